This design comes from an exercise in tuning for small area on the open sky130 flow, not from production work. In this exercise RTL edits were held to simulation tests only and were not proved equivalent to the original. Order is by start time. A run may have started before the one above it ended, and the first run may already hold edits. Some runs may be left out. An edit can pass the tests and still lose a function that they never use. Power and IR drop assume default switching activity.

**design/flow/config.mk**
```make
export PLATFORM = sky130hd
export DESIGN_NAME = Hdlc
export DESIGN_NICKNAME = Hdlc
export VERILOG_FILES = /design/flow/design.v
export SDC_FILE = /design/flow/constraint.sdc
export NUM_CORES = 4
export LEC_CHECK = 0
export CAP_MARGIN = 20
export CORE_MARGIN = 2
export CORE_UTILIZATION = 35
export PLACE_DENSITY_LB_ADDON = 0.1
export SLEW_MARGIN = 20
```
**design/flow/constraint.sdc**
```tcl
create_clock -name core_clock -period 10.0 [get_ports {Clk}]
set_input_delay 2.0000 -clock core_clock [delete_from_list [all_inputs] [get_ports {Clk}]]
set_output_delay 2.0000 -clock core_clock [all_outputs]
set_load 0.01 [all_outputs]
```
**design/flow/design.v**
```verilog
module AddressIF (
  input logic        Clk,              
  input logic        Rst,              
  input logic  [2:0] Address,          
  input logic        WriteEnable,      
  input logic        ReadEnable,       
  input logic  [7:0] DataIn,           
  output logic [7:0] DataOut,          
  input logic        Rx_Overflow,      
  input logic        Rx_AbortedFrame,  
  input logic        Rx_FrameError,    
  input logic        RxReady,          
  input logic  [7:0] Rx_FrameSize,     
  input logic  [7:0] Rx_DataBuffer,    
  input logic        Tx_Done,          
  input logic        Tx_Full,          
  input logic        Tx_AbortedTrans,  
  output logic       Rx_Drop,          
  output logic       Rx_FCSen,         
  output logic       Rx_ReadBuff,      
  output logic       Tx_WrBuff,        
  output logic       Tx_Enable,        
  output logic [7:0] Tx_DataInBuff,    
  output logic       Tx_AbortFrame     
);
  logic [7:0] Rx_SC;    
  logic [7:0] Rx_Len;   
  logic [7:0] Rx_Buff;  
  logic [7:0] Tx_SC;    
  logic [7:0] Tx_Buff;  
  assign Rx_Drop       = Rx_SC[1];
  assign Rx_FCSen      = Rx_SC[5];
  assign Rx_Len        = Rx_FrameSize;
  assign Rx_Buff       = Rx_DataBuffer;
  assign Tx_Enable     = Tx_SC[1];
  assign Tx_AbortFrame = Tx_SC[2];
  assign Tx_DataInBuff = Tx_Buff;
  always_ff @(posedge Clk or negedge Rst) begin : proc_Write
    if(~Rst) begin
      Rx_SC <= '0;
      Tx_SC <= '0;
      Tx_WrBuff <= 1'b0;
      Tx_Buff   <=   '0;
    end else begin
      if(WriteEnable) begin
        case (Address)
          3'b000 : begin
            Tx_SC[1] <= DataIn[1];  
            Tx_SC[2] <= DataIn[2];  
          end
          3'b001 : begin
            Tx_Buff   <= DataIn;
            Tx_WrBuff <= 1'b1;
          end
          3'b010 : begin
            Rx_SC[1] <= DataIn[1];  
            Rx_SC[5] <= DataIn[5];  
          end
        endcase
      end
      else begin
        Tx_SC[1]  <= 1'b0;
        Tx_SC[2]  <= 1'b0;
        Tx_WrBuff <= 1'b0;
        Tx_Buff   <=   '0;
        Rx_SC[1]  <= 1'b0;
      end
      Rx_SC[0]   <= RxReady;
      Rx_SC[2]   <= Rx_FrameError;
      Rx_SC[3]   <= Rx_AbortedFrame;
      Rx_SC[4]   <= Rx_Overflow;
      Rx_SC[7:6] <= '0;
      Tx_SC[0]   <= Tx_Done;
      Tx_SC[3]   <= Tx_AbortedTrans;
      Tx_SC[4]   <= Tx_Full;
      Tx_SC[7:5] <= '0;
    end
  end
  always_comb begin : proc_Read
    DataOut     = '0;
    Rx_ReadBuff = 1'b0;
    if(ReadEnable) begin
      case (Address)
        3'b000 : DataOut = Tx_SC;
        3'b010 : DataOut = Rx_SC;
        3'b011 : begin
          DataOut     = Rx_Buff;
          Rx_ReadBuff = 1'b1;
        end
        3'b100 : DataOut = Rx_Len;
      endcase
    end
  end
endmodule
module TxController (
  input  logic Clk,           
  input  logic Rst,           
  input  logic DataAvail,     
  input  logic AbortFrame,    
  input  logic NewByte,       
  input  logic WrBuff,        
  input  logic FCSDone,       
  output logic ValidFrame,    
  output logic RdBuff,        
  output logic WriteFCS,      
  output logic AbortedTrans,  
  output logic InitZero,      
  output logic StartFCS       
);
  enum logic [2:0] {
    IDLE,
    WAIT_FCS,
    FIRST_READ,
    START,
    RUN,
    READ,
    FCS,
    ABORT
  } ControllerState;
  logic [2:0] NewByteCounter;  
  always_ff @(posedge Clk or negedge Rst) begin : la_Controller
    if(~Rst) begin
      ControllerState <= IDLE;
      ValidFrame      <= 1'b0;
      RdBuff          <= 1'b0;
      WriteFCS        <= 1'b0;
      AbortedTrans    <= 1'b0;
      InitZero        <= 1'b0;
      StartFCS        <= 1'b0;
      NewByteCounter  <=   '0;
    end else begin
      case (ControllerState)
        IDLE : begin
          ValidFrame      <= 1'b0;
          WriteFCS        <= 1'b0;
          AbortedTrans    <= 1'b0;
          InitZero        <= 1'b0;
          RdBuff          <= 1'b0;
          NewByteCounter  <=   '0;
          if(DataAvail && !AbortFrame) begin
            ControllerState <= WAIT_FCS;
            StartFCS        <= 1'b1;
          end
          else begin
            ControllerState <= IDLE;
            StartFCS        <= 1'b0;
          end
        end
        WAIT_FCS : begin
          StartFCS        <= 1'b0;
          if(AbortFrame)
            ControllerState <= ABORT;
          else if(FCSDone) begin
            ControllerState <= FIRST_READ;
            RdBuff          <= 1'b1;
          end
          else
            ControllerState <= WAIT_FCS;
        end
        FIRST_READ : begin
          RdBuff          <= 1'b0;
          if(AbortFrame)
            ControllerState <= ABORT;
          else 
            ControllerState <= START;
        end
        START : begin
          if(AbortFrame)
            ControllerState <= ABORT;
          else begin
            ControllerState <= READ;
            InitZero        <= 1'b1;
          end
        end
        RUN : begin
          ValidFrame      <= 1'b1;
          RdBuff          <= 1'b0;
          if(AbortFrame) begin
            ControllerState <= ABORT;
            WriteFCS        <=  1'b0;
          end
          else if(NewByte) begin
            if(DataAvail) begin  
              ControllerState <= READ;
              WriteFCS        <= 1'b0;
            end
            else begin  
              ControllerState <=  FCS;  
              WriteFCS        <= 1'b1;
            end
          end
          else begin
            ControllerState <=  RUN;
            WriteFCS        <= 1'b0;
          end
        end
        READ : begin
          ValidFrame      <= 1'b1;
          RdBuff          <= 1'b1;
          InitZero        <= 1'b0;
          if(AbortFrame)
            ControllerState <= ABORT;
          else
            ControllerState <= RUN;
        end
        FCS : begin
          if(AbortFrame)
            ControllerState <= ABORT;
          else begin
            if(NewByte) begin
              WriteFCS        <= 1'b1;
              NewByteCounter  <= NewByteCounter + 1;
            end
            else
              WriteFCS        <= 1'b0;
            if((NewByteCounter == 4) && NewByte) begin  
              ControllerState <= IDLE;
              ValidFrame      <= 1'b0;
            end
            else
              ControllerState <=  FCS;
          end
        end
        ABORT : begin
          ValidFrame   <= 1'b0;
          RdBuff       <= 1'b0;
          WriteFCS     <= 1'b0;
          InitZero     <= 1'b0;
          if(WrBuff) begin  
            ControllerState <= IDLE;
            AbortedTrans    <= 1'b0;
          end
          else begin
            ControllerState <= ABORT;
            AbortedTrans    <=  1'b1;
          end
        end
      endcase
    end
  end
endmodule
module TxBuff(
  input logic               Clk,           
  input logic               Rst,           
  input logic               RdBuff,        
  input logic               WrBuff,        
  input logic               Enable,        
  input logic         [7:0] DataInBuff,    
  input logic               AbortedTrans,  
  output logic              DataAvail,     
  output logic              Done,          
  output logic        [7:0] DataOutBuff,   
  output logic              Full,          
  output logic [127:0][7:0] DataArray,     
  output logic        [7:0] FrameSize      
);
  localparam MAX_COUNT = 8'b0111_1110;  
  enum logic [1:0] {
    IDLE  = 2'b00,
    WRITE = 2'b01,
    READ  = 2'b10
  } CurrentState, NextState;
  logic       LoadFrameSize;  
  logic       EnCount;        
  logic [7:0] Count;          
  logic       RstCount;       
  assign DataOutBuff = Count[7] ? 8'h00 : DataArray[Count[6:0]];
  assign Full        = (Count == MAX_COUNT) ? 1'b1 : 1'b0;
  always_ff @(posedge Clk or negedge Rst) begin : la_Buffer
    if(~Rst) begin
      DataArray <= 0;
    end else begin
      if(WrBuff && !Full && !DataAvail)
        DataArray[Count[6:0]] <= DataInBuff;
      else if(CurrentState==IDLE)  
        DataArray <= '0;
    end
  end
  always_ff @(posedge Clk or negedge Rst) begin : la_Counter
    if(~Rst) begin
      Count <= '0;
    end else begin
      if(RstCount)
        Count <= '0;
      else if(EnCount)
        Count <= Count + 1;
    end
  end
  always_ff @(posedge Clk or negedge Rst) begin : la_FrameSize
    if(~Rst) begin
      FrameSize <= '0;
    end else begin
      if(LoadFrameSize)
        FrameSize <= Count;
    end
  end
  always_ff @(posedge Clk or negedge Rst) begin : la_FSM
    if(~Rst) begin
      CurrentState <= IDLE;
    end else begin
      CurrentState <= NextState;
    end
  end
  always_comb begin : la_ReadWrite
    case (CurrentState)
      IDLE : begin
        Done          = 1'b1;
        DataAvail     = 1'b0;
        LoadFrameSize = 1'b0;
        if(WrBuff) begin
          NextState = WRITE;
          EnCount   =  1'b1;
          RstCount  =  1'b0;
        end
        else begin
          NextState = IDLE;
          EnCount   = 1'b0;
          RstCount  = 1'b1;
        end
      end
      WRITE : begin
        if(Count == MAX_COUNT)
          EnCount = 1'b0;
        else
          EnCount = WrBuff;
        Done      = 1'b0;
        DataAvail = 1'b0;
        if(Enable) begin
          NextState     = READ;
          LoadFrameSize = 1'b1;
          RstCount      = 1'b1;
        end
        else begin
          NextState     = WRITE;
          LoadFrameSize =  1'b0;
          RstCount      =  1'b0;
        end
      end
      READ : begin
        DataAvail     = 1'b1;
        EnCount       = RdBuff;
        LoadFrameSize = 1'b0;
        if((Count == (FrameSize-1)) || AbortedTrans) begin  
          Done      = 1'b1;
          NextState = IDLE;
          RstCount  = 1'b1;
        end
        else begin
          Done      = 1'b0;
          NextState = READ;
          RstCount  = 1'b0;
        end
      end
      default : begin
        Done          = 1'b0;
        DataAvail     = 1'b0;
        LoadFrameSize = 1'b0;
        NextState     = IDLE;
        EnCount       = 1'b0;
        RstCount      = 1'b1;
      end
    endcase
  end
endmodule
module TxFCS(
  input logic               Clk,         
  input logic               Rst,         
  input logic               DataAvail,   
  input logic               ValidFrame,  
  input logic  [127:0][7:0] DataBuff,    
  input logic         [7:0] TxBuff,      
  input logic         [7:0] FrameSize,   
  input logic               WriteFCS,    
  input logic               StartFCS,    
  output logic        [7:0] Data,        
  output logic              FCSDone      
);
  enum logic [2:0] {
    IDLE,
    CALC_FCS,
    RUN,
    FCS1,
    FCS2
  } FCSstate;
  logic [15:0] FCS_reg;          
  logic  [7:0] FCSFrameCounter;  
  logic  [2:0] BitCounter;       
  always_ff @(posedge Clk or negedge Rst) begin : la_FCS
    if(~Rst) begin
      Data            <=   '1;
      FCS_reg         <=   '1;
      FCSstate        <= IDLE;
      FCSFrameCounter <=   '0;
      BitCounter      <=   '0;
      FCSDone         <= 1'b0;
    end else begin
      case (FCSstate)
        IDLE : begin
          Data            <=   '1;
          FCS_reg         <=   '0;
          FCSFrameCounter <=   '0;
          BitCounter      <=   '0;
          FCSDone         <= 1'b0;
          FCSFrameCounter <=   '0;
          if(StartFCS)
            FCSstate        <= CALC_FCS;
          else
            FCSstate        <= IDLE;
        end
        CALC_FCS : begin
          FCS_reg[0]    <= (FCSFrameCounter[7] ? 1'b0 : DataBuff[FCSFrameCounter[6:0]][BitCounter]) ^ FCS_reg[15];
          FCS_reg[1]    <= FCS_reg[0];
          FCS_reg[2]    <= FCS_reg[1] ^ FCS_reg[15];
          FCS_reg[14:3] <= FCS_reg[13:2];
          FCS_reg[15]   <= FCS_reg[14] ^ FCS_reg[15];
          Data    <= TxBuff;
          if(BitCounter == 7) begin
            BitCounter      <=   '0;
            FCSFrameCounter <= FCSFrameCounter + 1;
            if(FCSFrameCounter != (FrameSize+1)) begin  
              FCSstate <= CALC_FCS;
              FCSDone  <= 1'b0;
            end
            else begin
              FCSstate <=  RUN;
              FCSDone  <= 1'b1;
            end
          end
          else begin
            FCSstate        <= CALC_FCS;
            BitCounter      <= BitCounter + 1;
            FCSFrameCounter <= FCSFrameCounter;
          end
        end
        RUN : begin
          FCS_reg <= FCS_reg;
          if(DataAvail)
            Data <= TxBuff;
          else
            Data <= Data;
          if(!ValidFrame && !DataAvail)
            FCSstate <= IDLE;
          else if(WriteFCS)
            FCSstate <= FCS1;
          else
            FCSstate <= RUN;
        end
        FCS1 : begin
          FCS_reg  <= FCS_reg;
          if(!ValidFrame) begin
            FCSstate <= IDLE;
            Data     <= Data;
          end
          else if(WriteFCS) begin  
            FCSstate  <= FCS2;
            Data[7] <= FCS_reg[0];
            Data[6] <= FCS_reg[1];
            Data[5] <= FCS_reg[2];
            Data[4] <= FCS_reg[3];
            Data[3] <= FCS_reg[4];
            Data[2] <= FCS_reg[5];
            Data[1] <= FCS_reg[6];
            Data[0] <= FCS_reg[7];
          end
          else begin  
            FCSstate  <= FCS1;
            Data[7] <= FCS_reg[8];
            Data[6] <= FCS_reg[9];
            Data[5] <= FCS_reg[10];
            Data[4] <= FCS_reg[11];
            Data[3] <= FCS_reg[12];
            Data[2] <= FCS_reg[13];
            Data[1] <= FCS_reg[14];
            Data[0] <= FCS_reg[15];
          end
        end
        FCS2 : begin
          FCS_reg  <= FCS_reg;
          if(!ValidFrame) begin
            FCSstate <= IDLE;
            Data     <=   '0;
          end
          else if(WriteFCS) begin  
            FCSstate <= FCS2;
            Data     <=   '0;
          end
          else begin
            FCSstate <= FCS2;
          end
        end
      endcase
    end
  end
endmodule
module TxChannel(
  input logic       Clk,           
  input logic       Rst,           
  input logic       TxEN,          
  input logic       ValidFrame,    
  input logic       AbortedTrans,  
  input logic [7:0] Data,          
  input logic       InitZero,      
  output logic      Tx,            
  output logic      NewByte        
);
  logic        TxD;            
  logic [15:0] Temp_reg;       
  logic  [2:0] ZeroCounter;    
  logic  [7:0] Transmitt_reg;  
  logic        FlagState;      
  logic        OnesDetected;   
  assign OnesDetected = &Temp_reg[4:0];
  always_ff @(posedge Clk or negedge Rst) begin : la_ZeroDetect
    if(~Rst) begin
      NewByte     <= 1'b0;
      TxD         <= 1'b0;
      Temp_reg    <=   '0;
      ZeroCounter <=   '0;
    end
    else begin
      if(TxEN) begin
        TxD <= Temp_reg[0];
        if(ValidFrame) begin
          if(OnesDetected) begin  
            Temp_reg[3:0] <= Temp_reg[4:1];
            Temp_reg[4]   <= 1'b0;
            NewByte       <= 1'b0;
          end
          else begin
            if(ZeroCounter == 3'b111) begin  
              ZeroCounter <= '0;
              Temp_reg[7:0]  <= Temp_reg >> 1;
              Temp_reg[15:8] <= Data;
              NewByte        <= 1'b1;
            end
            else begin
              ZeroCounter  <= ZeroCounter + 1;
              Temp_reg     <= Temp_reg >> 1;
              Temp_reg[15] <= 1'b0;
              NewByte      <= 1'b0;
            end
          end
        end
        else begin
          if(InitZero)
            Temp_reg[7:0]  <= Temp_reg[7:0];
          else
            Temp_reg[7:0]  <= Data;
          Temp_reg[15:8] <= Data;
          NewByte        <= 1'b0;
          ZeroCounter    <=   '0;
        end
      end
    end
  end
  always_ff @(posedge Clk or negedge Rst) begin : la_FlagInsert
    if(~Rst) begin
      Tx            <= 1'b1;
      FlagState     <= 1'b0;
      Transmitt_reg <=   '1;
    end
    else begin
      case (FlagState)
        0 : begin 
          Tx <= Transmitt_reg[0];
          if(ValidFrame && !AbortedTrans) begin  
            Transmitt_reg <= 8'b0111_1110;  
            FlagState     <= 1'b1;
          end
          else begin
            Transmitt_reg[7]   <= 1'b1;
            Transmitt_reg[6:0] <= Transmitt_reg >> 1;
          end
        end
        1 : begin 
          if(AbortedTrans) begin  
            Transmitt_reg <= 8'b1111_1110;  
            FlagState     <= 1'b0;
            Tx            <= Transmitt_reg[0];
          end
          else if(!ValidFrame) begin  
            Transmitt_reg <= 8'b1011_1111;  
            FlagState     <= 1'b0;
            Tx            <= 1'b0;
          end
          else begin
            Transmitt_reg[7]   <= TxD;
            Transmitt_reg[6:0] <= Transmitt_reg >> 1;
            Tx                 <= Transmitt_reg[0];
          end
        end
      endcase
    end
  end
endmodule
module RxController(
  input logic       Clk,              
  input logic       Rst,              
  input logic       NewByte,          
  input logic       FlagDetect,       
  input logic       Overflow,         
  input logic       FCSerror,         
  input logic       Abort,            
  output logic      EoF,              
  output logic      ValidFrame,       
  output logic      AbortedFrame,     
  output logic      WriteByte,        
  output logic      StartZeroDetect,  
  output logic      FrameError,       
  output logic      StartFCS,         
  output logic      StopFCS           
);
  enum logic [1:0] {
    IDLE,
    WAIT,
    OVERFLOW
  } Controlstate;
  logic [2:0] FlagCounter;          
  logic       FrameStatus;          
  logic [7:0] FrameStatusReg;       
  logic       NonByteAlignedError;  
  assign ValidFrame = (FrameStatusReg[0] || StartZeroDetect) && FrameStatusReg[5];
  assign StopFCS    = FrameStatus && FlagDetect;
  assign StartFCS   = StartZeroDetect;
  always_ff @(posedge Clk or negedge Rst) begin : la_ValidFrame
    if(~Rst) begin
      FrameStatus     <= 1'b0;
      FrameStatusReg  <=   '0;
      FlagCounter     <=   '0;
      StartZeroDetect <= 1'b0;
      AbortedFrame    <= 1'b0;
    end else begin
      if(Abort) begin
        FrameStatus  <= 1'b0;
        FlagCounter  <=   '0;
        if(ValidFrame)
          AbortedFrame <= 1'b1;
        else
          AbortedFrame <= 1'b0;
      end
      else if(FlagDetect) begin
        if(!ValidFrame) begin
          FrameStatus  <= 1'b1;
          FlagCounter  <= FlagCounter + 1;
          AbortedFrame <= 1'b0;
        end
        else begin
          FrameStatus <= 1'b0;
          FlagCounter <= 1'b0;
        end
      end
      else if(FlagCounter == 7) begin
          StartZeroDetect <= 1'b1;
          FlagCounter     <= 1'b0;
      end
      else if(FlagCounter > 0) begin  
        FlagCounter <= FlagCounter + 1;
      end
      else
        StartZeroDetect <= 1'b0;
      FrameStatusReg[6:0] <= FrameStatusReg >> 1;
      FrameStatusReg[7]   <= FrameStatus;
    end
  end
  always_ff @(posedge Clk or negedge Rst) begin : la_Controller
    if(~Rst) begin
      WriteByte           <= 1'b0;
      Controlstate        <= IDLE;
      EoF                 <= 1'b0;
      NonByteAlignedError <= 1'b0;
    end else begin
      case (Controlstate)
        IDLE : begin
          WriteByte           <= 1'b0;
          EoF                 <= 1'b0;
          NonByteAlignedError <= 1'b0;
          if(ValidFrame)
            Controlstate <= WAIT;
          else
            Controlstate <= IDLE;
        end
        WAIT : begin
          WriteByte  <= 1'b0;
          if(ValidFrame) begin
            if(Overflow)
              Controlstate <= OVERFLOW;
            else
              Controlstate <= WAIT;
              if(NewByte)
                WriteByte    <= 1'b1;
              else if(FlagDetect && !NewByte) begin
                NonByteAlignedError <= 1'b1;
                WriteByte           <= 1'b0;
              end
              else
                WriteByte    <= 1'b0;
            end
          else begin
            EoF          <= 1'b1;
            Controlstate <= IDLE;
            WriteByte    <= 1'b0;
          end
        end
        OVERFLOW : begin
          if(ValidFrame) begin
            Controlstate <= OVERFLOW;
            if(FlagDetect && !NewByte)
              NonByteAlignedError <= 1'b1;
          end
          else begin
            Controlstate <= IDLE;
            EoF          <= 1'b1;
          end
        end
      endcase
    end
  end
  always_ff @(posedge Clk or negedge Rst) begin : la_Error
    if(~Rst) begin
      FrameError <= 1'b0;
    end else begin
      if(NonByteAlignedError || FCSerror)
        FrameError <= 1'b1;
      else if(FlagDetect)  
        FrameError <= 1'b0;
    end
  end
endmodule
module RxBuff(
  input logic        Clk,            
  input logic        Rst,            
  input logic  [7:0] DataBuff,      
  input logic        EoF,            
  input logic        WrBuff,         
  input logic        ReadBuff,       
  input logic        AbortedFrame,   
  input logic        FrameError,     
  input logic        Drop,           
  input logic        FlagDetect,     
  output logic [7:0] FrameSize,      
  output logic       RxReady,        
  output logic [7:0] RxDataBuffOut,  
  output logic       Overflow        
);
  localparam [7:0] MAX_COUNT = 8'b1000_0000;  
  logic              LoadFrameSize;  
  logic              EnCount;        
  logic              RstCount;       
  logic        [7:0] Count;          
  logic [127:0][7:0] DataArray;      
  logic              OverflowHold;   
  enum logic [1:0] {
    IDLE,
    WRITE,
    READ
  } CurrentState, NextState;
  always_ff @(posedge Clk or negedge Rst) begin : la_Buffer
    if(~Rst) begin
      DataArray     <= '0;
      RxDataBuffOut <= '0;
    end else begin
      if(WrBuff && !Overflow) begin
        if(!Count[7])
          DataArray[Count[6:0]] <= DataBuff;
        RxDataBuffOut     <= '0;
      end
      else if(!RxReady) begin
        RxDataBuffOut <= '0;
      end
      else
        RxDataBuffOut <= Count[7] ? 8'h00 : DataArray[Count[6:0]];
    end
  end
  always_ff @(posedge Clk or negedge Rst) begin : la_OverflowHold
    if(~Rst) begin
      OverflowHold <= 1'b0;
    end else begin
      OverflowHold <= Overflow;
    end
  end
  always_ff @(posedge Clk or negedge Rst) begin : la_Counter
    if(~Rst) begin
      Count <= '0;
    end else begin
      if(RstCount)
        Count <= '0;
      else if(EnCount)
        Count <= Count + 1;
    end
  end
  always_ff @(posedge Clk or negedge Rst) begin : la_FrameSize
    if(~Rst) begin
      FrameSize   <= '0;
    end else begin
      if(LoadFrameSize)
        FrameSize <= Count - 2;
    end
  end
  always_ff @(posedge Clk or negedge Rst) begin : la_FSM
    if(~Rst) begin
      CurrentState <= IDLE;
    end else begin
      CurrentState <= NextState;
    end
  end
  always_comb begin : la_ReadWrite
    RxReady       = 1'b0;
    LoadFrameSize = 1'b0;
    Overflow      = OverflowHold;
    NextState     = IDLE;
    EnCount       = 1'b0;
    RstCount      = 1'b1;
    case (CurrentState)
      IDLE : begin
        RxReady       = 1'b0;
        LoadFrameSize = 1'b0;
        Overflow      = 1'b0;
        if(WrBuff) begin
          NextState = WRITE;
          EnCount   =  1'b1;
          RstCount  =  1'b0;
        end
        else begin
          NextState = IDLE;
          EnCount   = 1'b0;
          RstCount  = 1'b1;
        end
      end
      WRITE : begin
        if(Count == MAX_COUNT) begin
          if(WrBuff)
            Overflow = 1'b1;
          EnCount = 1'b0;
        end
        else begin
          Overflow = 1'b0;
          EnCount  = WrBuff;
        end
        if(FrameError) begin
          RxReady   = 1'b0;
          NextState = IDLE;
          RstCount  = 1'b1;
        end
        else if((EoF)) begin
          RxReady       = 1'b1;
          NextState     = READ;
          LoadFrameSize = 1'b1;
          RstCount      = 1'b1;
        end
        else begin
          RxReady       = 1'b0;
          NextState     = WRITE;
          LoadFrameSize = 1'b0;
          RstCount      = 1'b0;
        end
      end
      READ : begin
        EnCount       = ReadBuff;
        LoadFrameSize = 1'b0;
        if((Count == FrameSize) || Drop || FrameError || AbortedFrame) begin
          Overflow  = 1'b0;
          RxReady   = 1'b0;
          NextState = IDLE;
          RstCount  = 1'b1;
        end
        else begin
          RxReady = 1'b1;
          if(FlagDetect) begin  
            NextState = WRITE;
            Overflow  =  1'b0;
            RxReady   =  1'b0;
            RstCount  =  1'b1;
          end
          else begin
            NextState = READ;
            RstCount  = 1'b0;
          end
        end
      end
    endcase
  end
endmodule
module RxFCS(
  input logic       Clk,       
  input logic       Rst,       
  input logic       Rx,        
  input logic       StartFCS,  
  input logic       StopFCS,   
  input logic       FCSen,     
  output logic      FCSerr     
);
  enum logic {
    IDLE,
    RUN
  } FCSState;
  logic [15:0] FCS_reg;     
  logic  [4:0] ZeroRemove;  
  always_ff @(posedge Clk or negedge Rst) begin : la_FCS
    if(~Rst) begin
      FCS_reg    <=   '0;
      FCSState   <= IDLE;
      ZeroRemove <=   '0;
      FCSerr     <= 1'b0;
    end else begin
      case (FCSState)
        IDLE : begin
          if(StartFCS) begin
            FCSState        <= RUN;
            FCS_reg[0]      <= Rx;
            ZeroRemove[4]   <= Rx;
            ZeroRemove[3:0] <= ZeroRemove[4:1];
          end
          else begin
            FCS_reg    <= '0;
            FCSState   <= IDLE;
            ZeroRemove <= '0;
          end
          FCSerr     <= 1'b0;
        end
        RUN : begin
          if(StopFCS) begin
            FCSState <= IDLE;
            FCSerr   <= FCSen && (|FCS_reg);
          end
          else begin
            FCSerr     <= 1'b0;
            FCSState <= RUN;
            ZeroRemove[4]   <= Rx;
            ZeroRemove[3:0] <= ZeroRemove[4:1];
            if(&ZeroRemove) begin  
              FCS_reg <= FCS_reg;
            end
            else begin
              FCS_reg[0]    <= Rx ^ FCS_reg[15];
              FCS_reg[1]    <= FCS_reg[0];
              FCS_reg[2]    <= FCS_reg[1] ^ FCS_reg[15];
              FCS_reg[14:3] <= FCS_reg[13:2];
              FCS_reg[15]   <= FCS_reg[14] ^ FCS_reg[15];
            end
          end
        end
      endcase
    end
  end
endmodule
module RxChannel (
  input logic        Clk,              
  input logic        Rst,              
  input logic        RxEN,             
  input logic        Rx,               
  input logic        ValidFrame,       
  input logic        StartZeroDetect,  
  output logic       FlagDetect,       
  output logic [7:0] RxData,           
  output logic       Abort,            
  output logic       NewByte,          
  output logic       RxD               
);
  logic       ZeroDetect;    
  logic [7:0] TempRegister;  
  logic [2:0] BitCounter;    
  logic [5:0] CheckReg;      
  logic [7:0] ShiftReg;      
  assign ZeroDetect = !RxD && &CheckReg[5:1];
  always_ff @(posedge Clk or negedge Rst) begin : la_ZeroDetect
    if(~Rst) begin
      BitCounter   <=   '0;
      TempRegister <=   '0;
      NewByte      <= 1'b0;
      CheckReg     <=   '0;
      RxData       <= 1'b0;
    end else begin
      if(ValidFrame) begin
        if(!StartZeroDetect) begin
          CheckReg[4:0] <= CheckReg >> 1;
          CheckReg[5]   <= RxD;
        end
        else begin
          CheckReg[4:0] <=  '0;
          CheckReg[5]   <= RxD;
          BitCounter    <=  '0;
        end
          TempRegister[BitCounter] <= RxD;
        if(ZeroDetect) begin
          NewByte <= 1'b0;
        end
        else begin
          if(BitCounter == 7) begin
            BitCounter  <=   '0;
            NewByte     <= 1'b1;
          end
          else begin
            BitCounter <= BitCounter + 1;
            NewByte    <= 1'b0;
          end
        end
        if(NewByte)
          RxData <= TempRegister;
      end
      else begin
        NewByte    <= 1'b0;
        BitCounter <= 1'b0;
      end
    end
  end
  always_ff @(posedge Clk or negedge Rst) begin : la_FlagDetect
    if(~Rst) begin
      FlagDetect <= 1'b0;
      Abort      <= 1'b0;
      RxD        <= 1'b0;
      ShiftReg   <=   '0;
    end else begin
      FlagDetect    <= !ShiftReg[0] && &ShiftReg[6:1] && !ShiftReg[7];
      Abort         <= !ShiftReg[0] && &ShiftReg[7:1];
      ShiftReg[6:0] <= ShiftReg >> 1;
      ShiftReg[7]   <= Rx;
      RxD           <= ShiftReg[0];
    end
  end
endmodule
module Hdlc (
  input logic        Clk,  
  input logic        Rst,  
  input logic  [2:0] Address,      
  input logic        WriteEnable,  
  input logic        ReadEnable,   
  input logic  [7:0] DataIn,       
  output logic [7:0] DataOut,      
  output logic       Tx,       
  input logic        TxEN,     
  output logic       Tx_Done,  
  input logic        Rx,       
  input logic        RxEN,     
  output logic       Rx_Ready  
);
  logic Tx_ValidFrame;    
  logic Tx_AbortedTrans;  
  logic Tx_WriteFCS;      
  logic Tx_InitZero;      
  logic Tx_StartFCS;      
  logic Tx_RdBuff;        
  logic Tx_NewByte;  
  logic       Tx_FCSDone;  
  logic [7:0] Tx_Data;     
  logic              Tx_Full;         
  logic              Tx_DataAvail;    
  logic        [7:0] Tx_FrameSize;    
  logic [127:0][7:0] Tx_DataArray;    
  logic        [7:0] Tx_DataOutBuff;  
  logic       Tx_WrBuff;      
  logic       Tx_Enable;      
  logic [7:0] Tx_DataInBuff;  
  logic       Tx_AbortFrame;  
  logic Rx_ValidFrame;       
  logic Rx_WrBuff;           
  logic Rx_EoF;              
  logic Rx_AbortSignal;      
  logic Rx_StartZeroDetect;  
  logic Rx_FrameError;       
  logic Rx_StartFCS;         
  logic Rx_StopFCS;          
  logic [7:0] Rx_Data;         
  logic       Rx_NewByte;      
  logic       Rx_FlagDetect;   
  logic       Rx_AbortDetect;  
  logic       RxD;             
  logic Rx_FCSerr;  
  logic [7:0] Rx_FrameSize;    
  logic       Rx_Overflow;     
  logic [7:0] Rx_DataBuffOut;  
  logic Rx_FCSen;   
  logic Rx_RdBuff;  
  logic Rx_Drop;    
  AddressIF u_AddressIF(
    .Clk(             Clk             ),
    .Rst(             Rst             ),
    .Address(         Address         ),
    .WriteEnable(     WriteEnable     ),
    .ReadEnable(      ReadEnable      ),
    .DataIn(          DataIn          ),
    .DataOut(         DataOut         ),
    .Rx_Overflow(     Rx_Overflow     ),
    .Rx_AbortedFrame( Rx_AbortSignal  ),
    .Rx_FrameError(   Rx_FrameError   ),
    .RxReady(         Rx_Ready        ),
    .Rx_FrameSize(    Rx_FrameSize    ),
    .Rx_DataBuffer(   Rx_DataBuffOut  ),
    .Tx_Done(         Tx_Done         ),
    .Tx_Full(         Tx_Full         ),
    .Tx_AbortedTrans( Tx_AbortedTrans ),
    .Rx_Drop(         Rx_Drop         ),
    .Rx_ReadBuff(     Rx_RdBuff       ),
    .Rx_FCSen(        Rx_FCSen        ),
    .Tx_WrBuff(       Tx_WrBuff       ),
    .Tx_Enable(       Tx_Enable       ),
    .Tx_DataInBuff(   Tx_DataInBuff   ),
    .Tx_AbortFrame(   Tx_AbortFrame   )
  );
  TxController u_TxController(
    .Clk(          Clk             ),
    .Rst(          Rst             ),
    .DataAvail(    Tx_DataAvail    ),
    .AbortFrame(   Tx_AbortFrame   ),
    .NewByte(      Tx_NewByte      ),
    .WrBuff(       Tx_WrBuff       ),
    .FCSDone(      Tx_FCSDone      ),
    .ValidFrame(   Tx_ValidFrame   ),
    .RdBuff(       Tx_RdBuff       ),
    .WriteFCS(     Tx_WriteFCS     ),
    .AbortedTrans( Tx_AbortedTrans ),
    .InitZero(     Tx_InitZero     ),
    .StartFCS(     Tx_StartFCS     )
  );
  TxBuff u_TxBuff(
    .Clk(          Clk             ),
    .Rst(          Rst             ),
    .RdBuff(       Tx_RdBuff       ),
    .WrBuff(       Tx_WrBuff       ),
    .Enable(       Tx_Enable       ),
    .DataInBuff(   Tx_DataInBuff   ),
    .AbortedTrans( Tx_AbortedTrans ),
    .DataOutBuff(  Tx_DataOutBuff  ),
    .DataAvail(    Tx_DataAvail    ),
    .Done(         Tx_Done         ),
    .Full(         Tx_Full         ),
    .DataArray(    Tx_DataArray    ),
    .FrameSize(    Tx_FrameSize    )
  );
  TxFCS u_TxFCS(
    .Clk(         Clk            ),
    .Rst(         Rst            ),
    .ValidFrame(  Tx_ValidFrame  ),
    .DataAvail(   Tx_DataAvail   ),
    .DataBuff(    Tx_DataArray   ),
    .TxBuff(      Tx_DataOutBuff ),
    .WriteFCS(    Tx_WriteFCS    ),
    .FrameSize(   Tx_FrameSize   ),
    .StartFCS(    Tx_StartFCS    ),
    .Data(        Tx_Data        ),
    .FCSDone(     Tx_FCSDone     )
  );
  TxChannel u_TxChannel(
    .Clk(          Clk             ),
    .Rst(          Rst             ),
    .TxEN(         TxEN            ),
    .ValidFrame(   Tx_ValidFrame   ),
    .AbortedTrans( Tx_AbortedTrans ),
    .Data(         Tx_Data         ),
    .InitZero(     Tx_InitZero     ),
    .Tx(           Tx              ),
    .NewByte(      Tx_NewByte      )
  );
  RxController u_RxController(
    .Clk(             Clk                ),
    .Rst(             Rst                ),
    .NewByte(         Rx_NewByte         ),
    .FlagDetect(      Rx_FlagDetect      ),
    .Overflow(        Rx_Overflow        ),
    .FCSerror(        Rx_FCSerr          ),
    .Abort(           Rx_AbortDetect     ),
    .AbortedFrame(    Rx_AbortSignal     ),
    .EoF(             Rx_EoF             ),
    .ValidFrame(      Rx_ValidFrame      ),
    .WriteByte(       Rx_WrBuff          ),
    .StartZeroDetect( Rx_StartZeroDetect ),
    .FrameError(      Rx_FrameError      ),
    .StartFCS(        Rx_StartFCS        ),
    .StopFCS(         Rx_StopFCS         )
  );
  RxBuff u_RxBuff(
    .Clk(           Clk             ),
    .Rst(           Rst             ),
    .DataBuff(      Rx_Data         ),
    .EoF(           Rx_EoF          ),
    .WrBuff(        Rx_WrBuff       ),
    .Drop(          Rx_Drop         ),
    .FlagDetect(    Rx_FlagDetect   ),
    .AbortedFrame(  Rx_AbortSignal  ),
    .FrameError(    Rx_FrameError   ),
    .ReadBuff(      Rx_RdBuff       ),
    .Overflow(      Rx_Overflow     ),
    .RxReady(       Rx_Ready        ),
    .FrameSize(     Rx_FrameSize    ),
    .RxDataBuffOut( Rx_DataBuffOut  )
  );
  RxFCS u_RxFCS(
    .Clk(        Clk           ),
    .Rst(        Rst           ),
    .Rx(         RxD           ),
    .StartFCS(   Rx_StartFCS   ),
    .StopFCS(    Rx_StopFCS    ),
    .FCSen(      Rx_FCSen      ),
    .FCSerr(     Rx_FCSerr     )
  );
  RxChannel u_RxChannel(
    .Clk(              Clk                ),
    .Rst(              Rst                ),
    .RxEN(             RxEN               ),
    .Rx(               Rx                 ),
    .ValidFrame(       Rx_ValidFrame      ),
    .StartZeroDetect(  Rx_StartZeroDetect ),
    .RxD(              RxD                ),
    .FlagDetect(       Rx_FlagDetect      ),
    .RxData(           Rx_Data            ),
    .Abort(            Rx_AbortDetect     ),
    .NewByte(          Rx_NewByte         )
  );
endmodule
```
**design/flow/run.sh**
```bash
#!/bin/bash
# synth_recipe.tcl (not shown) runs the flow's synth.tcl, then flattens the netlist and writes it again
# the make line also repeats each setting of config.mk as NAME=value (left out here)
make -C /OpenROAD-flow-scripts/flow DESIGN_CONFIG=/design/flow/config.mk WORK_HOME=/design/flow/orfs CLKGATE_MAP_FILE= SYNTH_SCRIPT=/design/flow/synth_recipe.tcl finish
```
==> results.toml, run 1 <==
[clock_network]
cts_tree = "yes"
cts-resized-gates = 0
root_buffer = "clkbuf_16"
cts_buffers = 278
clkLatencyLatePin_ps = 850
clk_pin_slew_ps = 60
cts_num_sinks = 2273
clock_tree.buffer_depth = 4
post_cts_buffers = 0
cts_max_level = 5
hold_buffers = 0

[sta]
max_freq_mhz = 155.9
worst_pin_slew_ps = 1198
final_hold_viol_count = 0
tns_ps = 0
grt_setup_unrepaired = "false"
worst_clock_skew_ps = 37.22
whs_ps = 343.7
period_needed_ps = 6416
final_max_slew_viol_count = 0
slew_headroom_pct = 19.79
final-setup-viol-count = 0
fin_crit_sh_pct = 64.16

[drt]
drtAntennaViolNets = 0
viasPerCell = 6.004
vias = 75651
drt_wl_total_mm = 393.1
firstDrtPassIters = 5
avgRoutedWirePerCell_um = 31.20
drc_errors = 0
drt_iter0_drc = 6123

[cells_and_area]
nets = 8127
layout_commonest_cell = "dfrtp_1"
area_growth_pct = 11.52
layout_common_cells = "2208 x dfrtp_1, 1054 x a22o_1, 988 x mux2_2, 686 x mux4_2, 452 x nand2_1"
post_route_cells_drive_above_1_share_pct = 30.60

[logic_synthesis]
yosysSeqAreaShare_pct = 50.12
synth_enable_flop_cells = 0
yosys_warnings = 9
synth.net_count = 8350
syn_inst = 8296
synth_seq_cells = 2273
async_reset_ff_share_pct = 100.0
ys.flop_type = "dfrtp_1"
yosysUniqueCellTypes = 76
synth_area_mm2 = 0.1136
post_synth.cell_area_avg_um2 = 13.69

[global_route]
antenna_found_initial = 19
grt_use_total_pct = 23.55
grt_pass1_vias = 77477
grt_max_degree = 192
grt_pass1_wl_mm = 577.8
grt_overflow = 0

[pwr]
peakVddDrop_mv = 0.2065
leakagePower_nw = 55.42
power_density_mw_per_mm2 = 180.9
power.total_mw = 22.91

[worst_setup_path]
start_kind = "primary input"
crit_type = "primary input to primary output"
crit_fanout = 13
cp_data_arrival_time_ps = 4420
critical_path.max_stage_delay_ps = 690
critPathCaptureType = "primary output"
cp_cell_sequence = "clkdlybuf4s50_1, nor2_1, a22oi_1, o21ai_0, and2_1, clkdlybuf4s50_1"
slowest_stage = "nor2_1"
crit_family = "buffers and inverters"
crit_required_ps = 8000
path_buf_inv = 2
critPathMostFrequentCell = "clkdlybuf4s50_1"

[floorplanning]
start_util_pct = 35.11
core_area_mm2 = 0.3235
die_h_um = 573.6
die_x_um = 573.6
dieArea_mm2 = 0.3291
num_io_pins = 29
num_rows = 209

[run_status]
status = "complete, no violations"

[flow_run]
cap_viol_max_count = 0

[hold_path]
hold_path_class = "flip-flop to flip-flop"

[placement]
hpwlAfterDp_mm = 250.6
io_buffer_count = 27
gp_congestion = 0.8721
==> synthesized netlist by cell type (10+ instances only) <==
cell | count | area [µm²]
o21ai_0 | 288 | 1441
nor2_8 | 50 | 1001
nand2_1 | 456 | 1712
nand4_1 | 12 | 75.07
a31oi_1 | 14 | 87.58
mux4_2 | 686 | 15450
a221oi_1 | 12 | 105.1
a22o_1 | 1054 | 9231
and3_1 | 13 | 81.33
xor2_1 | 30 | 262.8
nor2_4 | 50 | 563.0
ha_1 | 36 | 450.4
mux2_2 | 988 | 11130
nor4_1 | 10 | 62.56
nand3_1 | 66 | 330.3
o21ai_1 | 28 | 140.1
nor2_1 | 250 | 938.4
o22ai_1 | 114 | 713.2
xnor2_1 | 29 | 254.0
mux2i_1 | 318 | 3183
or2_1 | 16 | 100.1
and2_1 | 20 | 125.1
dfstp_2 | 33 | 867.1
nor3_1 | 40 | 200.2
nor2_2 | 11 | 68.82
buf_2 | 82 | 410.4
o221ai_1 | 83 | 727.0
mux2_4 | 104 | 1562
a21oi_1 | 201 | 1006
nand2b_1 | 26 | 162.7
clkbuf_1 | 476 | 1787
a22oi_1 | 37 | 277.8
dfrtp_1 | 2240 | 56050
inv_1 | 50 | 187.7
buf_1 | 61 | 229.0
buf_6 | 22 | 247.7
a211oi_1 | 51 | 382.9
nor2b_1 | 42 | 262.8
or3_1 | 11 | 68.82
mux2_1 | 39 | 439.2
buf_4 | 27 | 202.7
==> layout make-up <==
cell class / instances / area, µm²
clock inverters: 50 / 470.5
clock buffers: 423 / 8325
well taps: 4325 / 5411
multi-input cells: 5300 / 53640
diodes: 10 / 25.02
fillers: 30340 / 196800
inverters: 53 / 198.9
flip-flops and latches: 2273 / 57030
repair buffers: 167 / 1554
==> worst paths after layout <==
path                                                         endpoint  slack, ps                                       start  cells after the start
max                                                        DataOut[4]       3580                                  Address[0]                      6
min in group asynchronous         u_TxBuff.DataArray[238]$_DFFE_PN0P_       1130                                         Rst                      1
max reg2reg                               u_TxFCS.Data[4]$_DFFE_PN1P_       4200               u_TxBuff.Count[1]$_DFFE_PN0P_                     10
min                        u_RxController.FrameStatusReg[1]$_DFF_PN0_        340  u_RxController.FrameStatusReg[2]$_DFF_PN0_                      0
max in group asynchronous           u_RxChannel.RxData[0]$_DFFE_PN0P_       6380                                         Rst                      3
min reg2reg                u_RxController.FrameStatusReg[1]$_DFF_PN0_        340  u_RxController.FrameStatusReg[2]$_DFF_PN0_                      0
==> power breakdown <==
| part | internal (mW) | switching [mW] |
|---|---|---|
| combinational | 0.988 | 2.25 |
| clock | 5.90 | 4.07 |
| sequential | 9.38 | 0.316 |
| total | 16.3 | 6.64 |
==> cell families (layout without fill, tap and decap cells) <==
kind of cell / count (synthesis) / in the layout / share of synthesized area (%)
compound gates: 1962 / 1962 / 13.03
xor+xnor: 59 / 59 / 0.4550
fa+ha+maj: 36 / 36 / 0.3966
buf+inv: 723 / 693 / 2.725
flops: 2273 / 2273 / 50.12
mux: 2135 / 2135 / 27.96
other cells: 0 / 10 / 0
simple gates: 1108 / 1108 / 5.312
==> layer usage <==
layer | track usage, % | vias to the layer above | share of wire (%)
met1 | 32.59 | 41027 | 44
met2 | 37.74 | 2393 | 47
met3 | 3.244 | 608 | 5.1
li1 | - | 31617 | -
met4 | 8.533 | 6 | 3.8
met5 | 0 | - | 0.0099
==> per-stage QoR <==
| step | cells | setup WS [ps] | util, % | instance area [µm²] |
|---|---|---|---|---|
| 2_1_floorplan | 8296 | 4891 | - | 113600 |
| 3_3_place_gp | 12117 | 3598 | 36.42 | 117800 |
| 3_5_place_dp | 12117 | 3570 | 36.42 | 117800 |
| 4_1_cts | 12590 | 3507 | 39.13 | 126600 |
| 5_1_grt | 12594 | 3363 | 39.15 | 126600 |
| 6_report | 12601 | 3584 | 39.15 | 126700 |
==> run 2: changes to the inputs <==
--- a/design/flow/design.v
+++ b/design/flow/design.v
@@ -40,7 +40,6 @@
       Rx_SC <= '0;
       Tx_SC <= '0;
       Tx_WrBuff <= 1'b0;
-      Tx_Buff   <=   '0;
     end else begin
       if(WriteEnable) begin
         case (Address)
@@ -49,7 +48,6 @@
             Tx_SC[2] <= DataIn[2];  
           end
           3'b001 : begin
-            Tx_Buff   <= DataIn;
             Tx_WrBuff <= 1'b1;
           end
           3'b010 : begin
@@ -62,7 +60,6 @@
         Tx_SC[1]  <= 1'b0;
         Tx_SC[2]  <= 1'b0;
         Tx_WrBuff <= 1'b0;
-        Tx_Buff   <=   '0;
         Rx_SC[1]  <= 1'b0;
       end
       Rx_SC[0]   <= RxReady;
@@ -76,6 +73,10 @@
       Tx_SC[7:5] <= '0;
     end
   end
+  always_ff @(posedge Clk) begin : proc_TxBuff
+    if(WriteEnable && (Address == 3'b001))
+      Tx_Buff <= DataIn;
+  end
   always_comb begin : proc_Read
     DataOut     = '0;
     Rx_ReadBuff = 1'b0;
@@ -118,6 +119,12 @@
     ABORT
   } ControllerState;
   logic [2:0] NewByteCounter;  
+  always_ff @(posedge Clk) begin : la_NewByteCounter
+    if(ControllerState == IDLE)
+      NewByteCounter <= '0;
+    else if((ControllerState == FCS) && !AbortFrame && NewByte)
+      NewByteCounter <= NewByteCounter + 1;
+  end
   always_ff @(posedge Clk or negedge Rst) begin : la_Controller
     if(~Rst) begin
       ControllerState <= IDLE;
@@ -127,7 +134,6 @@
       AbortedTrans    <= 1'b0;
       InitZero        <= 1'b0;
       StartFCS        <= 1'b0;
-      NewByteCounter  <=   '0;
     end else begin
       case (ControllerState)
         IDLE : begin
@@ -136,7 +142,6 @@
           AbortedTrans    <= 1'b0;
           InitZero        <= 1'b0;
           RdBuff          <= 1'b0;
-          NewByteCounter  <=   '0;
           if(DataAvail && !AbortFrame) begin
             ControllerState <= WAIT_FCS;
             StartFCS        <= 1'b1;
@@ -209,7 +214,6 @@
           else begin
             if(NewByte) begin
               WriteFCS        <= 1'b1;
-              NewByteCounter  <= NewByteCounter + 1;
             end
             else
               WriteFCS        <= 1'b0;
@@ -251,7 +255,9 @@
   output logic              Done,          
   output logic        [7:0] DataOutBuff,   
   output logic              Full,          
-  output logic [127:0][7:0] DataArray,     
+  input  logic        [7:0] FcsAddr,       
+  input  logic        [2:0] FcsBitSel,     
+  output logic              FcsBit,        
   output logic        [7:0] FrameSize      
 );
   localparam MAX_COUNT = 8'b0111_1110;  
@@ -264,16 +270,44 @@
   logic       EnCount;        
   logic [7:0] Count;          
   logic       RstCount;       
-  assign DataOutBuff = Count[7] ? 8'h00 : DataArray[Count[6:0]];
+  logic [7:0] Mem [0:125];
+  logic [6:0] Valid;
+  logic       Write;
+  logic [7:0] FcsByte;
+  assign Write       = WrBuff && !Full && !DataAvail;
+  logic [7:0]  HiA, HiB;
+  logic [15:0] LoA, LoB;
+  logic [7:0]  RdA, RdB;
+  always_comb begin : la_Read
+    HiA = 8'b1 << Count[6:4];
+    LoA = 16'b1 << Count[3:0];
+    HiB = 8'b1 << FcsAddr[6:4];
+    LoB = 16'b1 << FcsAddr[3:0];
+    RdA = '0;
+    RdB = '0;
+    for (int k = 0; k < 126; k++) begin
+      RdA = RdA | ({8{HiA[k/16] & LoA[k%16]}} & Mem[k]);
+      RdB = RdB | ({8{HiB[k/16] & LoB[k%16]}} & Mem[k]);
+    end
+  end
+  assign DataOutBuff = (Count < {1'b0, Valid}) ? RdA : 8'h00;
+  assign FcsByte     = (FcsAddr < {1'b0, Valid}) ? RdB : 8'h00;
+  assign FcsBit      = FcsByte[FcsBitSel];
   assign Full        = (Count == MAX_COUNT) ? 1'b1 : 1'b0;
-  always_ff @(posedge Clk or negedge Rst) begin : la_Buffer
+  always_ff @(posedge Clk) begin : la_Buffer
+    if(Write)
+      Mem[Count[6:0]] <= DataInBuff;
+  end
+  always_ff @(posedge Clk or negedge Rst) begin : la_Valid
     if(~Rst) begin
-      DataArray <= 0;
+      Valid <= '0;
     end else begin
-      if(WrBuff && !Full && !DataAvail)
-        DataArray[Count[6:0]] <= DataInBuff;
+      if(Write) begin
+        if(Count[6:0] == Valid)
+          Valid <= Valid + 1;
+      end
       else if(CurrentState==IDLE)  
-        DataArray <= '0;
+        Valid <= '0;
     end
   end
   always_ff @(posedge Clk or negedge Rst) begin : la_Counter
@@ -286,13 +320,9 @@
         Count <= Count + 1;
     end
   end
-  always_ff @(posedge Clk or negedge Rst) begin : la_FrameSize
-    if(~Rst) begin
-      FrameSize <= '0;
-    end else begin
-      if(LoadFrameSize)
-        FrameSize <= Count;
-    end
+  always_ff @(posedge Clk) begin : la_FrameSize
+    if(LoadFrameSize)
+      FrameSize <= Count;
   end
   always_ff @(posedge Clk or negedge Rst) begin : la_FSM
     if(~Rst) begin
@@ -367,7 +397,9 @@
   input logic               Rst,         
   input logic               DataAvail,   
   input logic               ValidFrame,  
-  input logic  [127:0][7:0] DataBuff,    
+  input logic               FcsBit,      
+  output logic        [7:0] FcsAddr,     
+  output logic        [2:0] FcsBitSel,   
   input logic         [7:0] TxBuff,      
   input logic         [7:0] FrameSize,   
   input logic               WriteFCS,    
@@ -385,55 +417,57 @@
   logic [15:0] FCS_reg;          
   logic  [7:0] FCSFrameCounter;  
   logic  [2:0] BitCounter;       
+  assign FcsAddr   = FCSFrameCounter;
+  assign FcsBitSel = BitCounter;
+  logic LastBit;   
+  assign LastBit = (BitCounter == 7) && (FCSFrameCounter == (FrameSize+1));  
+  always_ff @(posedge Clk) begin : la_FCSCalc
+    case (FCSstate)
+      IDLE : begin
+        FCS_reg         <= '0;
+        FCSFrameCounter <= '0;
+        BitCounter      <= '0;
+      end
+      CALC_FCS : begin
+        FCS_reg[0]    <= FcsBit ^ FCS_reg[15];
+        FCS_reg[1]    <= FCS_reg[0];
+        FCS_reg[2]    <= FCS_reg[1] ^ FCS_reg[15];
+        FCS_reg[14:3] <= FCS_reg[13:2];
+        FCS_reg[15]   <= FCS_reg[14] ^ FCS_reg[15];
+        BitCounter    <= BitCounter + 1;
+        if(BitCounter == 7)
+          FCSFrameCounter <= FCSFrameCounter + 1;
+      end
+      default : ;
+    endcase
+  end
   always_ff @(posedge Clk or negedge Rst) begin : la_FCS
     if(~Rst) begin
       Data            <=   '1;
-      FCS_reg         <=   '1;
       FCSstate        <= IDLE;
-      FCSFrameCounter <=   '0;
-      BitCounter      <=   '0;
       FCSDone         <= 1'b0;
     end else begin
       case (FCSstate)
         IDLE : begin
           Data            <=   '1;
-          FCS_reg         <=   '0;
-          FCSFrameCounter <=   '0;
-          BitCounter      <=   '0;
           FCSDone         <= 1'b0;
-          FCSFrameCounter <=   '0;
           if(StartFCS)
             FCSstate        <= CALC_FCS;
           else
             FCSstate        <= IDLE;
         end
         CALC_FCS : begin
-          FCS_reg[0]    <= (FCSFrameCounter[7] ? 1'b0 : DataBuff[FCSFrameCounter[6:0]][BitCounter]) ^ FCS_reg[15];
-          FCS_reg[1]    <= FCS_reg[0];
-          FCS_reg[2]    <= FCS_reg[1] ^ FCS_reg[15];
-          FCS_reg[14:3] <= FCS_reg[13:2];
-          FCS_reg[15]   <= FCS_reg[14] ^ FCS_reg[15];
           Data    <= TxBuff;
-          if(BitCounter == 7) begin
-            BitCounter      <=   '0;
-            FCSFrameCounter <= FCSFrameCounter + 1;
-            if(FCSFrameCounter != (FrameSize+1)) begin  
-              FCSstate <= CALC_FCS;
-              FCSDone  <= 1'b0;
-            end
-            else begin
-              FCSstate <=  RUN;
-              FCSDone  <= 1'b1;
-            end
+          if(LastBit) begin
+            FCSstate <=  RUN;
+            FCSDone  <= 1'b1;
           end
           else begin
-            FCSstate        <= CALC_FCS;
-            BitCounter      <= BitCounter + 1;
-            FCSFrameCounter <= FCSFrameCounter;
+            FCSstate <= CALC_FCS;
+            FCSDone  <= 1'b0;
           end
         end
         RUN : begin
-          FCS_reg <= FCS_reg;
           if(DataAvail)
             Data <= TxBuff;
           else
@@ -446,7 +480,6 @@
             FCSstate <= RUN;
         end
         FCS1 : begin
-          FCS_reg  <= FCS_reg;
           if(!ValidFrame) begin
             FCSstate <= IDLE;
             Data     <= Data;
@@ -475,7 +508,6 @@
           end
         end
         FCS2 : begin
-          FCS_reg  <= FCS_reg;
           if(!ValidFrame) begin
             FCSstate <= IDLE;
             Data     <=   '0;
@@ -488,6 +520,7 @@
             FCSstate <= FCS2;
           end
         end
+        default : ;
       endcase
     end
   end
@@ -747,28 +780,50 @@
   logic              EnCount;        
   logic              RstCount;       
   logic        [7:0] Count;          
-  logic [127:0][7:0] DataArray;      
+  logic        [7:0] Mem [0:127];    
+  logic        [7:0] Valid;          
+  logic              Write;          
   logic              OverflowHold;   
   enum logic [1:0] {
     IDLE,
     WRITE,
     READ
   } CurrentState, NextState;
-  always_ff @(posedge Clk or negedge Rst) begin : la_Buffer
+  assign Write = WrBuff && !Overflow && !Count[7];
+  logic [7:0]  Hi;
+  logic [15:0] Lo;
+  logic [7:0]  Rd;
+  always_comb begin : la_Read
+    Hi = 8'b1 << Count[6:4];
+    Lo = 16'b1 << Count[3:0];
+    Rd = '0;
+    for (int k = 0; k < 128; k++)
+      Rd = Rd | ({8{Hi[k/16] & Lo[k%16]}} & Mem[k]);
+  end
+  always_ff @(posedge Clk) begin : la_Buffer
+    if(Write)
+      Mem[Count[6:0]] <= DataBuff;
+  end
+  always_ff @(posedge Clk or negedge Rst) begin : la_Valid
+    if(~Rst) begin
+      Valid <= '0;
+    end else begin
+      if(Write && (Count == Valid))
+        Valid <= Valid + 1;
+    end
+  end
+  always_ff @(posedge Clk or negedge Rst) begin : la_BufferOut
     if(~Rst) begin
-      DataArray     <= '0;
       RxDataBuffOut <= '0;
     end else begin
       if(WrBuff && !Overflow) begin
-        if(!Count[7])
-          DataArray[Count[6:0]] <= DataBuff;
         RxDataBuffOut     <= '0;
       end
       else if(!RxReady) begin
         RxDataBuffOut <= '0;
       end
       else
-        RxDataBuffOut <= Count[7] ? 8'h00 : DataArray[Count[6:0]];
+        RxDataBuffOut <= (Count < Valid) ? Rd : 8'h00;
     end
   end
   always_ff @(posedge Clk or negedge Rst) begin : la_OverflowHold
@@ -965,10 +1020,8 @@
   always_ff @(posedge Clk or negedge Rst) begin : la_ZeroDetect
     if(~Rst) begin
       BitCounter   <=   '0;
-      TempRegister <=   '0;
       NewByte      <= 1'b0;
       CheckReg     <=   '0;
-      RxData       <= 1'b0;
     end else begin
       if(ValidFrame) begin
         if(!StartZeroDetect) begin
@@ -980,7 +1033,6 @@
           CheckReg[5]   <= RxD;
           BitCounter    <=  '0;
         end
-          TempRegister[BitCounter] <= RxD;
         if(ZeroDetect) begin
           NewByte <= 1'b0;
         end
@@ -994,8 +1046,6 @@
             NewByte    <= 1'b0;
           end
         end
-        if(NewByte)
-          RxData <= TempRegister;
       end
       else begin
         NewByte    <= 1'b0;
@@ -1003,6 +1053,13 @@
       end
     end
   end
+  always_ff @(posedge Clk) begin : la_Data
+    if(ValidFrame) begin
+      TempRegister[BitCounter] <= RxD;
+      if(NewByte)
+        RxData <= TempRegister;
+    end
+  end
   always_ff @(posedge Clk or negedge Rst) begin : la_FlagDetect
     if(~Rst) begin
       FlagDetect <= 1'b0;
@@ -1045,7 +1102,9 @@
   logic              Tx_Full;         
   logic              Tx_DataAvail;    
   logic        [7:0] Tx_FrameSize;    
-  logic [127:0][7:0] Tx_DataArray;    
+  logic        [7:0] Tx_FcsAddr;      
+  logic        [2:0] Tx_FcsBitSel;    
+  logic              Tx_FcsBit;       
   logic        [7:0] Tx_DataOutBuff;  
   logic       Tx_WrBuff;      
   logic       Tx_Enable;      
@@ -1123,7 +1182,9 @@
     .DataAvail(    Tx_DataAvail    ),
     .Done(         Tx_Done         ),
     .Full(         Tx_Full         ),
-    .DataArray(    Tx_DataArray    ),
+    .FcsAddr(      Tx_FcsAddr      ),
+    .FcsBitSel(    Tx_FcsBitSel    ),
+    .FcsBit(       Tx_FcsBit       ),
     .FrameSize(    Tx_FrameSize    )
   );
   TxFCS u_TxFCS(
@@ -1131,7 +1192,9 @@
     .Rst(         Rst            ),
     .ValidFrame(  Tx_ValidFrame  ),
     .DataAvail(   Tx_DataAvail   ),
-    .DataBuff(    Tx_DataArray   ),
+    .FcsBit(      Tx_FcsBit      ),
+    .FcsAddr(     Tx_FcsAddr     ),
+    .FcsBitSel(   Tx_FcsBitSel   ),
     .TxBuff(      Tx_DataOutBuff ),
     .WriteFCS(    Tx_WriteFCS    ),
     .FrameSize(   Tx_FrameSize   ),
--- a/design/flow/config.mk
+++ b/design/flow/config.mk
@@ -7,6 +7,9 @@
 export LEC_CHECK = 0
 export CAP_MARGIN = 20
 export CORE_MARGIN = 2
-export CORE_UTILIZATION = 35
+export CORE_UTILIZATION = 60
+export CTS_BUF_LIST = sky130_fd_sc_hd__clkbuf_8
+export CTS_CLUSTER_DIAMETER = 100
+export CTS_CLUSTER_SIZE = 30
 export PLACE_DENSITY_LB_ADDON = 0.1
 export SLEW_MARGIN = 20
==> run 2 against run 1 <==
  * The flow now stops in global routing
  * Synthesized cell count fell by 18%
  * Area after synthesis fell by 16%
==> results.toml, run 2 <==
[logic_synthesis]
synth_top_area_cell = "edfxtp_1"
async_reset_ff_share_pct = 7.835
synth-xor-area-share_pct = 0.5763
synth_compound_area_share_pct = 13.47
synth_enable_flop_cells = 2091
synth_fa_ha_area_share_pct = 0.9409
synth_top_family_by_area = "compound AO/OA/AOI/OAI gates"
synth.net_count = 6923
synth_top_area_share_pct = 65.58
synth.most_common_cell = "edfxtp_1"
ys.flop_type = "edfxtp_1"
yosys_warnings = 9
yosysUniqueCellTypes = 94
synth_simple_gate_area_share_pct = 11.70
synth_seq_cells = 2272
synth_mux_area_share_pct = 0.7175
syn_inst = 6833
synth_area_leaders = "edfxtp_1 66%, dfrtp_1 4.2%, a22oi_1 3.4%"
ys_top_cells_by_count = "2091 x edfxtp_1, 616 x nand3_1, 598 x nor2_1"
synth_area_mm2 = 0.09574
post_synth.cell_area_avg_um2 = 14.01
yosysSeqAreaShare_pct = 70.32

[floorplanning]
num_io_pins = 29
die_h_um = 403.5
die_x_um = 403.5
num_rows = 146
start_util_pct = 60.45

[clock_network]
cts_max_level = 3
hold_buffers = 0
root_buffer = "clkbuf_8"
cts-resized-gates = 0
cts_num_sinks = 2272
cts_buffers = 87
clock_tree.buffer_depth = 3
post_cts_buffers = 0

[run_status]
stop_error = "[ERROR GRT-0232] Routing congestion too high. Check the congestion heatmap in the GUI."
status = "did not finish"
haltStage = "global routing"

[placement]
postPlaceCellArea_mm2 = 0.1014
hpwlAfterDp_mm = 403.0
gp_congestion = 1.482
io_buffer_count = 27

[global_route]
grt_use_total_pct = 77.38
grt_overflow = 8
grt_max_degree = 112
-- run 2: changes by cell type after synthesis, moves of 401 or more --
cell,before,now
mux2_2,988,19
a22o_1,1054,249
edfxtp_1,0,2091
mux4_2,686,0
nand3_1,66,616
a22oi_1,37,438
dfrtp_1,2240,161
-- run 2: power by group through the flow --
stage	Clock, mW	Combinational, mW	Sequential [mW]
after global placement	0	2.35	10.8
after CTS	3.68	2.36	10.6
after floorplan	0	1.16	10.8
after detailed placement	0	2.36	10.8
-- run 2: worst min-delay path by stage --
stage                                               startpoint                                    endpoint
floorplan           u_RxController.FrameStatusReg[1]$_DFF_PN0_  u_RxController.FrameStatusReg[0]$_DFF_PN0_
global placement    u_RxController.FrameStatusReg[3]$_DFF_PN0_  u_RxController.FrameStatusReg[2]$_DFF_PN0_
detailed placement  u_RxController.FrameStatusReg[2]$_DFF_PN0_  u_RxController.FrameStatusReg[1]$_DFF_PN0_
CTS                 u_RxController.FrameStatusReg[4]$_DFF_PN0_  u_RxController.FrameStatusReg[3]$_DFF_PN0_
-- run 2: metal layers --
metal,GRT usage [%],overflow
met1,82.06,2
met2,85.41,2
met3,70.48,4
met4,63.41,0
met5,63.40,0
-- run 2: per-stage QoR --
| stage | instances | setup WS [ps] | util (%) | hold slack [ps] |
|---|---|---|---|---|
| floorplan | 6833 | 5039 | - | 331.2 |
| global placement | 8980 | 3721 | 63.94 | 335.8 |
| detailed placement | 8984 | 3655 | 64.02 | 338.0 |
| CTS | 9108 | 3653 | 64.97 | 375.0 |
-- run 2: cells by family after synthesis --
group           after synthesis
compound gates             1651
simple gates               2209
buf+inv                     500
fa+ha+maj                    72
xor+xnor                     63
flops                      2272
mux                          66
==> run 3: changes to the inputs <==
--- a/design/flow/design.v
+++ b/design/flow/design.v
@@ -275,23 +275,8 @@
   logic       Write;
   logic [7:0] FcsByte;
   assign Write       = WrBuff && !Full && !DataAvail;
-  logic [7:0]  HiA, HiB;
-  logic [15:0] LoA, LoB;
-  logic [7:0]  RdA, RdB;
-  always_comb begin : la_Read
-    HiA = 8'b1 << Count[6:4];
-    LoA = 16'b1 << Count[3:0];
-    HiB = 8'b1 << FcsAddr[6:4];
-    LoB = 16'b1 << FcsAddr[3:0];
-    RdA = '0;
-    RdB = '0;
-    for (int k = 0; k < 126; k++) begin
-      RdA = RdA | ({8{HiA[k/16] & LoA[k%16]}} & Mem[k]);
-      RdB = RdB | ({8{HiB[k/16] & LoB[k%16]}} & Mem[k]);
-    end
-  end
-  assign DataOutBuff = (Count < {1'b0, Valid}) ? RdA : 8'h00;
-  assign FcsByte     = (FcsAddr < {1'b0, Valid}) ? RdB : 8'h00;
+  assign DataOutBuff = (Count < {1'b0, Valid}) ? Mem[Count[6:0]] : 8'h00;
+  assign FcsByte     = (FcsAddr < {1'b0, Valid}) ? Mem[FcsAddr[6:0]] : 8'h00;
   assign FcsBit      = FcsByte[FcsBitSel];
   assign Full        = (Count == MAX_COUNT) ? 1'b1 : 1'b0;
   always_ff @(posedge Clk) begin : la_Buffer
@@ -790,16 +775,6 @@
     READ
   } CurrentState, NextState;
   assign Write = WrBuff && !Overflow && !Count[7];
-  logic [7:0]  Hi;
-  logic [15:0] Lo;
-  logic [7:0]  Rd;
-  always_comb begin : la_Read
-    Hi = 8'b1 << Count[6:4];
-    Lo = 16'b1 << Count[3:0];
-    Rd = '0;
-    for (int k = 0; k < 128; k++)
-      Rd = Rd | ({8{Hi[k/16] & Lo[k%16]}} & Mem[k]);
-  end
   always_ff @(posedge Clk) begin : la_Buffer
     if(Write)
       Mem[Count[6:0]] <= DataBuff;
@@ -823,7 +798,7 @@
         RxDataBuffOut <= '0;
       end
       else
-        RxDataBuffOut <= (Count < Valid) ? Rd : 8'h00;
+        RxDataBuffOut <= (Count < Valid) ? Mem[Count[6:0]] : 8'h00;
     end
   end
   always_ff @(posedge Clk or negedge Rst) begin : la_OverflowHold
==> design/flow/config.mk (replaced) <==
export PLATFORM = sky130hd
export DESIGN_NAME = Hdlc
export DESIGN_NICKNAME = Hdlc
export VERILOG_FILES = /design/flow/design.v
export SDC_FILE = /design/flow/constraint.sdc
export NUM_CORES = 4
export LEC_CHECK = 0
export CAP_MARGIN = 20
export CORE_MARGIN = 2
export CORE_UTILIZATION = 65
export CTS_BUF_LIST = sky130_fd_sc_hd__clkbuf_16
export CTS_CLUSTER_DIAMETER = 80
export CTS_CLUSTER_SIZE = 24
export PLACE_DENSITY_LB_ADDON = 0.1
export SLEW_MARGIN = 20
==> run 3 against run 2 <==
  * Now clean on timing, DRC and antenna
  * Area after synthesis increased by 2.6%
  * Synthesized cell count is 18% lower
==> results.toml, run 3 <==
[run_status]
status = "complete, no violations"

[floorplanning]
die_x_um = 392.7
core_area_mm2 = 0.1500
die_h_um = 392.7
start_util_pct = 65.50
dieArea_mm2 = 0.1542
num_io_pins = 29
num_rows = 142

[sta]
period_needed_ps = 6300
max_freq_mhz = 158.7
final_hold_viol_count = 0
worst_clock_skew_ps = 35.19
worst_pin_slew_ps = 1366
slew_headroom_pct = 8.735
final-setup-viol-count = 0
tns_ps = 0
final_max_slew_viol_count = 0
fin_crit_sh_pct = 63.00
grt_setup_unrepaired = "false"

[clock_network]
cts-resized-gates = 0
hold_buffers = 0
clock_tree.buffer_depth = 3
cts_num_sinks = 2279
cts_tree = "yes"
root_buffer = "clkbuf_16"
post_cts_buffers = 0
cts_buffers = 114
cts_max_level = 3
clkLatencyLatePin_ps = 780
clk_pin_slew_ps = 100

[worst_setup_path]
start_kind = "primary input"
path_buf_inv = 2
cp_data_arrival_time_ps = 4300
crit_required_ps = 8000
crit_fanout = 18
cp_cell_sequence = "clkdlybuf4s50_1, nor2_1, nand3_1, o21ai_0, and2_1, clkdlybuf4s50_1"
critical_path.max_stage_delay_ps = 820
critPathMostFrequentCell = "clkdlybuf4s50_1"
slowest_stage = "clkdlybuf4s50_1"
crit_family = "buffers and inverters"
critPathCaptureType = "primary output"
crit_type = "primary input to primary output"

[drt]
wl_met2_mm = 123.9
wl_met1_mm = 93.91
drt_wl_total_mm = 270.1
vias = 56677
drt_iter0_drc = 8772
top_layer = "met5"
wl_met3_mm = 30.97
avgRoutedWirePerCell_um = 35.52
drtAntennaViolNets = 0
firstDrtPassIters = 8
viasPerCell = 7.454
drc_errors = 0

[logic_synthesis]
synth_area_mm2 = 0.09821
ys.flop_type = "edfxtp_1"
synth_top_area_share_pct = 63.93
syn_inst = 5622
yosysUniqueCellTypes = 90
synth_enable_flop_cells = 2091
async_reset_ff_share_pct = 7.810
synth_area_leaders = "edfxtp_1 64%, mux4_2 12%, dfrtp_1 4.1%"
synth.most_common_cell = "edfxtp_1"
synth_top_area_cell = "edfxtp_1"
ys_top_cells_by_count = "2091 x edfxtp_1, 529 x mux4_2, 431 x nor2_1"
post_synth.cell_area_avg_um2 = 17.47
yosys_warnings = 9
yosysSeqAreaShare_pct = 68.69
synth.net_count = 5698
synth_seq_cells = 2279

[placement]
io_buffer_count = 27
gp_congestion = 1.025
hpwlAfterDp_mm = 166.5

[global_route]
grt_max_degree = 134
grt_use_total_pct = 35.31
grt_pass1_wl_mm = 387.4
grt_overflow = 0
grt_pass1_vias = 54750
antenna_found_initial = 15

[pwr]
power_density_mw_per_mm2 = 194.6
sw_frac_of_total_pct = 29.10
seqPwrFrac_pct = 53.9
clkPwrFrac_pct = 25.8
p_switching_mw = 5.871
peakVddDrop_mv = 0.1749
intPower_mw = 14.30
leakagePower_nw = 30.99
comb_power_share_pct = 20.3

[cells_and_area]
nets = 5591
post_route_cells_drive_above_1_share_pct = 17.17
layout_common_cells = "2091 x edfxtp_1, 529 x mux4_2, 426 x nor2_1, 317 x a22oi_1, 199 x nand2_1"
layout_commonest_cell = "edfxtp_1"
finish.utilization_pct = 69.13
nFillCells = 9532
area_growth_pct = 5.541
largest_register_ffs = 1024

[hold_path]
hold_path_class = "flip-flop to flip-flop"

[flow_run]
cap_viol_max_count = 0
run 3: changes by cell type after synthesis, moves of 130 or more:
cell      change
a32oi_1     -164
mux4_2      +529
nor2_1      -167
nand4_1     -209
nand3_1     -520
a221oi_1    -130
a22o_1      -166
run 3: area by class of cell:
type | instances | area, µm² | area share (%)
inverter | 67 | 251.5 | 0.2426
clock inverter | 64 | 544.3 | 0.5251
clock buffer | 115 | 2878 | 2.776
tap | 2016 | 2522 | 2.433
sequential | 2279 | 67510 | 65.13
antenna | 10 | 25.02 | 0.02414
multi-input combinational | 2894 | 28480 | 27.48
timing repair buffer | 159 | 1446 | 1.395
run 3: kinds of logic after synthesis:
family                   count (synthesis)  synth area share [%]
flip-flops                            2279                 68.69
XOR/XNOR                                72                0.6421
multiplexers                           786                 15.60
AND/OR/NAND/NOR                       1013                 4.781
adder cells (fa/ha/maj)                 58                0.7389
AO/OA/AOI/OAI                          965                 7.106
buffers and inverters                  449                 2.443
run 3: path summary, 6_finish.rpt:
path	from	end	slack, ps	cells past startpoint
setup / recovery	Address[1]	DataOut[2]	3700	6
hold / removal	u_RxController.FrameStatusReg[3]$_DFF_PN0_	u_RxController.FrameStatusReg[2]$_DFF_PN0_	350	0
setup reg to reg	flip-flop	u_TxFCS.FCS_reg[0]$_DFFE_PP_	4410	11
hold reg to reg	u_RxController.FrameStatusReg[3]$_DFF_PN0_	u_RxController.FrameStatusReg[2]$_DFF_PN0_	350	0
max in group asynchronous	Rst	u_RxBuff.Count[1]$_DFFE_PN0P_	7120	2
min in group asynchronous	Rst	u_TxBuff.Count[5]$_DFFE_PN0P_	1320	1
run 3: routing by layer:
layer | track usage [%] | vias up
met5 | 0.2233 | -
met4 | 22.04 | 8
met3 | 8.256 | 991
met2 | 53.49 | 4212
met1 | 46.95 | 28653
li1 | - | 22813
run 3: power by group through the flow:
| stage | combinational (mW) | sequential (mW) | clock, mW |
|---|---|---|---|
| floorplan | 2.89 | 10.9 | 0 |
| global placement | 3.85 | 11.1 | 0 |
| detailed placement | 3.90 | 11.1 | 0 |
| CTS | 3.91 | 10.9 | 5.24 |
| global route | 4.18 | 10.9 | 5.54 |
| finish | 4.09 | 10.9 | 5.21 |
run 3: through the flow:
| stage | hold slack [ps] | std cells | setup WS [ps] | power [mW] | instance area (µm²) |
|---|---|---|---|---|---|
| detailed placement | 342.0 | 7412 | 3769 | 14.97 | 100100 |
| global placement | 336.1 | 7412 | 3791 | 14.91 | 100100 |
| global route | 367.0 | 7595 | 3483 | 20.62 | 103600 |
| finish | 348.4 | 7604 | 3700 | 20.18 | 103700 |
| CTS | 353.1 | 7591 | 3767 | 20.01 | 103500 |
| floorplan | 331.2 | 5622 | 4926 | 13.74 | 98210 |
==> run 4: changes to the inputs <==
--- a/design/flow/config.mk
+++ b/design/flow/config.mk
@@ -9,7 +9,7 @@
 export CORE_MARGIN = 2
 export CORE_UTILIZATION = 65
 export CTS_BUF_LIST = sky130_fd_sc_hd__clkbuf_16
-export CTS_CLUSTER_DIAMETER = 80
-export CTS_CLUSTER_SIZE = 24
+export CTS_CLUSTER_DIAMETER = 70
+export CTS_CLUSTER_SIZE = 16
 export PLACE_DENSITY_LB_ADDON = 0.1
 export SLEW_MARGIN = 20
==> run 4 against run 3 <==
  * Still clean on timing, DRC and antenna
  * Clock-buffer cell count increased by 50
  * Via count increased by 0.98%
  * First-iteration DRC count decreased by 2.1%
  * Clock power increased by 19%
  * Sequential cell count unchanged
  * Critical path type unchanged
  * Largest cell class unchanged
==> results.toml, run 4 <==
[sta]
tns_ps = 0
worst_pin_slew_ps = 1317
final_hold_viol_count = 0
worst_clock_skew_ps = 21.46
max_freq_mhz = 158.1
grt_setup_unrepaired = "false"
final-setup-viol-count = 0
slew_headroom_pct = 11.95
final_max_slew_viol_count = 0
period_needed_ps = 6325
setup_ws_ps = 3675
fin_crit_sh_pct = 63.25

[clock_network]
cts_num_sinks = 2279
clkLatencyLatePin_ps = 810
cts_buffers = 164
clock_tree.buffer_depth = 3
root_buffer = "clkbuf_16"
cts_tree = "yes"
cts-resized-gates = 0
hold_buffers = 0
post_cts_buffers = 0
cts_max_level = 4
clk_pin_slew_ps = 70

[worst_setup_path]
cp.depth = 6
r2r_setup_slack_ps = 4390
rr_endpoint = "u_TxFCS.FCS_reg[0]$_DFFE_PP_"
reg2reg_depth = 11
cp_data_arrival_time_ps = 4320
worstSetupStartpoint = "Address[1]"
crit_required_ps = 8000
slowest_stage = "clkdlybuf4s50_1"
cp_cell_sequence = "clkdlybuf4s50_1, nor2_1, nand3_1, o21ai_0, and2_1, clkdlybuf4s50_1"
start_kind = "primary input"
path_buf_inv = 2
critical_path.max_stage_delay_ps = 820
crit_type = "primary input to primary output"
critPathMostFrequentCell = "clkdlybuf4s50_1"
crit_family = "buffers and inverters"
crit_fanout = 18
cp-endpoint = "DataOut[2]"
critPathCaptureType = "primary output"

[logic_synthesis]
synth.most_common_cell = "edfxtp_1"
synth_top_area_cell = "edfxtp_1"
synth_seq_cells = 2279
syn_inst = 5622
synth_top_area_share_pct = 63.93
yosysUniqueCellTypes = 90
async_reset_ff_share_pct = 7.810
ys.flop_type = "edfxtp_1"
post_synth.cell_area_avg_um2 = 17.47
synth_enable_flop_cells = 2091
synth_area_leaders = "edfxtp_1 64%, mux4_2 12%, dfrtp_1 4.1%"
yosys_warnings = 9
synth_area_mm2 = 0.09821
synth.net_count = 5698
ys_top_cells_by_count = "2091 x edfxtp_1, 529 x mux4_2, 431 x nor2_1"
yosysSeqAreaShare_pct = 68.69

[drt]
viasPerCell = 7.490
vias = 57230
drtAntennaViolNets = 0
avgRoutedWirePerCell_um = 35.90
drt_wl_total_mm = 274.3
firstDrtPassIters = 12
drc_errors = 0
drt_iter0_drc = 8586

[pwr]
power.total_mw = 21.16
power_density_mw_per_mm2 = 201.9
peakVddDrop_mv = 0.1839
leakagePower_nw = 31.55

[floorplanning]
die_h_um = 392.7
start_util_pct = 65.50
dieArea_mm2 = 0.1542
die_x_um = 392.7
num_io_pins = 29
num_rows = 142
core_area_mm2 = 0.1500

[hold_path]
hold_path_class = "flip-flop to flip-flop"

[global_route]
antenna_found_initial = 14
grt_max_degree = 134
grt_use_total_pct = 35.80
grt_pass1_wl_mm = 391.8
grt_overflow = 0
grt_pass1_vias = 55222

[placement]
postPlaceCellArea_mm2 = 0.1001
pre_cts_ws_ps = 3769
gp_congestion = 1.025
io_buffer_count = 27
hpwlAfterDp_mm = 166.5

[cells_and_area]
nFillCells = 9392
nets = 5644
layout_common_cells = "2091 x edfxtp_1, 529 x mux4_2, 426 x nor2_1, 317 x a22oi_1, 200 x nand2_1"
fin_area_mm2 = 0.1048
layout_commonest_cell = "edfxtp_1"
post_route_cells_drive_above_1_share_pct = 17.70
area_growth_pct = 6.718
largest_register_ffs = 1024

[run_status]
status = "complete, no violations"

[flow_run]
cap_viol_max_count = 0
[run 4: cell counts after synthesis]
Identical to the previous run, type by type.
[run 4: where the power goes]
part	total [mW]	switching, mW	internal [mW]	leakage [nW]
clock network	6.18	3.20	2.98	2.29
logic	4.10	2.52	1.58	8.85
registers	10.9	0.354	10.5	20.4
[run 4: logic make-up after synthesis]
family	synth area share (%)
compound gates	7.106
xor+xnor	0.6421
fa+ha+maj	0.7389
buf+inv	2.443
flops	68.69
mux	15.60
simple gates	4.781
[run 4: worst min path at each step]
stage                                                     startpoint                                         end  slack (ps)  cells past startpoint
after floorplan           u_RxController.FrameStatusReg[1]$_DFF_PN0_  u_RxController.FrameStatusReg[0]$_DFF_PN0_         330                      0
after global placement    u_RxController.FrameStatusReg[4]$_DFF_PN0_  u_RxController.FrameStatusReg[3]$_DFF_PN0_         340                      0
after detailed placement  u_RxController.FrameStatusReg[2]$_DFF_PN0_  u_RxController.FrameStatusReg[1]$_DFF_PN0_         340                      0
after CTS                 u_RxController.FrameStatusReg[1]$_DFF_PN0_  u_RxController.FrameStatusReg[0]$_DFF_PN0_         350                      0
after global routing      u_RxController.FrameStatusReg[6]$_DFF_PN0_  u_RxController.FrameStatusReg[5]$_DFF_PN0_         360                      0
final                     u_RxController.FrameStatusReg[3]$_DFF_PN0_  u_RxController.FrameStatusReg[2]$_DFF_PN0_         350                      0
[run 4: area by class of cell]
type | instances | area [µm²] | area share [%]
antenna | 8 | 20.02 | 0.01910
clock buffer | 165 | 4129 | 3.939
clock inverter | 50 | 405.4 | 0.3868
inverter | 67 | 251.5 | 0.2399
multi-input combinational | 2894 | 28480 | 27.17
sequential | 2279 | 67510 | 64.41
tap | 2016 | 2522 | 2.407
timing repair buffer | 162 | 1500 | 1.431
[run 4: through the flow]
step / utilization [%] / instances / hold WS, ps
final: 69.90 / 7641 / 351.2
after global routing: 69.88 / 7633 / 359.4
after CTS: 69.79 / 7627 / 353.8
after detailed placement: 66.77 / 7412 / 342.0
after global placement: 66.76 / 7412 / 336.1
after floorplan: - / 5622 / 331.2
[run 4: layer usage]
layer	routed length, µm	share of wire (%)	GRT usage (%)	vias up
met2	126300	46	53.89	4273
met1	95500	35	47.71	29015
met3	31530	11	8.576	1009
met4	20870	7.6	22.51	14
li1	-	-	-	22919
met5	88	0.032	0	-
==> run 5: changes to the inputs <==
--- a/design/flow/config.mk
+++ b/design/flow/config.mk
@@ -7,9 +7,9 @@
 export LEC_CHECK = 0
 export CAP_MARGIN = 20
 export CORE_MARGIN = 2
-export CORE_UTILIZATION = 65
+export CORE_UTILIZATION = 72
 export CTS_BUF_LIST = sky130_fd_sc_hd__clkbuf_16
-export CTS_CLUSTER_DIAMETER = 70
-export CTS_CLUSTER_SIZE = 16
+export CTS_CLUSTER_DIAMETER = 80
+export CTS_CLUSTER_SIZE = 24
 export PLACE_DENSITY_LB_ADDON = 0.1
 export SLEW_MARGIN = 20
==> run 5 against run 4 <==
  * Setup slack gained 44 ps
  * Largest power group unchanged
  * Combinational power about the same
  * Still clean
  * Critical path depth unchanged
  * Critical endpoint unchanged
  * Register-to-register slack worse by 30 ps
  * Clock-buffer cell count down 52
  * Highest routed layer unchanged
==> results.toml, run 5 <==
[cells_and_area]
layout_commonest_cell = "edfxtp_1"
nets = 5598
area_growth_pct = 4.963
multi_input_area_mm2 = 0.02847
layout_common_cells = "2091 x edfxtp_1, 529 x mux4_2, 425 x nor2_1, 317 x a22oi_1, 199 x nand2_1"
finish.utilization_pct = 76.10
seqCellArea_mm2 = 0.06750
stdcell_count = 7364
largest_register_ffs = 1024
post_route_cells_drive_above_1_share_pct = 17.03
nFillCells = 7354

[logic_synthesis]
syn_inst = 5622
async_reset_ff_share_pct = 7.810
yosys_warnings = 9
synth.net_count = 5698
ys_top_cells_by_count = "2091 x edfxtp_1, 529 x mux4_2, 431 x nor2_1"
synth_top_area_share_pct = 63.93
yosysSeqAreaShare_pct = 68.69
synth_area_mm2 = 0.09821
synth.most_common_cell = "edfxtp_1"
synth_area_leaders = "edfxtp_1 64%, mux4_2 12%, dfrtp_1 4.1%"
ys.flop_type = "edfxtp_1"
post_synth.cell_area_avg_um2 = 17.47
synth_top_area_cell = "edfxtp_1"
yosysUniqueCellTypes = 90
synth_seq_cells = 2279
synth_enable_flop_cells = 2091

[worst_setup_path]
reg2reg_depth = 11
critical_path.max_stage_delay_ps = 800
slowest_stage = "clkdlybuf4s50_1"
critPathCaptureType = "primary output"
cp_data_arrival_time_ps = 4280
r2r_setup_slack_ps = 4360
critPathMostFrequentCell = "clkdlybuf4s50_1"
crit_required_ps = 8000
crit_fanout = 18
crit_type = "primary input to primary output"
start_kind = "primary input"
cp_cell_sequence = "clkdlybuf4s50_1, nor2_1, nand3_1, o21ai_0, and2_1, clkdlybuf4s50_1"

[pwr]
clkPwrFrac_pct = 25.2
power_density_mw_per_mm2 = 193.9
leakagePower_nw = 30.92
peakVddDrop_mv = 0.1904
sw_frac_of_total_pct = 29.11
intPower_mw = 14.17
seqPwrFrac_pct = 54.3
p_switching_mw = 5.819
comb_power_share_pct = 20.5

[sta]
worst_pin_slew_ps = 1303
fin_crit_sh_pct = 62.81
period_needed_ps = 6281
final-setup-viol-count = 0
final_max_slew_viol_count = 0
slew_headroom_pct = 12.93
tns_ps = 0
worst_clock_skew_ps = 41.41
setup_ws_ps = 3719
final_hold_viol_count = 0
max_freq_mhz = 159.2
whs_ps = 354.2
grt_setup_unrepaired = "false"

[floorplanning]
start_util_pct = 72.50
dieArea_mm2 = 0.1394
core_area_mm2 = 0.1355
num_io_pins = 29
num_rows = 135
die_x_um = 373.3
die_h_um = 373.3

[clock_network]
cts_buffers = 109
post_cts_buffers = 0
root_buffer = "clkbuf_16"
cts_num_sinks = 2279
cts-resized-gates = 0
cts_tree = "yes"
clkLatencyLatePin_ps = 780
clk_pin_slew_ps = 90
clock_tree.buffer_depth = 3
cts_max_level = 3
hold_buffers = 0

[drt]
vias = 58827
drt_wl_total_mm = 282.6
drtAntennaViolNets = 0
firstDrtPassIters = 7
avgRoutedWirePerCell_um = 38.38
drt_iter0_drc = 10646
drc_errors = 0
viasPerCell = 7.988

[global_route]
grt_pass1_wl_mm = 404.3
grt_overflow = 0
grt_pass1_vias = 56764
grt_max_degree = 117
grt_use_total_pct = 40.66
antenna_found_initial = 12

[hold_path]
hold_path_class = "flip-flop to flip-flop"
hold_depth = 0

[flow_run]
cap_viol_max_count = 0

[placement]
hpwlAfterDp_mm = 171.9
io_buffer_count = 27
gp_congestion = 0.9906
placedCellCount = 7189
pre_cts_ws_ps = 3784

[run_status]
status = "complete, no violations"
-- run 5: per-layer routing --
layer	global-route usage [%]	wire, µm
met5	0	127
met4	24.89	21860
met3	9.873	37120
met2	62.84	131700
met1	53.30	91800
-- run 5: cell type report --
cell class	count	area share [%]
sequential	2279	65.48
multi-input combinational	2894	27.62
clock buffer	113	2.743
tap	1781	2.162
timing repair buffer	171	1.407
clock inverter	53	0.3265
inverter	67	0.2440
antenna	6	0.01456
-- run 5: worst max-delay path: cells and delay by family --
kind	cells	cell delay (ps)
buf+inv	2	1330
simple gates	3	820
compound gates	1	120
-- run 5: worst paths after layout --
kind,startpoint,end
min in group asynchronous,Rst,u_TxController.ControllerState[0]$_DFF_PN0_
max in group asynchronous,Rst,u_RxBuff.Count[0]$_DFFE_PN0P_
min reg2reg,u_RxController.FrameStatusReg[2]$_DFF_PN0_,u_RxController.FrameStatusReg[1]$_DFF_PN0_
max,Address[1],DataOut[2]
min,u_RxController.FrameStatusReg[2]$_DFF_PN0_,u_RxController.FrameStatusReg[1]$_DFF_PN0_
max reg2reg,u_TxBuff.Count[0]$_DFFE_PN0P_,u_TxFCS.Data[4]$_DFFE_PN1P_
-- run 5: cell families after synthesis --
logic type | Yosys count | share of synthesized area (%)
muxes | 786 | 15.60
xor gates and xnor gates | 72 | 0.6421
and+or+nand+nor | 1013 | 4.781
AOI/OAI and AO/OA | 965 | 7.106
adders and majority gates | 58 | 0.7389
DFF | 2279 | 68.69
buffers and inverters | 449 | 2.443
-- run 5: through the flow --
stage	area [µm²]	power, mW
floorplan	98210	13.74
global placement	99820	14.87
detailed placement	99830	14.95
CTS	103000	19.75
global route	103100	20.35
finish	103100	19.99
-- run 5: power by group through the flow --
stage | logic, mW | registers, mW | clock network (mW)
detailed placement | 3.90 | 11.0 | 0
finish | 4.10 | 10.9 | 5.03
global route | 4.19 | 10.9 | 5.28
global placement | 3.84 | 11.0 | 0
CTS | 3.91 | 10.8 | 5.00
floorplan | 2.89 | 10.9 | 0
==> run 6: changes to the inputs <==
--- a/design/flow/config.mk
+++ b/design/flow/config.mk
@@ -7,9 +7,9 @@
 export LEC_CHECK = 0
 export CAP_MARGIN = 20
 export CORE_MARGIN = 2
-export CORE_UTILIZATION = 72
+export CORE_UTILIZATION = 65
 export CTS_BUF_LIST = sky130_fd_sc_hd__clkbuf_16
-export CTS_CLUSTER_DIAMETER = 80
-export CTS_CLUSTER_SIZE = 24
+export CTS_CLUSTER_DIAMETER = 90
+export CTS_CLUSTER_SIZE = 28
 export PLACE_DENSITY_LB_ADDON = 0.1
 export SLEW_MARGIN = 20
==> run 6 against run 5 <==
  * Still clean
  * Core utilization fell by 7.4 points
  * Clock power decreased by 7.6%
  * Hold slack gained 3.6 ps
  * Area after synthesis unchanged
  * Sequential cell count did not move
  * Sequential share of layout area is 0.077 points higher
  * Register-to-register slack improved by 310 ps
  * Via count down 3.5%
  * Synthesized cell count unchanged
  * Clock skew decreased by 10 ps
  * Critical endpoint is now DataOut[0]
==> results.toml, run 6 <==
[cells_and_area]
layout_commonest_cell = "edfxtp_1"
nFillCells = 9597
post_route_cells_drive_above_1_share_pct = 16.55
fin_area_mm2 = 0.1030
nets = 5573
area_growth_pct = 4.843
layout_common_cells = "2091 x edfxtp_1, 529 x mux4_2, 425 x nor2_1, 317 x a22oi_1, 199 x nand2_1"
largest_register_ffs = 1024

[logic_synthesis]
yosysUniqueCellTypes = 90
synth_area_leaders = "edfxtp_1 64%, mux4_2 12%, dfrtp_1 4.1%"
syn_inst = 5622
synth_top_area_cell = "edfxtp_1"
ys.flop_type = "edfxtp_1"
yosys_warnings = 9
yosysSeqAreaShare_pct = 68.69
ys_top_cells_by_count = "2091 x edfxtp_1, 529 x mux4_2, 431 x nor2_1"
synth_enable_flop_cells = 2091
async_reset_ff_share_pct = 7.810
post_synth.cell_area_avg_um2 = 17.47
synth.most_common_cell = "edfxtp_1"
synth_top_area_share_pct = 63.93
synth_area_mm2 = 0.09821
synth_seq_cells = 2279
synth.net_count = 5698

[worst_setup_path]
slowest_stage = "clkdlybuf4s50_1"
reg2reg_depth = 11
start_kind = "primary input"
crit_required_ps = 8000
r2r_setup_slack_ps = 4670
critPathMostFrequentCell = "clkdlybuf4s50_1"
cp_data_arrival_time_ps = 4310
crit_type = "primary input to primary output"
critical_path.max_stage_delay_ps = 810
rr_endpoint = "u_TxFCS.FCS_reg[0]$_DFFE_PP_"
cp_cell_sequence = "clkdlybuf4s50_1, nor2_1, nand3_1, o21ai_0, and2_1, clkdlybuf4s50_1"
crit_fanout = 18
cp-endpoint = "DataOut[0]"
worstSetupStartpoint = "Address[1]"
critPathCaptureType = "primary output"

[clock_network]
cts_num_sinks = 2279
clkLatencyLatePin_ps = 790
root_buffer = "clkbuf_16"
cts_buffers = 94
cts_max_level = 3
cts_tree = "yes"
clk_pin_slew_ps = 110
post_cts_buffers = 0
clock_tree.buffer_depth = 3
hold_buffers = 0
cts-resized-gates = 0

[sta]
fin_crit_sh_pct = 63.09
grt_setup_unrepaired = "false"
final-setup-viol-count = 0
final_max_slew_viol_count = 0
worst_clock_skew_ps = 31.03
tns_ps = 0
max_freq_mhz = 158.5
worst_pin_slew_ps = 1357
slew_headroom_pct = 9.521
period_needed_ps = 6309
final_hold_viol_count = 0

[drt]
drtAntennaViolNets = 0
drt_wl_total_mm = 269.5
firstDrtPassIters = 7
vias = 56757
viasPerCell = 7.505
avgRoutedWirePerCell_um = 35.63
drc_errors = 0
drt_iter0_drc = 9168

[global_route]
grt_pass1_vias = 54272
grt_max_degree = 134
grt_use_total_pct = 35.17
grt_overflow = 0
antenna_found_initial = 13
grt_pass1_wl_mm = 385.7

[pwr]
leakagePower_nw = 30.65
power_density_mw_per_mm2 = 190.4
peakVddDrop_mv = 0.1794

[hold_path]
hold_path_class = "flip-flop to flip-flop"
hold_path.startpoint = "u_RxController.FrameStatusReg[3]$_DFF_PN0_"
hold_depth = 0

[floorplanning]
core_area_mm2 = 0.1500
num_io_pins = 29
die_x_um = 392.7
die_h_um = 392.7
start_util_pct = 65.50
num_rows = 142
dieArea_mm2 = 0.1542

[placement]
hpwlAfterDp_mm = 166.5
postPlaceCellArea_mm2 = 0.1001
io_buffer_count = 27
gp_congestion = 1.025

[flow_run]
cap_viol_max_count = 0

[run_status]
status = "complete, no violations"
==> run 6: through the flow <==
stage	std cells	setup WS (ps)	util, %	hold WS, ps	total power [mW]
floorplan	5622	4926	-	331.2	13.74
global placement	7412	3791	66.76	336.1	14.91
detailed placement	7412	3769	66.77	342.0	14.97
CTS	7547	3767	68.56	363.0	19.43
global route	7553	3483	68.65	373.2	20.05
finish	7563	3691	68.67	357.8	19.61
==> run 6: final cells by class <==
class	count	area (µm²)	area share, %
Antenna cell	11	27.53	0.02673
Clock buffer	96	2402	2.333
Clock inverter	39	292.8	0.2843
Inverter	67	251.5	0.2442
Multi-Input combinational cell	2894	28480	27.66
Sequential cell	2279	67510	65.56
Tap cell	2016	2522	2.450
Timing Repair Buffer	161	1485	1.442
==> run 6: critical path: cells and delay by family <==
family / cells / cell delay (ps)
AO/OA/AOI/OAI: 1 / 120
buffers and inverters: 2 / 1340
AND/OR/NAND/NOR: 3 / 850
==> run 6: logic make-up after synthesis <==
family                     count (synthesis)  share of synthesized area, %
and+or+nand+nor                         1013                         4.781
muxes                                    786                         15.60
xor gates and xnor gates                  72                        0.6421
buffers and inverters                    449                         2.443
DFF                                     2279                         68.69
AOI/OAI and AO/OA                        965                         7.106
adders and majority gates                 58                        0.7389
==> run 6: worst min-delay path by stage <==
stage	endpoint
floorplan	u_RxController.FrameStatusReg[0]$_DFF_PN0_
global placement	u_RxController.FrameStatusReg[3]$_DFF_PN0_
detailed placement	u_RxController.FrameStatusReg[1]$_DFF_PN0_
CTS	u_RxController.FrameStatusReg[2]$_DFF_PN0_
global route	u_RxController.FrameStatusReg[5]$_DFF_PN0_
finish	u_RxController.FrameStatusReg[2]$_DFF_PN0_
==> run 6: layer usage <==
layer  track usage, %  routed length, µm  vias up
li1                 -                  -    22743
met1            47.15              94200    28827
met2            53.34             124500     4182
met3            7.721              29690      993
met4            21.78              21030       12
met5          0.06380                 80        -
==> run 6: power breakdown <==
part	switching (mW)	total [mW]	internal (mW)	leakage (nW)
logic	2.51	4.09	1.58	8.84
registers	0.354	10.9	10.5	20.4
clock network	2.86	4.65	1.78	1.40
==> run 7: changes to the inputs <==
--- a/design/flow/config.mk
+++ b/design/flow/config.mk
@@ -7,7 +7,7 @@
 export LEC_CHECK = 0
 export CAP_MARGIN = 20
 export CORE_MARGIN = 2
-export CORE_UTILIZATION = 65
+export CORE_UTILIZATION = 72
 export CTS_BUF_LIST = sky130_fd_sc_hd__clkbuf_16
 export CTS_CLUSTER_DIAMETER = 90
 export CTS_CLUSTER_SIZE = 28
==> run 7 against run 6 <==
  * Synthesized cell count unchanged
  * Sequential cell count unchanged
  * Routed wire length increased by 5.4%
  * Non-clock buffer count increased by 11
  * Sequential power about the same
  * Register-to-register slack got worse by 320 ps
  * Setup slack improved by 20 ps
  * Largest cell class unchanged
==> results.toml, run 7 <==
[global_route]
grt_max_degree = 117
grt_pass1_wl_mm = 406.3
grt_pass1_vias = 56672
grt_use_total_pct = 40.94
grt_overflow = 0
antenna_found_initial = 11

[drt]
drtAntennaViolNets = 0
viasPerCell = 7.983
drc_errors = 0
drt_iter0_drc = 10954
drt_wl_total_mm = 284.1
avgRoutedWirePerCell_um = 38.80
vias = 58463
firstDrtPassIters = 7

[placement]
io_buffer_count = 27
gp_congestion = 0.9906
hpwlAfterDp_mm = 171.9
pre_cts_ws_ps = 3784
postPlaceCellArea_mm2 = 0.09983

[cells_and_area]
area_growth_pct = 4.344
post_route_cells_drive_above_1_share_pct = 16.50
largest_register_ffs = 1024
finish.utilization_pct = 75.65
layout_common_cells = "2091 x edfxtp_1, 529 x mux4_2, 425 x nor2_1, 317 x a22oi_1, 200 x nand2_1"
nets = 5581
fin_area_mm2 = 0.1025
layout_commonest_cell = "edfxtp_1"

[sta]
fin_crit_sh_pct = 62.90
tns_ps = 0
grt_setup_unrepaired = "false"
setup_ws_ps = 3710
final_max_slew_viol_count = 0
final_hold_viol_count = 0
worst_pin_slew_ps = 1340
period_needed_ps = 6290
slew_headroom_pct = 10.47
max_freq_mhz = 159.0
final-setup-viol-count = 0
worst_clock_skew_ps = 40.92

[hold_path]
hold_path_class = "flip-flop to flip-flop"

[logic_synthesis]
ys_top_cells_by_count = "2091 x edfxtp_1, 529 x mux4_2, 431 x nor2_1"
synth.most_common_cell = "edfxtp_1"
yosys_warnings = 9
ys.flop_type = "edfxtp_1"
synth_area_mm2 = 0.09821
synth_seq_cells = 2279
synth_area_leaders = "edfxtp_1 64%, mux4_2 12%, dfrtp_1 4.1%"
async_reset_ff_share_pct = 7.810
yosysSeqAreaShare_pct = 68.69
synth_top_area_share_pct = 63.93
post_synth.cell_area_avg_um2 = 17.47
synth.net_count = 5698
synth_top_area_cell = "edfxtp_1"
syn_inst = 5622
synth_enable_flop_cells = 2091
yosysUniqueCellTypes = 90

[clock_network]
cts-resized-gates = 0
clock_tree.buffer_depth = 3
post_cts_buffers = 0
clkLatencyLatePin_ps = 790
cts_tree = "yes"
hold_buffers = 0
root_buffer = "clkbuf_16"
cts_max_level = 3
clk_pin_slew_ps = 110
cts_num_sinks = 2279
cts_buffers = 91

[worst_setup_path]
reg2reg_depth = 11
cp.depth = 6
critPathCaptureType = "primary output"
critPathMostFrequentCell = "clkdlybuf4s50_1"
cp_data_arrival_time_ps = 4290
r2r_setup_slack_ps = 4350
cp_cell_sequence = "clkdlybuf4s50_1, nor2_1, nand3_1, o21ai_0, and2_1, clkdlybuf4s50_1"
worstSetupStartpoint = "Address[1]"
start_kind = "primary input"
crit_family = "buffers and inverters"
crit_type = "primary input to primary output"
crit_fanout = 18
r2r_start = "u_TxBuff.Count[0]$_DFFE_PN0P_"
rr_endpoint = "u_TxFCS.Data[6]$_DFFE_PN1P_"
path_buf_inv = 2
critical_path.max_stage_delay_ps = 800
slowest_stage = "clkdlybuf4s50_1"
crit_required_ps = 8000
cp-endpoint = "DataOut[2]"

[flow_run]
cap_viol_max_count = 0

[pwr]
power_density_mw_per_mm2 = 190.2
peakVddDrop_mv = 0.1776
leakagePower_nw = 30.62
power.total_mw = 19.50

[floorplanning]
start_util_pct = 72.50
die_x_um = 373.3
num_io_pins = 29
num_rows = 135
die_h_um = 373.3
dieArea_mm2 = 0.1394
core_area_mm2 = 0.1355

[run_status]
status = "complete, no violations"
run 7: cell counts after synthesis:
No cell type changed its count.
run 7: layout make-up:
cell class	count	area [µm²]
Timing Repair Buffer	172	1465
Fill cell	7410	32990
Inverter	67	251.5
Multi-Input combinational cell	2894	28460
Antenna cell	4	10.01
Sequential cell	2279	67500
Clock inverter	33	230.2
Tap cell	1781	2228
Clock buffer	93	2327
run 7: where the power goes:
group          switching (mW)  internal, mW
combinational            2.53          1.57
sequential              0.335          10.5
clock                    2.83          1.73
total                    5.69          13.8
run 7: layer usage:
| metal | vias to the layer above | routed length (µm) | part of all wire [%] | track usage, % |
|---|---|---|---|---|
| met2 | 5317 | 132400 | 47 | 62.85 |
| met3 | 1177 | 37230 | 13 | 9.924 |
| met5 | - | 119 | 0.042 | 0 |
| met1 | 29209 | 90770 | 32 | 53.29 |
| li1 | 22744 | - | - | - |
| met4 | 16 | 23580 | 8.3 | 26.84 |
run 7: through the flow:
step,hold slack [ps],std cells
floorplan,331.2,5622
global placement,335.3,7189
detailed placement,336.3,7189
CTS,360.9,7315
global route,372.1,7319
finish,359.3,7323
run 7: worst min-delay path by stage:
| stage | to | start | cells past startpoint | slack [ps] |
|---|---|---|---|---|
| 6_report | u_RxController.FrameStatusReg[1]$_DFF_PN0_ | u_RxController.FrameStatusReg[2]$_DFF_PN0_ | 0 | 360 |
| 5_1_grt | u_RxController.FrameStatusReg[3]$_DFF_PN0_ | u_RxController.FrameStatusReg[4]$_DFF_PN0_ | 0 | 370 |
| 4_1_cts | u_RxController.FrameStatusReg[1]$_DFF_PN0_ | u_RxController.FrameStatusReg[2]$_DFF_PN0_ | 0 | 360 |
| 3_5_place_dp | u_RxController.FrameStatusReg[1]$_DFF_PN0_ | u_RxController.FrameStatusReg[2]$_DFF_PN0_ | 0 | 340 |
| 3_3_place_gp | u_RxController.FrameStatusReg[3]$_DFF_PN0_ | u_RxController.FrameStatusReg[4]$_DFF_PN0_ | 0 | 340 |
| 2_1_floorplan | u_RxController.FrameStatusReg[0]$_DFF_PN0_ | u_RxController.FrameStatusReg[1]$_DFF_PN0_ | 0 | 330 |
run 7: kinds of logic (layout without fill, tap and decap cells):
kind of cell	after synthesis	in the layout	synth area share (%)
flip-flops	2279	2279	68.69
AND/OR/NAND/NOR	1013	1013	4.781
AO/OA/AOI/OAI	965	965	7.106
multiplexers	786	786	15.60
buffers and inverters	449	365	2.443
XOR/XNOR	72	72	0.6421
adder cells (fa/ha/maj)	58	58	0.7389
other	0	4	0

[what the ideal ports hide]
In the flow no input, the clock included, has a driving cell. The finished layouts below were timed again as built, in two steps. Step 1: set_driving_cell puts a clkbuf_16 on Clk and a buf_2 on each other input, an assumption about the parent block. Step 2 times the ports against the registers' clock, not the clock port: input delays grow and output delays shrink by t, the midpoint of the rising clock arrivals with the driver on. Slacks: ideal / step 1 / step 2; pairs: ideal / step 1.
| run | shift t [ns] | setup slack, ns | hold WS [ns] | latest minus earliest clock arrival (ns) | worst register clock-pin slew, ns |
|---|---|---|---|---|---|
| run 1 | 0.938 | 3.584 / 3.561 / 3.561 | 0.344 / 0.344 / 0.344 | 0.058 / 0.058 | 0.06 / 0.06 |
| run 3 | 0.853 | 3.700 / 3.676 / 3.676 | 0.348 / 0.348 / 0.348 | 0.048 / 0.049 | 0.10 / 0.10 |
| run 4 | 0.888 | 3.675 / 3.651 / 3.651 | 0.351 / 0.351 / 0.351 | 0.028 / 0.028 | 0.08 / 0.08 |
| run 5 | 0.846 | 3.719 / 3.696 / 3.696 | 0.354 / 0.354 / 0.354 | 0.048 / 0.048 | 0.11 / 0.11 |
| run 6 | 0.845 | 3.691 / 3.667 / 3.667 | 0.358 / 0.358 / 0.358 | 0.047 / 0.048 | 0.12 / 0.12 |
| run 7 | 0.861 | 3.710 / 3.687 / 3.687 | 0.359 / 0.359 / 0.359 | 0.049 / 0.049 | 0.12 / 0.12 |
After both steps setup and hold are still met in every run listed.
